This design comes from an exercise in tuning for small area and a short achievable clock period on the open sky130 flow, not from production work. At most, simulation tests tie the RTL to the original design; equivalence was not proved. Runs are listed by start time; runs that overlapped did not see each other's results, and the first one shown may already differ from the original design. Some runs may be left out. An edit can pass the tests and still lose a function that they never use. Only the layout flow was run in runs 2 to 6 and 15; the RTL was not checked for function there. Power and IR drop assume default switching activity.

### design/flow/config.mk
export PLATFORM = sky130hd
export DESIGN_NAME = bcd_adder100
export DESIGN_NICKNAME = bcd_adder100
export VERILOG_FILES = /design/flow/design.v
export SDC_FILE = /design/flow/constraint.sdc
export NUM_CORES = 4
export LEC_CHECK = 0
export CAP_MARGIN = 20
export CORE_MARGIN = 2
export CORE_UTILIZATION = 40
export SLEW_MARGIN = 20
### design/flow/constraint.sdc
create_clock -name core_clock -period 180.0 [get_ports {clk}]
set_input_delay 36.0000 -clock core_clock [delete_from_list [all_inputs] [get_ports {clk}]]
set_output_delay 36.0000 -clock core_clock [all_outputs]
set_load 0.01 [all_outputs]
### design/flow/design.v
module bcd_fadd(
    input  [3:0] a,
    input  [3:0] b,
    input        cin,
    output       cout,
    output [3:0] sum );
    wire [4:0] s = a + b + cin;
    assign cout = (s > 5'd9);
    assign sum  = cout ? (s[3:0] + 4'd6) : s[3:0];
endmodule
module bcd_adder100_core( 
    input [399:0] a, b,
    input cin,
    output cout,
    output [399:0] sum );
	wire [99:0] cout_temp;
	bcd_fadd u_bcd_fadd(
		.a(a[3:0]),
		.b(b[3:0]),
		.cin(cin),
		.cout(cout_temp[0]),
		.sum(sum[3:0])
	);
	generate
		genvar i;
		for(i=1; i<100; i=i+1)
		begin : block1
			bcd_fadd u_bcd_fadd(
				.a(a[4*i+3 : 4*i]),
				.b(b[4*i+3 : 4*i]),
				.cin(cout_temp[i-1]),
				.cout(cout_temp[i]),
				.sum(sum[4*i+3 : 4*i])
			);
		end
	endgenerate
	assign cout = cout_temp[99]; 
endmodule
module bcd_adder100(
    input              clk,
    input      [399:0] a,
    input      [399:0] b,
    input              cin,
    output reg         cout,
    output reg [399:0] sum );
    reg  [399:0] a_r;
    reg  [399:0] b_r;
    reg          cin_r;
    wire         cout_w;
    wire [399:0] sum_w;
    bcd_adder100_core u_core(
        .a(a_r), .b(b_r), .cin(cin_r), .cout(cout_w), .sum(sum_w));
    always @(posedge clk) begin
        a_r   <= a;
        b_r   <= b;
        cin_r <= cin;
        cout  <= cout_w;
        sum   <= sum_w;
    end
endmodule
### design/flow/run.sh
#!/bin/bash
# synth_recipe.tcl (not shown) runs the flow's synth.tcl, then flattens the netlist and writes it again
# the make line also repeats each setting of config.mk as NAME=value (left out here)
make -C /OpenROAD-flow-scripts/flow DESIGN_CONFIG=/design/flow/config.mk WORK_HOME=/design/flow/orfs CLKGATE_MAP_FILE= SYNTH_SCRIPT=/design/flow/synth_recipe.tcl finish
==> run_results.csv, run 1 <==
group,metric,value,unit
timing,slew_headroom,65.8,%
grt,overflow,0,
layout,fillCellCount,10100,
grt,grt_pass1_wl,220000,um
setup_path,cp_max_fo,5,
power_and_ir_drop,p_switching,299,uW
routing,drcViolationCount,0,
clocking,cts.clk_slew.worst_paths,60,ps
clocking,cts.sinks,1202,
grt,grt_util_all_layers,24.9,%
timing,fin_crit,172610,ps
setup_path,critPathMostFrequentCell,"inv_1",
yosys,syn-num-nets,5550,
placement,hpwl,135000,um
power_and_ir_drop,totalPowerFinal,976,uW
routing,drt_iter0_markers,1557,
timing,finClkSkew,29.4,ps
clocking,ctsHtreeMaxLevel,4,
power_and_ir_drop,comb_power,357,uW
power_and_ir_drop,swShare,30.6,%
floorplan,start_util,40.2,%
routing,wire_per_inst,21.9,um
setup_path,cp_top_family,"adder cells",
setup_path,worstSetupPathType,"reg -> reg",
yosys,synth.area.top_cells,"dfxtp_1 (50%), ha_1 (13%), fa_1 (8.3%)",
hold_path,hold_class,"reg -> reg",
yosys,yosys.area.top_type_share,50.0,%
placement,io_buffers,1202,
power_and_ir_drop,p_leak,30.9,nW
timing,finalSetupViolCount,0,
clocking,root_buffer,"clkbuf_16",
layout,nets,7075,
timing,holdWs,610,ps
setup_path,crit_path_start,"a_r[0]$_DFF_P_",
routing,antenna_left,0,
grt,antenna_found_initial,102,
yosys,synth-seq-cells,1202,
placement,gp_congestion,0.946,
layout,mostFrequentLayoutCells,"dfxtp_1 (1,202), clkdlybuf4s50_1 (1,202), ha_1 (498)",
routing,viasPerCell,4.80,
clocking,clock_latency,760,ps
timing,max_freq,0.00579,GHz
yosys,syn_area,48200,um^2
yosys,synthesis.instances,4050,
setup_path,slowest_stage,"fa_2",
yosys,avgSynthCellArea,11.9,um^2
yosys,yosysWarnings,1,
setup_path,endpoint_kind,"register",
setup_path,cp.arrival,173230,ps
hold_path,hp-start,"b_r[0]$_DFF_P_",
run,maxCapViolCount,0,
floorplan,num_rows,127,
setup_path,slowest_delay,560,ps
floorplan,die-area,123000,um^2
power_and_ir_drop,seqPwrFrac,34.4,%
power_and_ir_drop,p_clk_share,29.1,%
timing,worst_pin_slew,511,ps
yosys,seq_area_frac_synth,50.0,%
setup_path,ff2ff_path_depth,796,
setup_path,worstSetupEndpoint,"sum[399]$_DFF_P_",
setup_path,cp-start-kind,"register",
layout,drive_above_1_share,11.4,%
floorplan,die_h,351,um
power_and_ir_drop,p_clk,284,uW
grt,grt_max_degree,17,
power_and_ir_drop,p_int,677,uW
timing,fin_crit_sh,95.9,%
clocking,cts_hold_buf,0,
yosys,yosysTopAreaCell,"dfxtp_1",
outcome,outcome,"no timing/DRC/antenna violations",
floorplan,core_area,120000,um^2
layout,area_delta_synth_final,43.8,%
clocking,cts_tree,"yes",
hold_path,holdPathStages,1,
setup_path,reg2reg_slack,7390,ps
setup_path,timing.rr.end,"sum[399]$_DFF_P_",
setup_path,crit_cells,955,
routing,wl,161000,um
floorplan,die_w,351,um
routing,vias,35300,
power_and_ir_drop,powerDensity,14.1,nW/um^2
clocking,numCtsBuffers,136,
setup_path,rr_startpoint,"a_r[0]$_DFF_P_",
power_and_ir_drop,top_power_group,"combinational cells",
setup_path,required,180620,ps
timing,hold_viol,0,
clocking,clk_path_buf_depth,3,
timing,slew_viol_final,0,
power_and_ir_drop,ir_worst_vdd,9.60,uV
power_and_ir_drop,sequentialPower,336,uW
yosys,yosysUniqueCellTypes,26,
power_and_ir_drop,p_comb_share,36.6,%
grt,grt_pass1_vias,34500,
setup_path,crit_buf_inv,236,
hold_path,hold_end,"sum[0]$_DFF_P_",
routing,firstDrtPassIters,5,
floorplan,ioPinCount,1203,
[cell usage after synthesis]
cell type	count
inv_1	495
nand3_1	2
nand2b_1	97
nand3b_1	98
o31ai_4	1
a31o_2	41
nor2_1	155
xnor2_1	200
dfxtp_1	1202
and3_1	2
o31a_1	137
a31oi_1	58
and3b_1	98
or2_2	2
o22ai_1	99
fa_1	200
nor2b_1	3
mux2i_1	100
a21oi_1	203
o41a_1	1
a22o_1	97
ha_1	498
a21boi_0	157
and3_4	1
a2111oi_0	3
a21o_1	100
[flip-flops by register name (all words and copies together) (netlist names)]
signal,flops
sum,400
cout,1
a_r,400
cin_r,1
b_r,400
[layout make-up]
class | instances | area [um^2] | share of cell area (%)
flip-flops and latches | 1202 | 24100 | 34.8
multi-input cells | 2353 | 23100 | 33.4
repair buffers | 1387 | 13400 | 19.4
clock buffers | 208 | 4130 | 5.97
well taps | 1612 | 2020 | 2.91
inverters | 495 | 1860 | 2.68
clock inverters | 38 | 487 | 0.703
diodes | 48 | 120 | 0.173
[cells by family after synthesis]
family / Yosys count / share of synthesized area (%)
flip-flops: 1202 / 50.0
AO/OA/AOI/OAI: 897 / 13.3
adder cells (fa/ha/maj): 698 / 21.3
buffers and inverters: 495 / 3.86
AND/OR/NAND/NOR: 458 / 5.91
XOR/XNOR: 200 / 3.64
multiplexers: 100 / 2.08
[metrics by stage]
step           cell area [um^2]  TNS [ps]  utilization (%)  instances  worst slack, ps
6_report                  69200         0             57.9       7343             7390
5_1_grt                   69200     -3350             57.8       7325             -915
4_1_cts                   66800         0             55.8       7110             4010
3_5_place_dp              62200         0             52.0       6864             4620
3_3_place_gp              62200         0             52.0       6864             7120
2_1_floorplan             48200         0                -       4050            17470
[routing by layer]
| layer | track usage (%) | share of wire [%] |
|---|---|---|
| met1 | 25.9 | 36 |
| met2 | 43.9 | 50 |
| met3 | 9.15 | 8.8 |
| met4 | 12.6 | 4.6 |
| met5 | 0 | 0.32 |
[what timing repair did]
item / in CTS / in global routing
endpoints found under the setup margin: 0 / 20
gates resized for setup: 0 / 208
buffers inserted: 0 / 185
==> run 2, diff against run 1 <==
==> design/flow/design.v (replaced) <==
module bcd_fadd(
    input  [3:0] a,
    input  [3:0] b,
    output       g,
    output [3:0] l );
    wire [4:0] s = a + b;
    assign g = (s > 5'd9);
    assign l = g ? (s[3:0] + 4'd6) : s[3:0];
endmodule
module bcd_finc(
    input  [3:0] l,
    input        g,
    input        c,
    output       cout,
    output [3:0] sum );
    assign cout = g | (l[3] & l[0] & c);            
    assign sum  = (c & l[3] & l[0]) ? 4'd0 : (l + {3'd0, c});
endmodule
module bcd_adder100_core(
    input  [399:0] l,
    input  [99:0]  g,
    input          cin,
    output         cout,
    output [399:0] sum );
    wire [100:0] c;
    assign c[0] = cin;
    genvar i;
    generate
        for (i = 0; i < 100; i = i + 1) begin : digit
            bcd_finc u_inc(
                .l(l[4*i+3 : 4*i]),
                .g(g[i]),
                .c(c[i]),
                .cout(c[i+1]),
                .sum(sum[4*i+3 : 4*i]));
        end
    endgenerate
    assign cout = c[100];
endmodule
module bcd_adder100(
    input              clk,
    input      [399:0] a,
    input      [399:0] b,
    input              cin,
    output reg         cout,
    output reg [399:0] sum );
    wire [399:0] l_w;
    wire [99:0]  g_w;
    reg  [399:0] l_r;
    reg  [99:0]  g_r;
    reg          cin_r;
    wire         cout_w;
    wire [399:0] sum_w;
    genvar i;
    generate
        for (i = 0; i < 100; i = i + 1) begin : pre
            bcd_fadd u_pre(
                .a(a[4*i+3 : 4*i]),
                .b(b[4*i+3 : 4*i]),
                .g(g_w[i]),
                .l(l_w[4*i+3 : 4*i]));
        end
    endgenerate
    bcd_adder100_core u_core(
        .l(l_r), .g(g_r), .cin(cin_r), .cout(cout_w), .sum(sum_w));
    always @(posedge clk) begin
        l_r   <= l_w;
        g_r   <= g_w;
        cin_r <= cin;
        cout  <= cout_w;
        sum   <= sum_w;
    end
endmodule
==> run 2 against run 1 <==
Effect of this change:
- die area is 1.7% lower
- utilization decreased by 2.9 points
- clock power is 27% lower
- synthesized area shrank 1.8%
- flip-flop and latch count is 300 lower
- hold slack lost 120 ps
- design area down 6.6%
- non-clock buffer count fell by 181
- worst setup slack improved by 130000 ps
- sequential power barely moved
- count of clock-buffer cells in the layout decreased by 56
- critical path type is now in -> reg
- critical endpoint is now l_r[267]$_DFF_P_
- highest routed layer unchanged
==> run_results.csv, run 2 <==
group,metric,value,unit
timing,holdWs,485,ps
power_and_ir_drop,ir_worst_vdd,7.52,uV
outcome,outcome,"no timing/DRC/antenna violations",
layout,final_area,64700,um^2
grt,grt_pass1_vias,37400,
setup_path,path_cells,"clkdlybuf4s50_1 > ha_1 > fa_1 > xnor2_1 > ha_1 > nor2b_1 > a31oi_1 > a221o_1 > nand2b_1 > xnor2_1",
timing,rsz0062_at_grt,"no",
placement,io_buffers,1202,
routing,viasPerCell,5.08,
yosys,yosysWarnings,1,
clocking,post_cts_buffers,0,
yosys,yosysUniqueCellTypes,72,
hold_path,hold_class,"reg -> reg",
layout,drive_above_1_share,3.86,%
layout,final_cells,7322,
setup_path,required,180580,ps
placement,gp_congestion,0.957,
setup_path,crit_buf_inv,1,
yosys,async_flop_share,0,%
setup_path,endpoint_kind,"register",
floorplan,die-area,121000,um^2
run,maxCapViolCount,0,
clocking,cts_tree,"yes",
yosys,yosys.area.top_type_share,38.2,%
grt,antenna_found_initial,62,
routing,drcViolationCount,0,
clocking,cts.sinks,902,
setup_path,cp.arrival,38630,ps
timing,slew_headroom,32.3,%
placement,placed_cell_area,61300,um^2
floorplan,num_rows,126,
layout,regArea,18100,um^2
clocking,ctsResizeCount,0,
floorplan,start_util,40.2,%
layout,final_util,55.0,%
clocking,clk_path_buf_depth,3,
setup_path,cp-start-kind,"input port",
timing,setup_ws,141950,ps
yosys,syn_area,47300,um^2
placement,place_inst,7118,
yosys,yosysTopAreaCell,"dfxtp_1",
grt,grt_util_all_layers,27.5,%
setup_path,slowest_delay,550,ps
clocking,root_buffer,"clkbuf_16",
floorplan,die_w,348,um
layout,mostFrequentLayoutCell,"clkdlybuf4s50_1",
yosys,synth_most_common_cell,"dfxtp_1",
floorplan,ioPinCount,1203,
grt,grt_pass1_wl,244000,um
setup_path,worstSetupPathType,"in -> reg",
yosys,synth.area.top_cells,"dfxtp_1 (38%), ha_1 (20%), xnor2_1 (9.1%)",
grt,overflow,0,
yosys,synth-edff-count,0,
power_and_ir_drop,p_leak,28.4,nW
routing,drt_iter0_markers,1561,
timing,fin_crit,38050,ps
yosys,syn-num-nets,6039,
timing,hold_viol,0,
timing,finalSetupViolCount,0,
timing,slew_viol_final,0,
routing,vias,37200,
placement,hpwl,151000,um
layout,mostFrequentLayoutCells,"clkdlybuf4s50_1 (1,202), dfxtp_1 (902), ha_1 (754)",
timing,fin_crit_sh,21.1,%
setup_path,cp_top_family,"adder cells",
grt,grt_max_degree,15,
floorplan,core_area,118000,um^2
yosys,avgSynthCellArea,10.8,um^2
floorplan,die_h,348,um
routing,antenna_left,0,
yosys,seq_area_frac_synth,38.2,%
layout,nets,7339,
routing,wl,172000,um
routing,firstDrtPassIters,5,
placement,place_ws,141320,ps
clocking,cts_hold_buf,0,
power_and_ir_drop,powerDensity,14.4,nW/um^2
layout,multi_input_area,28800,um^2
clocking,clock_latency,670,ps
routing,wire_per_inst,23.5,um
layout,top_regs,"l_r (400), sum (400), g_r (100)",
yosys,synth_ff_type,"dfxtp_1",
setup_path,cp_max_fo,4,
timing,worst_pin_slew,1010,ps
layout,area_delta_synth_final,36.7,%
clocking,ctsHtreeMaxLevel,3,
setup_path,slowest_stage,"clkdlybuf4s50_1",
yosys,synthesis.instances,4383,
timing,max_freq,0.0263,GHz
power_and_ir_drop,totalPowerFinal,929,uW
clocking,cts.clk_slew.worst_paths,60,ps
clocking,numCtsBuffers,99,
timing,tns,0,ps
timing,finClkSkew,24.0,ps
layout,fillCellCount,10500,
yosys,synth-seq-cells,902,
yosys,synth_common_cells,"dfxtp_1 (902), ha_1 (754), xnor2_1 (493)",
-- run 2: worst reg2reg max path, cell delays in order, from the launching register on --
cell and delay (ps):
dfxtp_1 400, a31oi_1 290, nor2_1 180, nor3_1 510, a2111oi_0 250, o31ai_1 610
o21a_1 470, a31o_2 530, a31oi_1 280, or2_2 370, ha_1 210, ha_1 280
nor3b_1 350
-- run 2: path summary, 6_finish.rpt --
kind | from | endpoint | slack (ps) | depth (start not counted)
worst max register to register | g_r[63]$_DFF_P_ | sum[377]$_SDFF_PP0_ | 175160 | 12
worst max-delay path | a[264] | l_r[267]$_DFF_P_ | 141950 | 10
worst min-delay path | l_r[151]$_DFF_P_ | sum[151]$_SDFF_PP0_ | 490 | 2
worst min register to register | l_r[151]$_DFF_P_ | sum[151]$_SDFF_PP0_ | 490 | 2
-- run 2: layout make-up --
| type | count | share of cell area (%) |
|---|---|---|
| antenna | 30 | 0.116 |
| clock buffer | 152 | 4.58 |
| clock inverter | 22 | 0.546 |
| inverter | 127 | 0.737 |
| multi-input combinational | 3347 | 44.5 |
| sequential | 902 | 27.9 |
| tap | 1536 | 2.97 |
| timing repair buffer | 1206 | 18.7 |
-- run 2: logic make-up (layout without fill, tap and decap cells) --
logic type / count (synthesis) / in the layout / synth area share (%)
flops: 902 / 902 / 38.2
other cells: 0 / 30 / 0
compound gates: 790 / 790 / 12.5
simple gates: 1017 / 1017 / 11.2
fa+ha+maj: 854 / 854 / 24.2
buf+inv: 134 / 1507 / 1.07
mux: 100 / 100 / 2.12
xor+xnor: 586 / 586 / 10.8
-- run 2: power breakdown --
part / internal (mW) / switching, mW / total [mW] / leakage (nW)
clock: 0.125 / 0.0822 / 0.207 / 1.63
sequential: 0.285 / 0.0487 / 0.333 / 7.60
combinational: 0.192 / 0.197 / 0.389 / 19.1
total: 0.601 / 0.328 / 0.929 / 28.4
-- run 2: routing by layer --
metal	GRT usage [%]	share of wire (%)	routed length, um	up-vias
li1	-	-	-	18300
met1	29.8	38	65500	17600
met2	48.8	50	85100	984
met3	8.38	7.3	12600	311
met4	12.9	4.7	8120	60
met5	0	0.24	412	-
==> run 3, diff against run 2 <==
--- a/design/flow/design.v
+++ b/design/flow/design.v
@@ -3,9 +3,20 @@
     input  [3:0] b,
     output       g,
     output [3:0] l );
-    wire [4:0] s = a + b;
-    assign g = (s > 5'd9);
-    assign l = g ? (s[3:0] + 4'd6) : s[3:0];
+    wire       k = a[0] & b[0];
+    wire [3:0] h;
+    wire       c1, c2;
+    assign h[0] = a[1] ^ b[1] ^ k;
+    assign c1   = (a[1] & b[1]) | (a[1] & k) | (b[1] & k);
+    assign h[1] = a[2] ^ b[2] ^ c1;
+    assign c2   = (a[2] & b[2]) | (a[2] & c1) | (b[2] & c1);
+    assign h[2] = a[3] ^ b[3] ^ c2;
+    assign h[3] = (a[3] & b[3]) | (a[3] & c2) | (b[3] & c2);
+    assign g = h[3] | (h[2] & (h[1] | h[0]));
+    assign l[0] = a[0] ^ b[0];
+    assign l[1] = g ? ~(h[0] ^ h[3]) : h[0];
+    assign l[2] = g ? (h[3] | (h[1] & h[0])) & ~(h[3] & h[0]) : h[1];
+    assign l[3] = g ? (h[3] & h[0]) : h[2];
 endmodule
 module bcd_finc(
     input  [3:0] l,
@@ -13,8 +24,12 @@
     input        c,
     output       cout,
     output [3:0] sum );
-    assign cout = g | (l[3] & l[0] & c);            
-    assign sum  = (c & l[3] & l[0]) ? 4'd0 : (l + {3'd0, c});
+    wire w = l[0] & c;
+    assign cout   = g | (w & l[3]);                   
+    assign sum[0] = l[0] ^ c;
+    assign sum[1] = l[1] ^ (w & ~l[3]);
+    assign sum[2] = l[2] ^ (w & l[1]);
+    assign sum[3] = w ? (l[1] & l[2]) : l[3];
 endmodule
 module bcd_adder100_core(
     input  [399:0] l,
==> design/flow/flow/run.sh (new file) <==
#!/bin/bash
set -euo pipefail
export BUFFER_PORTS_ARGS="-buffer_cell sky130_fd_sc_hd__buf_1"
bash standard.sh > standard.log 2>&1
==> design/flow/standard.sh (new file) <==
#!/bin/bash
# synth_recipe.tcl (not shown) runs the flow's synth.tcl, then flattens the netlist and writes it again
# the make line also repeats each setting of config.mk as NAME=value (left out here)
make -C /OpenROAD-flow-scripts/flow DESIGN_CONFIG=/design/flow/config.mk WORK_HOME=/design/flow/orfs CLKGATE_MAP_FILE= SYNTH_SCRIPT=/design/flow/synth_recipe.tcl "${@:-finish}"
removed: design/flow/run.sh
==> run 3 against run 2 <==
Effect of this change:
- the flow now stops in I/O pin placement (3_2_place_iop)
- synthesized area is 11% lower
- synthesized cell count is 7.4% lower
==> run_results.csv, run 3 <==
group,metric,value,unit
yosys,synth_most_common_cell,"dfxtp_1",
yosys,synth_ff_type,"dfxtp_1",
yosys,synth-edff-count,0,
floorplan,die_h,329,um
yosys,syn_area,42200,um^2
floorplan,die_w,329,um
outcome,error,"[ERROR PPL-0024] Number of IO pins (1203) exceeds maximum number of available positions (1186). Increase the die perimeter from 1314.66um to 1636.08um.",
outcome,outcome,"did not finish",
yosys,synth.area.top_cells,"dfxtp_1 (43%), fa_1 (14%), ha_1 (8.9%)",
yosys,synth_common_cells,"dfxtp_1 (902), inv_1 (760), fa_1 (300), ha_1 (300), nor2_1 (278)",
yosys,yosys.area.top_type_share,42.8,%
yosys,yosysTopAreaCell,"dfxtp_1",
yosys,synthesis.instances,4058,
floorplan,num_rows,119,
yosys,seq_area_frac_synth,42.8,%
floorplan,start_util,40.2,%
yosys,async_flop_share,0,%
yosys,syn-num-nets,5460,
yosys,synth-seq-cells,902,
yosys,yosysWarnings,1,
yosys,yosysUniqueCellTypes,20,
outcome,haltStage,"I/O pin placement (3_2_place_iop)",
yosys,avgSynthCellArea,10.4,um^2
==> run 3: cells by family after synthesis <==
| group | Yosys count | synth area share (%) |
|---|---|---|
| flops | 902 | 42.8 |
| compound gates | 622 | 11.5 |
| simple gates | 956 | 11.5 |
| xor+xnor | 200 | 4.15 |
| buf+inv | 778 | 6.93 |
| fa+ha+maj | 600 | 23.1 |
==> run 4, diff against run 3 <==
==> design/flow/run.sh (new file) <==
#!/bin/bash
# synth_recipe.tcl (not shown) runs the flow's synth.tcl, then flattens the netlist and writes it again
# the make line also repeats each setting of config.mk as NAME=value (left out here)
make -C /OpenROAD-flow-scripts/flow DESIGN_CONFIG=/design/flow/config.mk WORK_HOME=/design/flow/orfs CLKGATE_MAP_FILE= SYNTH_SCRIPT=/design/flow/synth_recipe.tcl finish
removed: design/flow/flow/run.sh
removed: design/flow/standard.sh
==> run 4 against run 3 <==
Effect of this change:
- the run again fails in I/O pin placement (3_2_place_iop)
- synthesized area is the same
- synthesized cell count unchanged
==> run_results.csv, run 4 <==
group,metric,value,unit
outcome,outcome,"did not finish",
outcome,haltStage,"I/O pin placement (3_2_place_iop)",
outcome,error,"[ERROR PPL-0024] Number of IO pins (1203) exceeds maximum number of available positions (1186). Increase the die perimeter from 1314.66um to 1636.08um.",
yosys,synth_mux_area_share,0,%
yosys,synthSimpleGateAreaFrac,11.5,%
floorplan,die_h,329,um
yosys,synth.area.top_cells,"dfxtp_1 (43%), fa_1 (14%), ha_1 (8.9%)",
yosys,synth_most_common_cell,"dfxtp_1",
yosys,synth-edff-count,0,
yosys,avgSynthCellArea,10.4,um^2
floorplan,start_util,40.2,%
yosys,synth-xor-area-share,4.15,%
floorplan,die_w,329,um
yosys,yosysUniqueCellTypes,20,
yosys,synth_common_cells,"dfxtp_1 (902), inv_1 (760), fa_1 (300), ha_1 (300), nor2_1 (278)",
yosys,yosysWarnings,1,
yosys,synthAdderAreaFrac,23.1,%
yosys,synth_top_family_by_area,"adder cells",
yosys,yosys.area.top_type_share,42.8,%
yosys,yosysTopAreaCell,"dfxtp_1",
yosys,syn-num-nets,5460,
yosys,synth_ff_type,"dfxtp_1",
yosys,syn_area,42200,um^2
yosys,seq_area_frac_synth,42.8,%
yosys,async_flop_share,0,%
yosys,synth-seq-cells,902,
yosys,synthesis.instances,4058,
floorplan,num_rows,119,
yosys,synth_compound_area_share,11.5,%
[run 4: cell counts after synthesis]
No cell type changed its count.
[run 4: logic make-up after synthesis]
kind of cell / after synthesis
DFF: 902
and+or+nand+nor: 956
adders and majority gates: 600
xor gates and xnor gates: 200
AOI/OAI and AO/OA: 622
buffers and inverters: 778
==> run 5, diff against run 4 <==
--- a/design/flow/config.mk
+++ b/design/flow/config.mk
@@ -6,6 +6,6 @@
 export NUM_CORES = 4
 export LEC_CHECK = 0
 export CAP_MARGIN = 20
-export CORE_MARGIN = 2
-export CORE_UTILIZATION = 40
+export CORE_AREA = 4 4 346 346
+export DIE_AREA = 0 0 350 350
 export SLEW_MARGIN = 20
==> run 5 against run 4 <==
Effect of this change:
- the run now finishes clean
- synthesized cell count unchanged
- synthesized area unchanged
==> run_results.csv, run 5 <==
group,metric,value,unit
outcome,outcome,"no timing/DRC/antenna violations",
routing,drcViolationCount,0,
run,maxCapViolCount,0,
setup_path,critPathMostFrequentCell,"ha_1",
grt,overflow,0,
yosys,syn-num-nets,5460,
placement,hpwl,129000,um
routing,drt_iter0_markers,1594,
yosys,synth.area.top_cells,"dfxtp_1 (43%), fa_1 (14%), ha_1 (8.9%)",
clocking,clock_latency,670,ps
layout,drive_above_1_share,5.59,%
routing,wl,148000,um
grt,grt_max_degree,15,
yosys,yosysUniqueCellTypes,20,
yosys,yosysWarnings,1,
timing,finClkSkew,28.2,ps
clocking,numCtsBuffers,99,
timing,rsz0062_at_grt,"no",
routing,antenna_left,0,
floorplan,die-area,123000,um^2
layout,final_area,59500,um^2
floorplan,num_rows,125,
timing,finalSetupViolCount,0,
timing,fin_crit,43130,ps
setup_path,worstSetupPathType,"reg -> reg",
layout,mostFrequentLayoutCells,"clkdlybuf4s50_1 (1,202), dfxtp_1 (902), inv_1 (760)",
clocking,cts_tree,"yes",
clocking,cts.clk_slew.worst_paths,60,ps
yosys,avgSynthCellArea,10.4,um^2
yosys,syn_area,42200,um^2
layout,mostFrequentLayoutCell,"clkdlybuf4s50_1",
grt,busiest_layer,"met2",
yosys,synthesis.instances,4058,
layout,nets,6763,
clocking,post_cts_buffers,0,
yosys,yosysTopAreaCell,"dfxtp_1",
yosys,synth-edff-count,0,
setup_path,cp-start-kind,"register",
routing,viasPerCell,4.56,
clocking,cts.sinks,902,
power_and_ir_drop,totalPowerFinal,760,uW
yosys,synth-seq-cells,902,
clocking,clk_path_buf_depth,3,
routing,wire_per_inst,21.2,um
timing,max_freq,0.0232,GHz
hold_path,hold_class,"reg -> reg",
timing,hold_viol,0,
routing,firstDrtPassIters,5,
floorplan,start_util,36.3,%
timing,tns,0,ps
placement,io_buffers,1202,
power_and_ir_drop,p_leak,26.1,nW
yosys,synth_ff_type,"dfxtp_1",
layout,multi_input_area,21200,um^2
grt,antenna_found_initial,24,
yosys,synth_common_cells,"dfxtp_1 (902), inv_1 (760), fa_1 (300), ha_1 (300), nor2_1 (278)",
setup_path,endpoint_kind,"register",
placement,placed_cell_area,56100,um^2
placement,gp_congestion,0.961,
hold_path,hp-start,"g_r[99]$_DFF_P_",
layout,fillCellCount,10400,
timing,slew_viol_final,0,
yosys,seq_area_frac_synth,42.8,%
floorplan,die_w,350,um
routing,vias,31800,
yosys,synth_most_common_cell,"dfxtp_1",
setup_path,cp_max_fo,5,
timing,holdWs,420,ps
setup_path,slowest_stage,"ha_1",
grt,use_met1,26.4,%
clocking,cts_hold_buf,0,
setup_path,required,180600,ps
layout,area_delta_synth_final,41.1,%
grt,grt_pass1_vias,31200,
setup_path,rr_startpoint,"l_r[0]$_DFF_P_",
grt,use_met2,41.3,%
timing,slew_headroom,57.2,%
clocking,ctsHtreeMaxLevel,3,
yosys,async_flop_share,0,%
floorplan,ioPinCount,1203,
floorplan,core_area,116000,um^2
grt,grt_pass1_wl,205000,um
setup_path,slowest_delay,320,ps
layout,top_regs,"l_r (400), sum (400), g_r (100)",
setup_path,crit_path_start,"l_r[0]$_DFF_P_",
power_and_ir_drop,ir_worst_vdd,8.16,uV
grt,grt_util_all_layers,23.2,%
floorplan,die_h,350,um
layout,regArea,18100,um^2
timing,fin_crit_sh,24.0,%
timing,worst_pin_slew,635,ps
yosys,yosys.area.top_type_share,42.8,%
grt,met3_usage,6.12,%
clocking,ctsResizeCount,0,
clocking,root_buffer,"clkbuf_16",
setup_path,cp.arrival,43730,ps
power_and_ir_drop,powerDensity,12.8,nW/um^2
[run 5: logic make-up (layout without fill, tap and decap cells)]
family          after synthesis  count (layout)  share of synthesized area, %
buf+inv                     778            2156                          6.93
xor+xnor                    200             200                          4.15
other cells                   0              10                             0
compound gates              622             622                          11.5
simple gates                956             956                          11.5
flops                       902             902                          42.8
fa+ha+maj                   600             600                          23.1
[run 5: final timing paths]
path                            depth (start not counted)  slack [ps]          endpoint
worst max-delay path                                  201      136870  sum[397]$_DFF_P_
worst min-delay path                                    1         420      cout$_DFF_P_
worst max register to register                        201      136870  sum[397]$_DFF_P_
worst min register to register                          1         420      cout$_DFF_P_
[run 5: power breakdown]
part | switching [mW] | internal, mW
Sequential | 0.0261 | 0.257
Clock | 0.0821 | 0.126
Combinational | 0.134 | 0.135
Total | 0.242 | 0.518
[run 5: stage by stage]
step	cells	util (%)	setup WS, ps
3_3_place_gp	6784	48.3	137260
4_1_cts	6960	51.2	136530
3_5_place_dp	6784	48.3	136710
2_1_floorplan	4058	-	141610
5_1_grt	6967	51.2	134090
6_report	6970	51.2	136870
[run 5: layer usage]
metal / up-vias / share of wire [%] / routed length [um]
li1: 15600 / - / -
met5: - / 0.036 / 53
met2: 965 / 50 / 74100
met3: 221 / 7.2 / 10600
met1: 15000 / 38 / 56700
met4: 8 / 4.3 / 6390
[run 5: critical path, delay by kind of cell, from the launching register on]
family	cells	cell delay (ps)
adders and majority gates	100	23340
AOI/OAI and AO/OA	99	19180
xor gates and xnor gates	1	110
DFF	1	300
and+or+nand+nor	1	100
[run 5: final cells by class]
cell class              instances  area share, %
clock inverters                39          0.889
repair buffers               1202           20.2
flip-flops and latches        902           30.3
inverters                     778           4.91
diodes                         10         0.0421
multi-input cells            2378           35.6
well taps                    1524           3.20
clock buffers                 137           4.79
==> run 6, diff against run 5 <==
==> design/flow/flow/run.sh (new file) <==
#!/bin/bash
set -euo pipefail
export BUFFER_PORTS_ARGS="-buffer_cell sky130_fd_sc_hd__buf_1"
bash standard.sh > standard.log 2>&1
==> design/flow/standard.sh (new file) <==
#!/bin/bash
# synth_recipe.tcl (not shown) runs the flow's synth.tcl, then flattens the netlist and writes it again
# the make line also repeats each setting of config.mk as NAME=value (left out here)
make -C /OpenROAD-flow-scripts/flow DESIGN_CONFIG=/design/flow/config.mk WORK_HOME=/design/flow/orfs CLKGATE_MAP_FILE= SYNTH_SCRIPT=/design/flow/synth_recipe.tcl "${@:-finish}"
removed: design/flow/run.sh
==> run 6 against run 5 <==
Effect of this change:
- still clean on timing, DRC and antenna
- utilization fell by 6.5 points
- register-to-register slack got worse by 70 ps
- worst setup slack got worse by 73 ps
- wire length fell by 6.6%
- die area did not move
- sequential power rose by 2%
- synthesized cell count did not move
- clock skew rose by 1.1 ps
- critical path depth fell by 1
- fmax fell by 0.17%
- largest power group unchanged
==> run_results.csv, run 6 <==
group,metric,value,unit
placement,gp_congestion,1.04,
floorplan,die_w,350,um
timing,setup_ws,136790,ps
clocking,cts.sinks,902,
clocking,cts_hold_buf,0,
routing,drcViolationCount,0,
yosys,avgSynthCellArea,10.4,um^2
clocking,clk_path_buf_depth,3,
yosys,synth-seq-cells,902,
floorplan,ioPinCount,1203,
yosys,syn_area,42200,um^2
grt,grt_pass1_vias,31400,
placement,hpwl,119000,um
setup_path,required,180550,ps
setup_path,cp-start-kind,"register",
yosys,synthesis.instances,4058,
layout,fillCellCount,11200,
yosys,synth_compound_area_share,11.5,%
yosys,yosysUniqueCellTypes,20,
yosys,synth.area.top_cells,"dfxtp_1 (43%), fa_1 (14%), ha_1 (8.9%)",
setup_path,endpoint_kind,"register",
timing,slew_viol_final,0,
layout,top_regs,"l_r (400), sum (400), g_r (100)",
layout,regArea,18100,um^2
placement,place_ws,136480,ps
run,maxCapViolCount,0,
yosys,syn-num-nets,5460,
floorplan,num_rows,125,
timing,fin_crit_sh,24.0,%
setup_path,cp.arrival,43760,ps
placement,io_buffers,1202,
timing,worst_pin_slew,985,ps
grt,grt_pass1_wl,195000,um
yosys,yosysWarnings,1,
grt,grt_max_degree,14,
yosys,synthAdderAreaFrac,23.1,%
power_and_ir_drop,p_leak,22.8,nW
setup_path,slowest_delay,320,ps
routing,vias,32100,
clocking,clock_latency,660,ps
clocking,cts.clk_slew.worst_paths,60,ps
routing,wl,138000,um
grt,overflow,0,
floorplan,die-area,123000,um^2
clocking,ctsResizeCount,0,
layout,multi_input_area,21200,um^2
timing,hold_viol,0,
grt,antenna_found_initial,22,
hold_path,hold_class,"reg -> reg",
layout,mostFrequentLayoutCells,"buf_1 (1,202), dfxtp_1 (902), inv_1 (760)",
yosys,synth_common_cells,"dfxtp_1 (902), inv_1 (760), fa_1 (300), ha_1 (300), nor2_1 (278)",
floorplan,core_area,116000,um^2
clocking,ctsHtreeMaxLevel,3,
timing,tns,0,ps
layout,final_cells,6971,
yosys,synth-xor-area-share,4.15,%
yosys,yosysTopAreaCell,"dfxtp_1",
yosys,yosys.area.top_type_share,42.8,%
timing,slew_headroom,33.7,%
layout,mostFrequentLayoutCell,"buf_1",
routing,antenna_left,0,
clocking,cts_tree,"yes",
placement,place_inst,6784,
timing,finClkSkew,29.3,ps
yosys,synth_ff_type,"dfxtp_1",
yosys,synth_mux_area_share,0,%
grt,grt_util_all_layers,21.6,%
clocking,numCtsBuffers,97,
floorplan,die_h,350,um
timing,max_freq,0.0231,GHz
timing,rsz0062_at_grt,"no",
yosys,async_flop_share,0,%
yosys,synthSimpleGateAreaFrac,11.5,%
layout,area_delta_synth_final,23.3,%
yosys,synth-edff-count,0,
yosys,seq_area_frac_synth,42.8,%
yosys,synth_top_family_by_area,"adder cells",
timing,finalSetupViolCount,0,
floorplan,start_util,36.3,%
clocking,post_cts_buffers,0,
setup_path,cp_max_fo,5,
layout,nets,6761,
power_and_ir_drop,ir_worst_vdd,8.64,uV
clocking,root_buffer,"clkbuf_16",
routing,drt_iter0_markers,1777,
yosys,synth_most_common_cell,"dfxtp_1",
setup_path,worstSetupPathType,"reg -> reg",
routing,firstDrtPassIters,5,
layout,drive_above_1_share,5.41,%
routing,wire_per_inst,19.8,um
routing,viasPerCell,4.61,
power_and_ir_drop,powerDensity,13.5,nW/um^2
setup_path,slowest_stage,"ha_1",
timing,fin_crit,43210,ps
outcome,outcome,"no timing/DRC/antenna violations",
[run 6: cell counts after synthesis]
Identical to the previous run, type by type.
[run 6: per-stage QoR]
step           hold WS [ps]  instance area, um^2  power [mW]  utilization, %
6_report                444                52000       0.703            44.7
5_1_grt                 450                52000       0.741            44.7
4_1_cts                 452                51900       0.712            44.7
3_5_place_dp            439                48600       0.500            41.8
3_3_place_gp            435                48600       0.498            41.8
2_1_floorplan           382                42200       0.402               -
[run 6: final timing paths]
kind	cells after the start	from	end	slack (ps)
setup / recovery	200	l_r[0]$_DFF_P_	cout$_DFF_P_	136790
hold / removal	1	l_r[92]$_DFF_P_	sum[92]$_DFF_P_	440
setup reg to reg	200	l_r[0]$_DFF_P_	cout$_DFF_P_	136790
hold reg to reg	1	l_r[92]$_DFF_P_	sum[92]$_DFF_P_	440
[run 6: worst max-delay path: cells and delay by family, from the launching register on]
| family | cells | cell delay [ps] |
|---|---|---|
| flip-flops | 1 | 300 |
| adder cells (fa/ha/maj) | 100 | 23270 |
| AO/OA/AOI/OAI | 100 | 19450 |
[run 6: cell families (layout without fill, tap and decap cells)]
group                      after synthesis  count (layout)
DFF                                    902             902
adders and majority gates              600             600
xor gates and xnor gates               200             200
buffers and inverters                  778            2153
AOI/OAI and AO/OA                      622             622
other                                    0              14
and+or+nand+nor                        956             956
[run 6: report_power, final]
group          switching (mW)  internal (mW)
logic                   0.125         0.0819
registers              0.0310          0.257
clock network          0.0815          0.127
total                   0.237          0.466
[run 6: layer usage]
metal  up-vias  global-route usage [%]  wire, um
li1      15600                       -         -
met1     15200                    26.1     56100
met2      1073                    36.3     66200
met3       253                    4.69      8610
met4         8                    10.8      7050
met5         -                   0.706       137
[run 6: cell type report]
cell class | instances | share of cell area [%]
antenna | 14 | 0.0674
clock buffer | 144 | 5.47
clock inverter | 29 | 0.982
inverter | 778 | 5.62
multi-input combinational | 2378 | 40.8
sequential | 902 | 34.7
tap | 1524 | 3.67
timing repair buffer | 1202 | 8.68
==> run 7, diff against run 6 <==
--- a/design/flow/design.v
+++ b/design/flow/design.v
@@ -3,20 +3,15 @@
     input  [3:0] b,
     output       g,
     output [3:0] l );
-    wire       k = a[0] & b[0];
-    wire [3:0] h;
-    wire       c1, c2;
-    assign h[0] = a[1] ^ b[1] ^ k;
+    wire k = a[0] & b[0];
+    wire c1, c2;
+    assign l[0] = a[0] ^ b[0];
+    assign l[1] = a[1] ^ b[1] ^ k;
     assign c1   = (a[1] & b[1]) | (a[1] & k) | (b[1] & k);
-    assign h[1] = a[2] ^ b[2] ^ c1;
+    assign l[2] = a[2] ^ b[2] ^ c1;
     assign c2   = (a[2] & b[2]) | (a[2] & c1) | (b[2] & c1);
-    assign h[2] = a[3] ^ b[3] ^ c2;
-    assign h[3] = (a[3] & b[3]) | (a[3] & c2) | (b[3] & c2);
-    assign g = h[3] | (h[2] & (h[1] | h[0]));
-    assign l[0] = a[0] ^ b[0];
-    assign l[1] = g ? ~(h[0] ^ h[3]) : h[0];
-    assign l[2] = g ? (h[3] | (h[1] & h[0])) & ~(h[3] & h[0]) : h[1];
-    assign l[3] = g ? (h[3] & h[0]) : h[2];
+    assign l[3] = a[3] ^ b[3] ^ c2;
+    assign g    = (a[3] & b[3]) | (a[3] & c2) | (b[3] & c2);
 endmodule
 module bcd_finc(
     input  [3:0] l,
@@ -24,12 +19,22 @@
     input        c,
     output       cout,
     output [3:0] sum );
-    wire w = l[0] & c;
-    assign cout   = g | (w & l[3]);                   
+    wire [3:0] h = {g, l[3:1]};
+    wire gen  = h[3] | (h[2] & (h[1] | h[0]));       
+    wire prop = (h[2] & ~h[1] & ~h[0]) & l[0];        
+    assign cout = gen | (c & prop);
+    wire is4 = h[2] & ~h[1] & ~h[0];
+    wire is9 = h[3] & h[0];
+    wire is3 = ~h[2] & h[1] & h[0];
+    wire is8 = h[3] & ~h[0];
+    wire [2:0] m;    
+    assign m[0] = h[0] ^ gen;
+    assign m[1] = h[1] ^ (~h[0] & (h[3] | (h[2] & h[1])));
+    assign m[2] = is4 | is9;
     assign sum[0] = l[0] ^ c;
-    assign sum[1] = l[1] ^ (w & ~l[3]);
-    assign sum[2] = l[2] ^ (w & l[1]);
-    assign sum[3] = w ? (l[1] & l[2]) : l[3];
+    assign sum[1] = m[0] ^ (c & (l[0] & ~m[2]));
+    assign sum[2] = m[1] ^ (c & (l[0] & m[0]));
+    assign sum[3] = m[2] ^ (c & (l[0] & (m[2] | is3 | is8)));
 endmodule
 module bcd_adder100_core(
     input  [399:0] l,
==> design/flow/flow/run.sh (replaced) <==
#!/bin/bash
# The standard layout (standard.sh), with two changes:
#  - synthesis maps with an area-oriented ABC script (flow/abc_area.script)
#    and skips the early "abc -fast" of Yosys's synth (-noabc), so the full
#    and half adders are extracted from the design as written;
#  - every port is buffered with the smallest buffer, buf_1.
# The rest of ORFS's scripts is used unchanged, from a copy in this folder.
set -euo pipefail
rm -rf scripts_local
cp -r "$FLOW_HOME/scripts" scripts_local
cp flow/abc_area.script scripts_local/abc_speed.script
export SCRIPTS_DIR="$PWD/scripts_local"
export SYNTH_ARGS="-noabc"
export BUFFER_PORTS_ARGS="-buffer_cell sky130_fd_sc_hd__buf_1"
bash standard.sh > standard.log 2>&1
==> design/flow/flow/abc_area.script (new file) <==
&get -n
&st
&dch
&nf -R 1000
&put
topo
stime -c
--- a/design/flow/config.mk
+++ b/design/flow/config.mk
@@ -7,5 +7,6 @@
 export LEC_CHECK = 0
 export CAP_MARGIN = 20
 export CORE_AREA = 4 4 346 346
+export CTS_BUF_LIST = sky130_fd_sc_hd__clkbuf_4
 export DIE_AREA = 0 0 350 350
 export SLEW_MARGIN = 20
==> run 7 against run 6 <==
Effect of this change:
- via count fell by 13%
- critical endpoint is now sum[168]
- wire length is 12% lower
- largest power group unchanged
- critical path depth shrank 199
- flip-flop and latch count unchanged
==> run_results.csv, run 7 <==
group,metric,value,unit
outcome,outcome,"no timing/DRC/antenna violations",
floorplan,die_h,350,um
yosys,syn-num-nets,4403,
yosys,synth.area.top_cells,"dfxtp_1 (49%), fa_1 (16%), xnor2_1 (7.1%)",
timing,rsz0062_at_grt,"no",
floorplan,die-area,123000,um^2
yosys,synth_top_family_by_area,"adder cells",
timing,finalSetupViolCount,0,
layout,mostFrequentLayoutCells,"buf_1 (1,202), dfxtp_1 (902), clkbuf_4 (317)",
clocking,ctsHtreeMaxLevel,4,
grt,grt_pass1_vias,28200,
clocking,numCtsBuffers,228,
setup_path,crit_buf_inv,1,
yosys,synthSimpleGateAreaFrac,10.2,%
yosys,synth_common_cells,"dfxtp_1 (902), nor2_1 (308), xnor2_1 (301)",
clocking,cts_tree,"yes",
placement,gp_congestion,0.914,
clocking,cts.sinks,902,
yosys,seq_area_frac_synth,49.0,%
layout,drive_above_1_share,7.02,%
layout,nets,5835,
yosys,yosysWarnings,1,
floorplan,die_w,350,um
yosys,yosysUniqueCellTypes,27,
setup_path,endpoint_kind,"output port",
grt,overflow,0,
run,maxCapViolCount,0,
setup_path,cp_top_family,"buffers and inverters",
yosys,yosys.area.top_type_share,49.0,%
clocking,root_buffer,"clkbuf_4",
floorplan,ioPinCount,1203,
yosys,synth_mux_area_share,0,%
routing,drt_iter0_markers,1450,
setup_path,slowest_stage,"buf_1",
timing,slew_viol_final,0,
setup_path,slowest_delay,600,ps
layout,area_delta_synth_final,24.8,%
timing,slew_headroom,46.5,%
placement,placed_cell_area,43300,um^2
routing,vias,27900,
power_and_ir_drop,p_leak,18.6,nW
power_and_ir_drop,swShare,35.9,%
yosys,synth-xor-area-share,12.2,%
timing,max_freq,0.0263,GHz
power_and_ir_drop,p_clk_share,25.7,%
power_and_ir_drop,p_switching,230,uW
timing,finClkSkew,85.0,ps
power_and_ir_drop,ir_worst_vdd,6.68,uV
timing,fin_crit,38010,ps
floorplan,num_rows,125,
routing,wire_per_inst,19.2,um
setup_path,worstSetupPathType,"reg -> out",
timing,tns,0,ps
yosys,syn_area,36900,um^2
setup_path,cp.arrival,2010,ps
yosys,synth_ff_type,"dfxtp_1",
hold_path,hold_class,"reg -> reg",
setup_path,path_cells,"buf_1",
grt,antenna_found_initial,28,
setup_path,cp-start-kind,"register",
timing,fin_crit_sh,21.1,%
routing,viasPerCell,4.41,
clocking,clock_latency,1140,ps
timing,hold_viol,0,
clocking,cts_hold_buf,0,
power_and_ir_drop,seqPwrFrac,44.9,%
timing,worst_pin_slew,806,ps
yosys,async_flop_share,0,%
floorplan,start_util,31.7,%
power_and_ir_drop,p_int,410,uW
routing,antenna_left,0,
routing,wl,122000,um
layout,final_area,46000,um^2
routing,firstDrtPassIters,5,
placement,io_buffers,1202,
clocking,clk_path_buf_depth,3,
placement,hpwl,104000,um
routing,drcViolationCount,0,
yosys,synth_compound_area_share,8.06,%
layout,mostFrequentLayoutCell,"buf_1",
clocking,cts.clk_slew.worst_paths,60,ps
setup_path,cp_max_fo,1,
yosys,synth-seq-cells,902,
yosys,synthesis.instances,3201,
setup_path,required,144000,ps
layout,fillCellCount,11600,
power_and_ir_drop,powerDensity,13.9,nW/um^2
yosys,avgSynthCellArea,11.5,um^2
grt,grt_pass1_wl,170000,um
power_and_ir_drop,p_comb_share,29.4,%
clocking,post_cts_buffers,0,
grt,grt_max_degree,17,
yosys,synth_most_common_cell,"dfxtp_1",
yosys,synthAdderAreaFrac,19.7,%
yosys,synth-edff-count,0,
layout,top_regs,"l_r (400), sum (400), g_r (100)",
clocking,ctsResizeCount,0,
yosys,yosysTopAreaCell,"dfxtp_1",
floorplan,core_area,116000,um^2
grt,grt_util_all_layers,19.0,%
run 7: final cells by class:
cell class              count  area (um^2)  area share (%)
repair buffers           1202         4510            9.80
multi-input cells        2204        18500            40.1
flip-flops and latches    902        18100            39.2
clock buffers             317         2380            5.17
inverters                  95          357           0.774
diodes                     20         50.0           0.109
well taps                1524         1910            4.14
clock inverters            53          315           0.685
run 7: path summary, 6_finish.rpt:
check | from | to | slack [ps] | cells after the start
worst max-delay path | sum[168]$_DFF_P_ | sum[168] | 141990 | 1
worst min-delay path | l_r[20]$_DFF_P_ | sum[20]$_DFF_P_ | 460 | 1
worst max register to register | l_r[1]$_DFF_P_ | sum[399]$_DFF_P_ | 148060 | 201
worst min register to register | l_r[20]$_DFF_P_ | sum[20]$_DFF_P_ | 460 | 1
run 7: routing by layer:
metal | GRT usage (%) | wire length [um] | part of all wire [%]
met2 | 32.5 | 59700 | 49
met3 | 5.97 | 9140 | 7.5
met4 | 7.21 | 3540 | 2.9
met5 | 0 | 40 | 0.033
met1 | 22.3 | 49100 | 40
run 7: kinds of logic (layout without fill, tap and decap cells):
kind of cell	count (synthesis)	after routing
adder cells (fa/ha/maj)	400	400
XOR/XNOR	512	512
AND/OR/NAND/NOR	819	819
buffers and inverters	95	1667
flip-flops	902	902
other	0	20
AO/OA/AOI/OAI	473	473
run 7: metrics by stage:
stage                     setup slack, ps  total power, mW  hold WS (ps)  instances  utilization [%]
final                              141990            0.640           456       6317             39.6
after global routing               141740            0.679           484       6312             39.6
after CTS                          141820            0.650           422       6297             39.6
after detailed placement           142140            0.481           484       5927             37.3
after global placement             142170            0.480           484       5927             37.3
after floorplan                    142520            0.386           457       3201                -
run 7: power groups by stage:
stage	registers (mW)	clock network (mW)	logic, mW
floorplan	0.300	0	0.0855
detailed placement	0.291	0	0.190
global placement	0.291	0	0.189
CTS	0.288	0.171	0.191
finish	0.287	0.164	0.188
global route	0.293	0.182	0.205
==> run 8, diff against run 7 <==
--- a/design/flow/config.mk
+++ b/design/flow/config.mk
@@ -7,6 +7,5 @@
 export LEC_CHECK = 0
 export CAP_MARGIN = 20
 export CORE_AREA = 4 4 346 346
-export CTS_BUF_LIST = sky130_fd_sc_hd__clkbuf_4
 export DIE_AREA = 0 0 350 350
 export SLEW_MARGIN = 20
==> run 8 against run 7 <==
Effect of this change:
- sequential share of layout area is 0.40 points lower
- cell count down 3.3%
- global-route usage fell by 0.32 points
- total power increased by 5.2%
- critical path type unchanged
- sequential power barely moved
==> run_results.csv, run 8 <==
group,metric,value,unit
grt,grt_pass1_wl,168000,um
yosys,avgSynthCellArea,11.5,um^2
routing,antenna_left,0,
setup_path,cp-start-kind,"register",
yosys,seq_area_frac_synth,49.0,%
setup_path,endpoint_kind,"output port",
yosys,yosys.area.top_type_share,49.0,%
layout,fillCellCount,11500,
clocking,ctsResizeCount,0,
clocking,ctsHtreeMaxLevel,3,
routing,wl,120000,um
hold_path,hold_class,"reg -> reg",
placement,place_ws,142140,ps
timing,tns,0,ps
power_and_ir_drop,p_leak,18.5,nW
clocking,root_buffer,"clkbuf_16",
layout,final_area,46500,um^2
power_and_ir_drop,totalPowerFinal,673,uW
layout,mostFrequentLayoutCells,"buf_1 (1,202), dfxtp_1 (902), nor2_1 (308)",
setup_path,cp.arrival,1580,ps
layout,drive_above_1_share,3.22,%
outcome,outcome,"no timing/DRC/antenna violations",
setup_path,cp_max_fo,1,
clocking,post_cts_buffers,0,
routing,vias,27100,
setup_path,rr_startpoint,"l_r[1]$_DFF_P_",
floorplan,die_w,350,um
floorplan,start_util,31.7,%
timing,rsz0062_at_grt,"no",
floorplan,die_h,350,um
hold_path,hp-start,"l_r[4]$_DFF_P_",
hold_path,holdPathStages,1,
grt,antenna_found_initial,23,
layout,nets,5704,
layout,final_util,40.0,%
yosys,syn_area,36900,um^2
floorplan,core_area,116000,um^2
placement,placed_cell_area,43300,um^2
grt,grt_util_all_layers,18.7,%
routing,firstDrtPassIters,5,
layout,top_regs,"l_r (400), sum (400), g_r (100)",
timing,fin_crit_sh,20.9,%
yosys,synth_common_cells,"dfxtp_1 (902), nor2_1 (308), xnor2_1 (301)",
setup_path,crit_cells,1,
yosys,synth-seq-cells,902,
yosys,synth_most_common_cell,"dfxtp_1",
routing,drt_iter0_markers,1544,
floorplan,num_rows,125,
placement,place_inst,5927,
timing,fin_crit,37580,ps
layout,final_cells,6107,
setup_path,path_cells,"buf_1",
yosys,syn-num-nets,4403,
grt,overflow,0,
clocking,cts_hold_buf,0,
routing,wire_per_inst,19.7,um
setup_path,ff2ff_path_depth,201,
routing,drcViolationCount,0,
grt,grt_max_degree,15,
timing,finClkSkew,23.5,ps
routing,viasPerCell,4.44,
setup_path,slowest_stage,"buf_1",
floorplan,ioPinCount,1203,
power_and_ir_drop,powerDensity,14.5,nW/um^2
clocking,cts.clk_slew.worst_paths,60,ps
clocking,cts_tree,"yes",
yosys,synth.area.top_cells,"dfxtp_1 (49%), fa_1 (16%), xnor2_1 (7.1%)",
timing,finalSetupViolCount,0,
setup_path,required,144000,ps
placement,gp_congestion,0.914,
floorplan,die-area,123000,um^2
yosys,async_flop_share,0,%
setup_path,slowest_delay,610,ps
run,maxCapViolCount,0,
setup_path,cp_top_family,"buffers and inverters",
timing,slew_headroom,45.8,%
timing,max_freq,0.0266,GHz
yosys,yosysWarnings,1,
yosys,synth-edff-count,0,
layout,mostFrequentLayoutCell,"buf_1",
timing,setup_ws,142420,ps
yosys,yosysUniqueCellTypes,27,
yosys,synthesis.instances,3201,
grt,grt_pass1_vias,27100,
timing,holdWs,490,ps
yosys,yosysTopAreaCell,"dfxtp_1",
placement,hpwl,104000,um
timing,slew_viol_final,0,
clocking,clock_latency,650,ps
timing,hold_viol,0,
placement,io_buffers,1202,
timing,worst_pin_slew,816,ps
setup_path,worstSetupPathType,"reg -> out",
clocking,numCtsBuffers,97,
yosys,synth_ff_type,"dfxtp_1",
setup_path,crit_buf_inv,1,
clocking,cts.sinks,902,
power_and_ir_drop,ir_worst_vdd,7.51,uV
setup_path,crit_path_start,"sum[168]$_DFF_P_",
clocking,clk_path_buf_depth,3,
layout,area_delta_synth_final,26.1,%
-- run 8: final timing paths --
path	slack (ps)	to
max	142420	sum[168]
min	490	sum[4]$_DFF_P_
max reg2reg	148020	sum[399]$_DFF_P_
min reg2reg	490	sum[4]$_DFF_P_
-- run 8: logic make-up (layout without fill, tap and decap cells) --
logic type / after synthesis / after routing / synth area share, %
adders and majority gates: 400 / 400 / 19.7
buffers and inverters: 95 / 1465 / 0.967
and+or+nand+nor: 819 / 819 / 10.2
DFF: 902 / 902 / 49.0
other: 0 / 12 / 0
AOI/OAI and AO/OA: 473 / 473 / 8.06
xor gates and xnor gates: 512 / 512 / 12.2
-- run 8: layout make-up --
type	count	area, um^2	share of cell area, %
timing repair buffer	1202	4510	9.70
sequential	902	18100	38.8
multi-input combinational	2204	18500	39.7
inverter	95	357	0.767
clock inverter	38	503	1.08
tap	1524	1910	4.10
antenna	12	30.0	0.0646
clock buffer	130	2680	5.77
-- run 8: routing by layer --
layer	share of wire [%]	vias up	wire, um	global-route usage, %
li1	-	13200	-	-
met1	41	12800	49300	22.4
met2	49	907	58500	32.2
met3	7.0	182	8420	4.95
met4	3.4	6	4100	6.72
met5	0.032	-	39	0
-- run 8: power by group --
part	switching (mW)	internal, mW
combinational	0.117	0.0704
clock	0.0814	0.117
sequential	0.0324	0.255
total	0.231	0.442
==> run 9, diff against run 8 <==
--- a/design/flow/design.v
+++ b/design/flow/design.v
@@ -23,18 +23,17 @@
     wire gen  = h[3] | (h[2] & (h[1] | h[0]));       
     wire prop = (h[2] & ~h[1] & ~h[0]) & l[0];        
     assign cout = gen | (c & prop);
+    wire w = l[0] & c;
+    assign sum[0] = l[0] ^ c;
     wire is4 = h[2] & ~h[1] & ~h[0];
     wire is9 = h[3] & h[0];
-    wire is3 = ~h[2] & h[1] & h[0];
-    wire is8 = h[3] & ~h[0];
     wire [2:0] m;    
     assign m[0] = h[0] ^ gen;
     assign m[1] = h[1] ^ (~h[0] & (h[3] | (h[2] & h[1])));
     assign m[2] = is4 | is9;
-    assign sum[0] = l[0] ^ c;
-    assign sum[1] = m[0] ^ (c & (l[0] & ~m[2]));
-    assign sum[2] = m[1] ^ (c & (l[0] & m[0]));
-    assign sum[3] = m[2] ^ (c & (l[0] & (m[2] | is3 | is8)));
+    assign sum[1] = m[0] ^ (w & ~m[2]);
+    assign sum[2] = m[1] ^ (w & m[0]);
+    assign sum[3] = w ? (m[0] & m[1]) : m[2];
 endmodule
 module bcd_adder100_core(
     input  [399:0] l,
--- a/design/flow/config.mk
+++ b/design/flow/config.mk
@@ -7,5 +7,8 @@
 export LEC_CHECK = 0
 export CAP_MARGIN = 20
 export CORE_AREA = 4 4 346 346
+export CTS_BUF_LIST = sky130_fd_sc_hd__clkbuf_16
+export CTS_CLUSTER_DIAMETER = 80
+export CTS_CLUSTER_SIZE = 20
 export DIE_AREA = 0 0 350 350
 export SLEW_MARGIN = 20
==> run 9 against run 8 <==
Effect of this change:
- total power is 12% lower
- cell count is 8.2% lower
- first-iteration DRC count is 10% lower
- largest cell class is now registers
==> run_results.csv, run 9 <==
group,metric,value,unit
floorplan,ioPinCount,1203,
yosys,synthAdderAreaFrac,24.4,%
setup_path,rr_startpoint,"l_r[1]$_DFF_P_",
timing,slew_headroom,37.4,%
layout,area_delta_synth_final,23.0,%
hold_path,hp-start,"l_r[356]$_DFF_P_",
clocking,numCtsBuffers,55,
timing,tns,0,ps
setup_path,worstSetupPathType,"reg -> out",
layout,mostFrequentLayoutCell,"buf_1",
setup_path,path_cells,"buf_1",
routing,viasPerCell,4.39,
yosys,yosys.area.top_type_share,51.9,%
setup_path,slowest_stage,"buf_1",
grt,antenna_found_initial,23,
grt,grt_util_all_layers,18.3,%
grt,grt_pass1_vias,25000,
yosys,synth_ff_type,"dfxtp_1",
yosys,synth_compound_area_share,5.39,%
timing,slew_viol_final,0,
yosys,synth_mux_area_share,0,%
setup_path,reg2reg_slack,155030,ps
setup_path,required,144000,ps
yosys,yosysUniqueCellTypes,12,
clocking,clk_path_buf_depth,3,
hold_path,holdPathStages,1,
yosys,syn-num-nets,4104,
grt,grt_pass1_wl,161000,um
hold_path,hold_end,"sum[356]$_DFF_P_",
routing,wl,118000,um
timing,finClkSkew,26.7,ps
placement,hpwl,104000,um
clocking,cts.sinks,902,
floorplan,die_w,350,um
yosys,synth_common_cells,"dfxtp_1 (902), fa_1 (300), nand2_1 (300), xnor2_1 (300)",
power_and_ir_drop,totalPowerFinal,591,uW
clocking,ctsResizeCount,0,
yosys,syn_area,34800,um^2
setup_path,crit_buf_inv,1,
setup_path,cp_top_family,"buffers and inverters",
placement,io_buffers,1202,
routing,wire_per_inst,21.1,um
setup_path,timing.rr.end,"sum[398]$_DFF_P_",
yosys,seq_area_frac_synth,51.9,%
yosys,synth_most_common_cell,"dfxtp_1",
grt,grt_max_degree,21,
yosys,synthSimpleGateAreaFrac,7.19,%
setup_path,cp.arrival,1630,ps
layout,nets,5363,
layout,top_regs,"l_r (400), sum (400), g_r (100)",
yosys,synth.area.top_cells,"dfxtp_1 (52%), fa_1 (17%), xnor2_1 (7.5%)",
routing,vias,24600,
timing,worst_pin_slew,943,ps
clocking,ctsHtreeMaxLevel,2,
clocking,post_cts_buffers,0,
setup_path,cp_max_fo,1,
routing,firstDrtPassIters,6,
yosys,yosysWarnings,1,
clocking,cts.clk_slew.worst_paths,80,ps
yosys,async_flop_share,0,%
yosys,synth-xor-area-share,10.1,%
routing,drcViolationCount,0,
setup_path,ff2ff_path_depth,202,
layout,regArea,18100,um^2
setup_path,endpoint_kind,"output port",
floorplan,num_rows,125,
floorplan,die-area,123000,um^2
yosys,yosysTopAreaCell,"dfxtp_1",
power_and_ir_drop,p_leak,16.2,nW
power_and_ir_drop,powerDensity,13.8,nW/um^2
clocking,clock_latency,630,ps
timing,finalSetupViolCount,0,
timing,fin_crit_sh,20.9,%
clocking,cts_hold_buf,0,
clocking,cts_tree,"yes",
routing,antenna_left,0,
yosys,synth-edff-count,0,
layout,multi_input_area,16400,um^2
layout,drive_above_1_share,1.57,%
layout,mostFrequentLayoutCells,"buf_1 (1,202), dfxtp_1 (902), nand2_1 (300), xnor2_1 (300), fa_1 (300)",
timing,hold_viol,0,
setup_path,slowest_delay,700,ps
timing,rsz0062_at_grt,"no",
floorplan,core_area,116000,um^2
yosys,avgSynthCellArea,12.4,um^2
clocking,root_buffer,"clkbuf_16",
routing,drt_iter0_markers,1382,
yosys,synth_top_family_by_area,"adder cells",
yosys,synth-seq-cells,902,
placement,gp_congestion,0.943,
yosys,synthesis.instances,2802,
timing,fin_crit,37630,ps
floorplan,die_h,350,um
floorplan,start_util,30.0,%
setup_path,cp-start-kind,"register",
outcome,outcome,"no timing/DRC/antenna violations",
power_and_ir_drop,ir_worst_vdd,8.68,uV
run,maxCapViolCount,0,
hold_path,hold_class,"reg -> reg",
timing,max_freq,0.0266,GHz
layout,fillCellCount,11600,
grt,overflow,0,
-- run 9: cell count changes in the layout (fill, tap and decap cells not counted), moves of 41 or more --
| cell | delta |
|---|---|
| a31o_1 | -86 |
| o22ai_1 | +99 |
| nand4_1 | +100 |
| xor2_1 | -111 |
| a22oi_1 | +100 |
| nand2_1 | +105 |
| or2_0 | -90 |
| clkbuf_16 | -41 |
| and3_1 | -104 |
| nor2_1 | -108 |
| a21oi_1 | -178 |
| ha_1 | +100 |
| a21o_1 | -87 |
| nand3_1 | -102 |
-- run 9: kinds of logic (layout without fill, tap and decap cells) --
| kind of cell | Yosys count | in the layout |
|---|---|---|
| fa+ha+maj | 500 | 500 |
| xor+xnor | 400 | 400 |
| flops | 902 | 902 |
| simple gates | 600 | 600 |
| other cells | 0 | 11 |
| buf+inv | 100 | 1369 |
| compound gates | 300 | 300 |
-- run 9: final cells by class --
type                    instances  share of cell area [%]
clock inverters                10                   0.283
multi-input cells            1800                    38.3
well taps                    1524                    4.45
repair buffers               1202                    10.5
flip-flops and latches        902                    42.2
clock buffers                  57                    3.33
diodes                         11                  0.0643
inverters                     100                   0.877
-- run 9: worst max path at each step --
stage / start / endpoint / slack [ps] / cells after the start
floorplan: a[100] / l_r[103]$_DFF_P_ / 142520 / 4
global placement: b[184] / l_r[187]$_DFF_P_ / 142280 / 5
detailed placement: b[184] / l_r[187]$_DFF_P_ / 142240 / 5
CTS: sum[349]$_DFF_P_ / sum[349] / 142290 / 1
global route: sum[191]$_DFF_P_ / sum[191] / 142280 / 1
finish: sum[349]$_DFF_P_ / sum[349] / 142370 / 1
-- run 9: stage by stage --
| stage | hold slack [ps] | utilization (%) | instances | cell area [um^2] | worst slack [ps] |
|---|---|---|---|---|---|
| final | 480 | 36.8 | 5606 | 42800 | 142370 |
| after detailed placement | 466 | 35.5 | 5528 | 41200 | 142240 |
| after floorplan | 443 | - | 2802 | 34800 | 142520 |
| after CTS | 490 | 36.8 | 5595 | 42800 | 142290 |
| after global routing | 502 | 36.8 | 5604 | 42800 | 142280 |
| after global placement | 463 | 35.5 | 5528 | 41200 | 142280 |
-- run 9: power breakdown --
part	internal, mW	switching, mW	total [mW]	leakage [nW]
combinational	0.0646	0.117	0.181	7.82
clock	0.0576	0.0669	0.125	0.767
sequential	0.255	0.0303	0.285	7.60
-- run 9: per-layer routing --
metal  GRT usage (%)  share of wire (%)  routed length [um]  vias up
li1                -                  -                   -    11900
met1            21.8                 40               47300    11600
met2            29.3                 46               54000      886
met3            7.10                9.8               11500      192
met4            7.96                4.4                5160       10
met5            1.53               0.28                 333        -
==> run 10, diff against run 9 <==
--- a/design/flow/config.mk
+++ b/design/flow/config.mk
@@ -9,6 +9,6 @@
 export CORE_AREA = 4 4 346 346
 export CTS_BUF_LIST = sky130_fd_sc_hd__clkbuf_16
 export CTS_CLUSTER_DIAMETER = 80
-export CTS_CLUSTER_SIZE = 20
+export CTS_CLUSTER_SIZE = 28
 export DIE_AREA = 0 0 350 350
 export SLEW_MARGIN = 20
==> run 10 against run 9 <==
Effect of this change:
- still clean
- design area down 0.43%
- fmax barely moved
- count of clock-buffer cells in the layout is 12 lower
- combinational power about the same
- utilization fell by 0.16 points
- worst setup slack got worse by 33 ps
- critical path type unchanged
- largest power group unchanged
- highest routed layer unchanged
==> run_results.csv, run 10 <==
group,metric,value,unit
outcome,outcome,"no timing/DRC/antenna violations",
timing,slew_viol_final,0,
floorplan,die_w,350,um
power_and_ir_drop,powerDensity,13.6,nW/um^2
clocking,cts.sinks,902,
power_and_ir_drop,totalPowerFinal,581,uW
timing,fin_crit_sh,20.9,%
timing,slew_headroom,34.0,%
routing,firstDrtPassIters,7,
yosys,avgSynthCellArea,12.4,um^2
timing,finalSetupViolCount,0,
yosys,yosysTopAreaCell,"dfxtp_1",
floorplan,die_h,350,um
routing,wire_per_inst,21.1,um
setup_path,cp_max_fo,1,
yosys,synthesis.instances,2802,
timing,max_freq,0.0265,GHz
power_and_ir_drop,p_leak,16.1,nW
yosys,synth-seq-cells,902,
floorplan,num_rows,125,
yosys,synth_ff_type,"dfxtp_1",
timing,tns,0,ps
layout,drive_above_1_share,1.50,%
clocking,root_buffer,"clkbuf_16",
routing,vias,24600,
floorplan,ioPinCount,1203,
floorplan,start_util,30.0,%
setup_path,endpoint_kind,"output port",
grt,grt_util_all_layers,18.3,%
routing,viasPerCell,4.38,
yosys,syn-num-nets,4104,
clocking,post_cts_buffers,0,
yosys,yosysWarnings,1,
yosys,async_flop_share,0,%
routing,drcViolationCount,0,
clocking,cts_tree,"yes",
yosys,yosysUniqueCellTypes,12,
power_and_ir_drop,ir_worst_vdd,7.85,uV
yosys,yosys.area.top_type_share,51.9,%
timing,worst_pin_slew,994,ps
placement,gp_congestion,0.943,
setup_path,slowest_stage,"buf_1",
placement,io_buffers,1202,
setup_path,required,144000,ps
setup_path,path_cells,"buf_1",
layout,mostFrequentLayoutCells,"buf_1 (1,202), dfxtp_1 (902), nand2_1 (300), xnor2_1 (300), fa_1 (300)",
floorplan,core_area,116000,um^2
setup_path,slowest_delay,740,ps
layout,top_regs,"l_r (400), sum (400), g_r (100)",
timing,finClkSkew,47.1,ps
yosys,syn_area,34800,um^2
run,maxCapViolCount,0,
floorplan,die-area,123000,um^2
setup_path,cp.arrival,1670,ps
grt,grt_pass1_vias,24900,
timing,fin_crit,37670,ps
yosys,synth.area.top_cells,"dfxtp_1 (52%), fa_1 (17%), xnor2_1 (7.5%)",
clocking,numCtsBuffers,44,
yosys,synth_common_cells,"dfxtp_1 (902), fa_1 (300), nand2_1 (300), xnor2_1 (300)",
placement,placed_cell_area,41200,um^2
grt,antenna_found_initial,23,
routing,drt_iter0_markers,1447,
grt,overflow,0,
routing,antenna_left,0,
setup_path,cp_top_family,"buffers and inverters",
setup_path,worstSetupPathType,"reg -> out",
clocking,clk_path_buf_depth,3,
layout,nets,5352,
setup_path,cp-start-kind,"register",
layout,final_area,42600,um^2
layout,area_delta_synth_final,22.4,%
grt,grt_pass1_wl,160000,um
clocking,cts.clk_slew.worst_paths,100,ps
routing,wl,118000,um
timing,holdWs,451,ps
grt,grt_max_degree,29,
clocking,cts_hold_buf,0,
clocking,ctsResizeCount,0,
placement,hpwl,104000,um
clocking,ctsHtreeMaxLevel,2,
layout,mostFrequentLayoutCell,"buf_1",
clocking,clock_latency,630,ps
hold_path,hold_class,"reg -> reg",
yosys,synth_most_common_cell,"dfxtp_1",
yosys,seq_area_frac_synth,51.9,%
timing,rsz0062_at_grt,"no",
layout,fillCellCount,11600,
yosys,synth-edff-count,0,
setup_path,crit_buf_inv,1,
layout,final_util,36.7,%
timing,hold_viol,0,
## run 10: changes by cell type in the layout (fill, tap and decap cells not counted), sizes merged
cell / before / now
clkinvlp: 0 / 3
clkbuf: 57 / 45
diode: 11 / 13
clkinv: 102 / 109
## run 10: cell families after synthesis
| logic type | Yosys count | share of synthesized area, % |
|---|---|---|
| DFF | 902 | 51.9 |
| and+or+nand+nor | 600 | 7.19 |
| adders and majority gates | 500 | 24.4 |
| xor gates and xnor gates | 400 | 10.1 |
| AOI/OAI and AO/OA | 300 | 5.39 |
| buffers and inverters | 100 | 1.08 |
## run 10: power by group
| part | internal, mW | leakage (nW) | total, mW | switching [mW] |
|---|---|---|---|---|
| Clock | 0.0478 | 0.657 | 0.115 | 0.0670 |
| Sequential | 0.255 | 7.60 | 0.285 | 0.0303 |
| Combinational | 0.0646 | 7.82 | 0.181 | 0.116 |
## run 10: area by class of cell
class                   instances  area, um^2  share of cell area (%)
clock buffers                  45        1130                    2.64
diodes                         13        32.5                  0.0763
inverters                     100         375                   0.880
well taps                    1524        1910                    4.47
repair buffers               1202        4510                    10.6
clock inverters                20         231                   0.543
flip-flops and latches        902       18100                    42.4
multi-input cells            1800       16400                    38.4
## run 10: path summary, 6_finish.rpt
kind | slack, ps | to | startpoint | cells past startpoint
setup / recovery | 142330 | sum[349] | sum[349]$_DFF_P_ | 1
hold / removal | 450 | sum[356]$_DFF_P_ | l_r[356]$_DFF_P_ | 1
setup reg to reg | 155280 | sum[398]$_DFF_P_ | l_r[1]$_DFF_P_ | 202
hold reg to reg | 450 | sum[356]$_DFF_P_ | l_r[356]$_DFF_P_ | 1
## run 10: per-layer routing
layer / part of all wire [%] / global-route usage, %
met3: 9.6 / 6.75
met4: 4.3 / 7.84
met2: 46 / 29.2
met5: 0.25 / 1.30
met1: 40 / 22.0
## run 10: per-stage QoR
step,setup slack [ps],std cells
global route,142250,5601
CTS,142290,5593
finish,142330,5606
global placement,142280,5528
floorplan,142520,2802
detailed placement,142240,5528
==> run 11, diff against run 10 <==
--- a/design/flow/config.mk
+++ b/design/flow/config.mk
@@ -6,9 +6,9 @@
 export NUM_CORES = 4
 export LEC_CHECK = 0
 export CAP_MARGIN = 20
-export CORE_AREA = 4 4 346 346
+export CORE_AREA = 4 4 616 156
 export CTS_BUF_LIST = sky130_fd_sc_hd__clkbuf_16
 export CTS_CLUSTER_DIAMETER = 80
 export CTS_CLUSTER_SIZE = 28
-export DIE_AREA = 0 0 350 350
+export DIE_AREA = 0 0 620 160
 export SLEW_MARGIN = 20
==> run 11 against run 10 <==
Effect of this change:
- cell count decreased by 5.3%
- count of clock-buffer cells in the layout decreased by 4
- fmax increased by 0.38%
- worst setup slack improved by 140 ps
- utilization increased by 9.2 points
- total power decreased by 1.9%
- design area decreased by 1.5%
- synthesized area unchanged
- largest cell class unchanged
==> run_results.csv, run 11 <==
group,metric,value,unit
floorplan,num_rows,55,
timing,tns,0,ps
yosys,yosys.area.top_type_share,51.9,%
clocking,cts.sinks,902,
yosys,avgSynthCellArea,12.4,um^2
clocking,clk_path_buf_depth,3,
routing,route.met2.wl,59800,um
timing,finalSetupViolCount,0,
timing,hold_viol,0,
yosys,async_flop_share,0,%
yosys,yosysUniqueCellTypes,12,
routing,drt_iter0_markers,1513,
layout,mostFrequentLayoutCells,"buf_1 (1,202), dfxtp_1 (902), nand2_1 (300), xnor2_1 (300), fa_1 (300)",
hold_path,hold_class,"reg -> reg",
yosys,syn_area,34800,um^2
yosys,syn-num-nets,4104,
run,maxCapViolCount,0,
layout,top_regs,"l_r (400), sum (400), g_r (100)",
floorplan,core_area,91500,um^2
yosys,synth_compound_area_share,5.39,%
power_and_ir_drop,powerDensity,13.6,nW/um^2
setup_path,endpoint_kind,"output port",
grt,grt_pass1_wl,164000,um
yosys,synth_ff_type,"dfxtp_1",
setup_path,required,144000,ps
routing,met1Wirelength,50000,um
placement,io_buffers,1202,
yosys,synth-edff-count,0,
yosys,synthAdderAreaFrac,24.4,%
setup_path,crit_buf_inv,1,
yosys,yosysWarnings,1,
yosys,yosysTopAreaCell,"dfxtp_1",
timing,fin_crit,37520,ps
outcome,outcome,"no timing/DRC/antenna violations",
layout,area_delta_synth_final,20.6,%
grt,grt_max_degree,29,
timing,fin_crit_sh,20.8,%
routing,topRoutingLayerUsed,"met5",
clocking,post_cts_buffers,0,
setup_path,cp-start-kind,"register",
routing,antenna_left,0,
grt,grt_pass1_vias,24300,
floorplan,die_w,620,um
floorplan,die-area,99200,um^2
clocking,ctsHtreeMaxLevel,2,
setup_path,cp.arrival,1520,ps
yosys,synth_top_family_by_area,"adder cells",
yosys,synth_most_common_cell,"dfxtp_1",
clocking,numCtsBuffers,38,
routing,vias,24500,
timing,finClkSkew,51.5,ps
setup_path,path_cells,"buf_1",
yosys,synthSimpleGateAreaFrac,7.19,%
routing,firstDrtPassIters,5,
power_and_ir_drop,ir_worst_vdd,6.03,uV
setup_path,slowest_stage,"buf_1",
setup_path,cp_top_family,"buffers and inverters",
clocking,cts_hold_buf,0,
setup_path,worstSetupPathType,"reg -> out",
grt,antenna_found_initial,20,
setup_path,slowest_delay,590,ps
timing,worst_pin_slew,965,ps
clocking,root_buffer,"clkbuf_16",
yosys,synth_common_cells,"dfxtp_1 (902), fa_1 (300), nand2_1 (300), xnor2_1 (300)",
routing,wire_per_inst,22.0,um
routing,viasPerCell,4.61,
clocking,ctsResizeCount,0,
power_and_ir_drop,p_leak,15.9,nW
routing,wl,117000,um
setup_path,cp_max_fo,1,
placement,hpwl,103000,um
yosys,seq_area_frac_synth,51.9,%
yosys,synth.area.top_cells,"dfxtp_1 (52%), fa_1 (17%), xnor2_1 (7.5%)",
floorplan,start_util,38.0,%
timing,max_freq,0.0266,GHz
timing,holdWs,489,ps
timing,slew_viol_final,0,
grt,grt_util_all_layers,22.9,%
layout,nets,5346,
yosys,synth_mux_area_share,0,%
floorplan,ioPinCount,1203,
timing,slew_headroom,35.2,%
yosys,synthesis.instances,2802,
timing,rsz0062_at_grt,"no",
clocking,clock_latency,620,ps
yosys,synth-xor-area-share,10.1,%
floorplan,die_h,160,um
clocking,cts_tree,"yes",
routing,drcViolationCount,0,
routing,routed-wl-met3,4610,um
layout,mostFrequentLayoutCell,"buf_1",
layout,drive_above_1_share,1.04,%
grt,overflow,0,
yosys,synth-seq-cells,902,
clocking,cts.clk_slew.worst_paths,100,ps
placement,gp_congestion,1.02,
run 11: area by class of cell:
type | instances | area [um^2]
multi-input cells | 1800 | 16400
repair buffers | 1202 | 4510
inverters | 100 | 375
clock inverters | 1 | 30.0
fillers | 8710 | 49500
flip-flops and latches | 902 | 18100
well taps | 1254 | 1570
clock buffers | 41 | 1030
diodes | 10 | 25.0
run 11: per-layer routing:
metal  vias up  track usage (%)
met5         -                0
met4         2             4.69
met3       122             3.64
met2       458             40.5
met1     12100             29.8
li1      11800                -
run 11: per-stage QoR:
| step | cell area, um^2 | total power, mW | util (%) | setup WS, ps | instances |
|---|---|---|---|---|---|
| final | 42000 | 0.569 | 45.9 | 142480 | 5310 |
| after global routing | 42000 | 0.601 | 45.9 | 142370 | 5306 |
| after CTS | 42000 | 0.576 | 45.8 | 142450 | 5300 |
| after detailed placement | 40900 | 0.470 | 44.7 | 142260 | 5258 |
| after global placement | 40900 | 0.469 | 44.7 | 142290 | 5258 |
| after floorplan | 34800 | 0.375 | - | 142520 | 2802 |
run 11: logic make-up (layout without fill, tap and decap cells):
family                     Yosys count  after routing
DFF                                902            902
and+or+nand+nor                    600            600
xor gates and xnor gates           400            400
AOI/OAI and AO/OA                  300            300
other                                0             10
adders and majority gates          500            500
buffers and inverters              100           1344
run 11: worst paths after layout:
kind / endpoint / slack (ps) / depth (start not counted) / startpoint
max: sum[265] / 142480 / 1 / sum[265]$_DFF_P_
min: sum[184]$_DFF_P_ / 490 / 1 / l_r[184]$_DFF_P_
max reg2reg: sum[398]$_DFF_P_ / 155750 / 202 / l_r[1]$_DFF_P_
min reg2reg: sum[184]$_DFF_P_ / 490 / 1 / l_r[184]$_DFF_P_
run 11: report_power, final:
group          switching (mW)  internal (mW)
sequential             0.0286          0.255
combinational           0.117         0.0646
clock                  0.0635         0.0414
==> run 12, diff against run 11 <==
==> design/flow/flow/run.sh (replaced) <==
#!/bin/bash
# The standard layout (standard.sh), with two changes:
#  - synthesis maps with an area-oriented ABC script (flow/abc_area.script)
#    and skips the early "abc -fast" of Yosys's synth (-noabc), so the full
#    and half adders are extracted from the design as written;
#  - every port is buffered with the smallest buffer, buf_1;
#  - the ports are placed digit by digit along the die (flow/io.tcl).
# The rest of ORFS's scripts is used unchanged, from a copy in this folder.
set -euo pipefail
rm -rf scripts_local
cp -r "$FLOW_HOME/scripts" scripts_local
cp flow/abc_area.script scripts_local/abc_speed.script
export SCRIPTS_DIR="$PWD/scripts_local"
export SYNTH_ARGS="-noabc"
export BUFFER_PORTS_ARGS="-buffer_cell sky130_fd_sc_hd__buf_1"
export IO_CONSTRAINTS="$PWD/flow/io.tcl"
bash standard.sh > standard.log 2>&1
==> design/flow/flow/io.tcl (new file) <==
# Pin placement: digit i of a, b and sum gets the edge slice of the die
# above and below x = [M + i*DW, M + (i+1)*DW): a and two sum bits on the
# top edge, b and the other two sum bits on the bottom edge, so each
# digit's logic sits in one column and its port wires stay short.
set M 10.0
set W [expr {[lindex [ord::get_die_area] 2] - [lindex [ord::get_die_area] 0]}]
set DW [expr {($W - 2 * $M) / 100.0}]
for {set i 0} {$i < 100} {incr i} {
  set x0 [expr {$M + $i * $DW}]
  set x1 [expr {$x0 + $DW}]
  set top {}
  set bot {}
  for {set j 0} {$j < 4} {incr j} {
    set k [expr {4 * $i + $j}]
    lappend top "a\[$k\]"
    lappend bot "b\[$k\]"
  }
  lappend top "sum\[[expr {4 * $i}]\]" "sum\[[expr {4 * $i + 1}]\]"
  lappend bot "sum\[[expr {4 * $i + 2}]\]" "sum\[[expr {4 * $i + 3}]\]"
  set_io_pin_constraint -pin_names $top -region top:[format %.2f $x0]-[format %.2f $x1]
  set_io_pin_constraint -pin_names $bot -region bottom:[format %.2f $x0]-[format %.2f $x1]
}
set_io_pin_constraint -pin_names {cin} -region left:*
set_io_pin_constraint -pin_names {cout} -region right:*
set xm [expr {$W / 2.0}]
set_io_pin_constraint -pin_names {clk} -region left:*
--- a/design/flow/config.mk
+++ b/design/flow/config.mk
@@ -6,9 +6,9 @@
 export NUM_CORES = 4
 export LEC_CHECK = 0
 export CAP_MARGIN = 20
-export CORE_AREA = 4 4 616 156
+export CORE_AREA = 4 4 756 126
 export CTS_BUF_LIST = sky130_fd_sc_hd__clkbuf_16
 export CTS_CLUSTER_DIAMETER = 80
 export CTS_CLUSTER_SIZE = 28
-export DIE_AREA = 0 0 620 160
+export DIE_AREA = 0 0 760 130
 export SLEW_MARGIN = 20
==> run 12 against run 11 <==
Effect of this change:
- worst setup slack improved by 310 ps
- non-clock buffer count stayed put
- largest cell class unchanged
- first-iteration DRC count down 30%
- die area down 0.40%
- wire length grew 4.1%
- sequential power about the same
- fmax is 0.84% higher
- synthesized cell count did not move
- count of clock-buffer cells in the layout fell by 2
==> run_results.csv, run 12 <==
group,metric,value,unit
floorplan,ioPinCount,1203,
clocking,post_cts_buffers,0,
timing,fin_crit_sh,20.7,%
setup_path,cp-start-kind,"register",
setup_path,worstSetupPathType,"reg -> out",
grt,overflow,0,
setup_path,cp.arrival,1210,ps
timing,finClkSkew,34.3,ps
yosys,synthAdderAreaFrac,24.4,%
clocking,ctsHtreeMaxLevel,2,
power_and_ir_drop,totalPowerFinal,558,uW
floorplan,core_area,90000,um^2
clocking,cts_tree,"yes",
grt,antenna_found_initial,0,
yosys,yosys.area.top_type_share,51.9,%
timing,finalSetupViolCount,0,
yosys,yosysTopAreaCell,"dfxtp_1",
floorplan,start_util,38.7,%
yosys,synth_ff_type,"dfxtp_1",
power_and_ir_drop,powerDensity,13.3,nW/um^2
setup_path,cp_max_fo,1,
clocking,clk_path_buf_depth,3,
timing,tns,0,ps
hold_path,hold_class,"reg -> reg",
grt,grt_pass1_vias,24600,
routing,wl,122000,um
timing,slew_viol_final,0,
yosys,syn_area,34800,um^2
yosys,yosysWarnings,1,
hold_path,hp-start,"l_r[348]$_DFF_P_",
yosys,synth_common_cells,"dfxtp_1 (902), fa_1 (300), nand2_1 (300), xnor2_1 (300)",
placement,gp_congestion,0.883,
clocking,ctsResizeCount,0,
yosys,synth_top_family_by_area,"adder cells",
setup_path,crit_buf_inv,1,
layout,mostFrequentLayoutCells,"buf_1 (1,202), dfxtp_1 (902), nand2_1 (300), xnor2_1 (300), fa_1 (300)",
routing,wire_per_inst,23.0,um
floorplan,die_w,760,um
timing,hold_viol,0,
setup_path,rr_startpoint,"l_r[1]$_DFF_P_",
routing,vias,24100,
yosys,synthesis.instances,2802,
layout,drive_above_1_share,1.01,%
yosys,synth_compound_area_share,5.39,%
setup_path,required,144000,ps
routing,viasPerCell,4.56,
setup_path,slowest_stage,"dfxtp_1",
yosys,async_flop_share,0,%
timing,slew_headroom,70.2,%
grt,grt_max_degree,29,
routing,firstDrtPassIters,5,
power_and_ir_drop,ir_worst_vdd,6.63,uV
routing,antenna_left,0,
yosys,avgSynthCellArea,12.4,um^2
yosys,syn-num-nets,4104,
yosys,synth-xor-area-share,10.1,%
timing,max_freq,0.0269,GHz
setup_path,path_cells,"buf_1",
floorplan,num_rows,44,
outcome,outcome,"no timing/DRC/antenna violations",
power_and_ir_drop,p_leak,15.9,nW
floorplan,die-area,98800,um^2
grt,grt_pass1_wl,161000,um
setup_path,cp_top_family,"flip-flops",
timing,worst_pin_slew,446,ps
layout,mostFrequentLayoutCell,"buf_1",
routing,drt_iter0_markers,1063,
clocking,cts_hold_buf,0,
layout,final_util,46.6,%
yosys,synth.area.top_cells,"dfxtp_1 (52%), fa_1 (17%), xnor2_1 (7.5%)",
grt,grt_util_all_layers,23.7,%
yosys,synthSimpleGateAreaFrac,7.19,%
yosys,synth_most_common_cell,"dfxtp_1",
layout,fillCellCount,8473,
yosys,synth-edff-count,0,
layout,n_antenna_cell,0,
yosys,synth_mux_area_share,0,%
setup_path,endpoint_kind,"output port",
yosys,seq_area_frac_synth,51.9,%
yosys,yosysUniqueCellTypes,12,
layout,nets,5346,
floorplan,die_h,130,um
run,maxCapViolCount,0,
clocking,numCtsBuffers,38,
timing,rsz0062_at_grt,"no",
routing,drcViolationCount,0,
setup_path,slowest_delay,400,ps
timing,fin_crit,37210,ps
clocking,cts.clk_slew.worst_paths,120,ps
setup_path,crit_path_start,"sum[17]$_DFF_P_",
clocking,root_buffer,"clkbuf_16",
clocking,cts.sinks,902,
setup_path,reg2reg_slack,157610,ps
layout,top_regs,"l_r (400), sum (400), g_r (100)",
yosys,synth-seq-cells,902,
placement,io_buffers,1202,
clocking,clock_latency,650,ps
layout,area_delta_synth_final,20.3,%
placement,hpwl,106000,um
## run 12: cell counts after synthesis
No cell type changed its count.
## run 12: cells by family after synthesis
family / Yosys count
simple gates: 600
flops: 902
fa+ha+maj: 500
buf+inv: 100
xor+xnor: 400
compound gates: 300
## run 12: worst register-to-register path: cells and delay by family, from the launching register on
family / cells / cell delay [ps]
fa+ha+maj: 1 / 190
flops: 1 / 360
simple gates: 200 / 21370
compound gates: 1 / 310
## run 12: per-stage QoR
step / hold slack [ps] / cells / setup WS (ps) / area (um^2)
CTS: 479 / 5287 / 142700 / 41900
floorplan: 443 / 2802 / 142520 / 34800
global route: 504 / 5287 / 142690 / 41900
global placement: 471 / 5246 / 142320 / 40900
finish: 480 / 5287 / 142790 / 41900
detailed placement: 464 / 5246 / 142240 / 40900
## run 12: final cells by class
class | count | area [um^2] | share of cell area (%)
clock buffers | 39 | 976 | 2.33
clock inverters | 2 | 38.8 | 0.0926
inverters | 100 | 375 | 0.896
multi-input cells | 1800 | 16400 | 39.1
flip-flops and latches | 902 | 18100 | 43.1
well taps | 1242 | 1550 | 3.71
repair buffers | 1202 | 4510 | 10.8
## run 12: worst paths after layout
kind,cells past startpoint,to
max,1,sum[17]
min reg2reg,1,sum[348]$_DFF_P_
max reg2reg,202,sum[399]$_DFF_P_
min,1,sum[348]$_DFF_P_
## run 12: routing by layer
| metal | wire [um] | vias up | part of all wire [%] | global-route usage [%] |
|---|---|---|---|---|
| li1 | - | 11800 | - | - |
| met1 | 27800 | 11900 | 23 | 14.7 |
| met2 | 86700 | 260 | 71 | 62.4 |
| met3 | 2230 | 164 | 1.8 | 3.18 |
| met4 | 4910 | 0 | 4.0 | 9.10 |
| met5 | 0 | - | 0 | 0 |
## run 12: power by group
part           switching [mW]  internal [mW]  total [mW]
Combinational           0.109         0.0631       0.172
Clock                  0.0656         0.0398       0.105
Sequential             0.0262          0.255       0.281
Total                   0.201          0.358       0.558
==> run 13, diff against run 12 <==
--- a/design/flow/flow/run.sh
+++ b/design/flow/flow/run.sh
@@ -1,5 +1,5 @@
 #!/bin/bash
-# The standard layout (standard.sh), with two changes:
+# The standard layout (standard.sh), with these changes:
 #  - synthesis maps with an area-oriented ABC script (flow/abc_area.script)
 #    and skips the early "abc -fast" of Yosys's synth (-noabc), so the full
 #    and half adders are extracted from the design as written;
--- a/design/flow/flow/io.tcl
+++ b/design/flow/flow/io.tcl
@@ -22,5 +22,4 @@
 }
 set_io_pin_constraint -pin_names {cin} -region left:*
 set_io_pin_constraint -pin_names {cout} -region right:*
-set xm [expr {$W / 2.0}]
 set_io_pin_constraint -pin_names {clk} -region left:*
==> run 13 against run 12 <==
Effect of this change:
- clock power is essentially flat
- wire length is the same
- design area unchanged
==> run_results.csv, run 13 <==
group,metric,value,unit
outcome,outcome,"no timing/DRC/antenna violations",
floorplan,die-area,98800,um^2
layout,drive_above_1_share,1.01,%
clocking,numCtsBuffers,38,
clocking,ctsHtreeMaxLevel,2,
power_and_ir_drop,p_int,358,uW
clocking,post_cts_buffers,0,
floorplan,core_area,90000,um^2
layout,mostFrequentLayoutCells,"buf_1 (1,202), dfxtp_1 (902), nand2_1 (300), xnor2_1 (300), fa_1 (300)",
setup_path,crit_buf_inv,1,
timing,finalSetupViolCount,0,
setup_path,cp-start-kind,"register",
grt,grt_max_degree,29,
routing,viasPerCell,4.56,
power_and_ir_drop,ir_worst_vdd,6.63,uV
setup_path,ff2ff_path_depth,202,
floorplan,start_util,38.7,%
yosys,synth-seq-cells,902,
clocking,root_buffer,"clkbuf_16",
yosys,synthSimpleGateAreaFrac,7.19,%
clocking,clock_latency,650,ps
setup_path,endpoint_kind,"output port",
setup_path,path_cells,"buf_1",
yosys,synth_most_common_cell,"dfxtp_1",
power_and_ir_drop,seqPwrFrac,50.3,%
timing,fin_crit,37210,ps
yosys,avgSynthCellArea,12.4,um^2
layout,top_regs,"l_r (400), sum (400), g_r (100)",
routing,wire_per_inst,23.0,um
power_and_ir_drop,p_switching,201,uW
timing,slew_headroom,70.2,%
clocking,clk_path_buf_depth,3,
placement,hpwl,106000,um
routing,vias,24100,
power_and_ir_drop,swShare,35.9,%
floorplan,die_h,130,um
timing,fin_crit_sh,20.7,%
yosys,synth_ff_type,"dfxtp_1",
setup_path,cp_top_family,"flip-flops",
yosys,synthesis.instances,2802,
clocking,cts.sinks,902,
routing,firstDrtPassIters,5,
routing,antenna_left,0,
yosys,synth_common_cells,"dfxtp_1 (902), fa_1 (300), nand2_1 (300), xnor2_1 (300)",
setup_path,crit_cells,1,
floorplan,die_w,760,um
yosys,yosysTopAreaCell,"dfxtp_1",
yosys,synthAdderAreaFrac,24.4,%
clocking,cts.clk_slew.worst_paths,120,ps
grt,antenna_found_initial,0,
timing,rsz0062_at_grt,"no",
floorplan,num_rows,44,
timing,worst_pin_slew,446,ps
yosys,synth-xor-area-share,10.1,%
timing,hold_viol,0,
timing,finClkSkew,34.3,ps
setup_path,cp.arrival,1210,ps
routing,drt_iter0_markers,1063,
placement,io_buffers,1202,
layout,n_antenna_cell,0,
timing,tns,0,ps
setup_path,slowest_delay,400,ps
yosys,yosysWarnings,1,
grt,grt_util_all_layers,23.7,%
yosys,synth-edff-count,0,
yosys,synth_top_family_by_area,"adder cells",
yosys,seq_area_frac_synth,51.9,%
clocking,cts_tree,"yes",
grt,grt_pass1_wl,161000,um
power_and_ir_drop,powerDensity,13.3,nW/um^2
yosys,syn-num-nets,4104,
grt,overflow,0,
yosys,async_flop_share,0,%
hold_path,hold_class,"reg -> reg",
layout,area_delta_synth_final,20.3,%
placement,gp_congestion,0.883,
timing,holdWs,480,ps
clocking,ctsResizeCount,0,
setup_path,cp_max_fo,1,
power_and_ir_drop,p_leak,15.9,nW
yosys,yosysUniqueCellTypes,12,
yosys,syn_area,34800,um^2
power_and_ir_drop,p_clk_share,18.9,%
routing,drcViolationCount,0,
grt,grt_pass1_vias,24600,
yosys,synth.area.top_cells,"dfxtp_1 (52%), fa_1 (17%), xnor2_1 (7.5%)",
setup_path,worstSetupPathType,"reg -> out",
run,maxCapViolCount,0,
routing,wl,122000,um
yosys,synth_mux_area_share,0,%
yosys,yosys.area.top_type_share,51.9,%
layout,mostFrequentLayoutCell,"buf_1",
timing,max_freq,0.0269,GHz
setup_path,required,144000,ps
yosys,synth_compound_area_share,5.39,%
setup_path,slowest_stage,"dfxtp_1",
clocking,cts_hold_buf,0,
layout,nets,5346,
floorplan,ioPinCount,1203,
hold_path,holdPathStages,1,
timing,slew_viol_final,0,
power_and_ir_drop,p_comb_share,30.8,%
## run 13: area by class of cell
| class | instances | area (um^2) |
|---|---|---|
| flip-flops and latches | 902 | 18100 |
| multi-input cells | 1800 | 16400 |
| inverters | 100 | 375 |
| well taps | 1242 | 1550 |
| clock buffers | 39 | 976 |
| clock inverters | 2 | 38.8 |
| repair buffers | 1202 | 4510 |
| fillers | 8473 | 48100 |
## run 13: logic make-up after synthesis
kind of cell / Yosys count
adder cells (fa/ha/maj): 500
buffers and inverters: 100
AND/OR/NAND/NOR: 600
flip-flops: 902
XOR/XNOR: 400
AO/OA/AOI/OAI: 300
## run 13: path summary, 6_finish.rpt
path | from | endpoint | slack (ps)
setup reg to reg | l_r[1]$_DFF_P_ | sum[399]$_DFF_P_ | 157610
hold reg to reg | l_r[348]$_DFF_P_ | sum[348]$_DFF_P_ | 480
hold / removal | l_r[348]$_DFF_P_ | sum[348]$_DFF_P_ | 480
setup / recovery | sum[17]$_DFF_P_ | sum[17] | 142790
## run 13: power groups by stage
stage / logic (mW) / clock network [mW] / registers, mW
after global placement: 0.174 / 0 / 0.286
after detailed placement: 0.175 / 0 / 0.286
after global routing: 0.188 / 0.117 / 0.286
after floorplan: 0.0765 / 0 / 0.299
after CTS: 0.176 / 0.110 / 0.282
final: 0.172 / 0.105 / 0.281
## run 13: per-stage QoR
step	power [mW]	worst slack [ps]	instance area, um^2	std cells	utilization [%]
after detailed placement	0.461	142240	40900	5246	45.5
after global placement	0.461	142320	40900	5246	45.5
final	0.558	142790	41900	5287	46.6
after floorplan	0.375	142520	34800	2802	-
after CTS	0.568	142700	41900	5287	46.6
after global routing	0.592	142690	41900	5287	46.6
## run 13: metal layers
layer | share of wire (%) | global-route usage [%]
met4 | 4.0 | 9.10
met2 | 71 | 62.4
met1 | 23 | 14.7
met5 | 0 | 0
met3 | 1.8 | 3.18
==> run 14, diff against run 13 <==
--- a/design/flow/flow/io.tcl
+++ b/design/flow/flow/io.tcl
@@ -22,4 +22,4 @@
 }
 set_io_pin_constraint -pin_names {cin} -region left:*
 set_io_pin_constraint -pin_names {cout} -region right:*
-set_io_pin_constraint -pin_names {clk} -region left:*
+set_io_pin_constraint -pin_names {clk} -region bottom:[format %.2f [expr {$W / 2.0 - 3.0}]]-[format %.2f [expr {$W / 2.0 + 3.0}]]
==> run 14 against run 13 <==
Effect of this change:
- still clean
- sequential power about the same
- non-clock buffer count unchanged
- flip-flop and latch count unchanged
- wire length down 0.14%
- register-to-register slack about the same
- synthesized area unchanged
- count of clock-buffer cells in the layout unchanged
- total power up 0.14%
- fmax about the same
- clock skew down 2.4 ps
- die area unchanged
- largest cell class unchanged
- highest routed layer unchanged
==> run_results.csv, run 14 <==
group,metric,value,unit
clocking,cts_hold_buf,0,
routing,firstDrtPassIters,5,
outcome,outcome,"no timing/DRC/antenna violations",
floorplan,num_rows,44,
yosys,synth_common_cells,"dfxtp_1 (902), fa_1 (300), nand2_1 (300), xnor2_1 (300)",
timing,fin_crit,37220,ps
timing,max_freq,0.0269,GHz
clocking,clk_path_buf_depth,3,
layout,mostFrequentLayoutCell,"buf_1",
clocking,cts.sinks,902,
placement,io_buffers,1202,
layout,nets,5346,
yosys,synth_most_common_cell,"dfxtp_1",
routing,viasPerCell,4.56,
routing,vias,24100,
yosys,synth_mux_area_share,0,%
layout,mostFrequentLayoutCells,"buf_1 (1,202), dfxtp_1 (902), nand2_1 (300), xnor2_1 (300), fa_1 (300)",
timing,rsz0062_at_grt,"no",
setup_path,slowest_delay,410,ps
routing,wire_per_inst,23.0,um
routing,antenna_left,0,
setup_path,cp_top_family,"flip-flops",
layout,top_regs,"l_r (400), sum (400), g_r (100)",
yosys,yosysTopAreaCell,"dfxtp_1",
clocking,post_cts_buffers,0,
layout,n_antenna_cell,0,
power_and_ir_drop,powerDensity,13.3,nW/um^2
hold_path,holdPathStages,1,
yosys,synth-edff-count,0,
setup_path,cp.arrival,1220,ps
setup_path,required,144000,ps
yosys,synth-xor-area-share,10.1,%
clocking,ctsHtreeMaxLevel,2,
yosys,synth-seq-cells,902,
setup_path,worstSetupPathType,"reg -> out",
floorplan,core_area,90000,um^2
clocking,root_buffer,"clkbuf_16",
setup_path,cp_max_fo,1,
yosys,async_flop_share,0,%
setup_path,crit_cells,1,
yosys,syn-num-nets,4104,
grt,overflow,0,
timing,finalSetupViolCount,0,
yosys,synth_compound_area_share,5.39,%
hold_path,hold_class,"reg -> reg",
setup_path,timing.rr.end,"sum[399]$_DFF_P_",
routing,wl,121000,um
yosys,synthAdderAreaFrac,24.4,%
yosys,synth.area.top_cells,"dfxtp_1 (52%), fa_1 (17%), xnor2_1 (7.5%)",
yosys,yosys.area.top_type_share,51.9,%
power_and_ir_drop,p_leak,15.9,nW
timing,worst_pin_slew,475,ps
yosys,yosysWarnings,1,
placement,hpwl,106000,um
timing,finClkSkew,31.9,ps
yosys,synth_top_family_by_area,"adder cells",
setup_path,ff2ff_path_depth,203,
yosys,syn_area,34800,um^2
clocking,cts.clk_slew.worst_paths,120,ps
setup_path,cp-start-kind,"register",
floorplan,start_util,38.7,%
timing,tns,0,ps
setup_path,endpoint_kind,"output port",
floorplan,die-area,98800,um^2
clocking,clock_latency,640,ps
power_and_ir_drop,ir_worst_vdd,6.03,uV
routing,drt_iter0_markers,1290,
run,maxCapViolCount,0,
yosys,avgSynthCellArea,12.4,um^2
setup_path,reg2reg_slack,157600,ps
setup_path,slowest_stage,"dfxtp_1",
grt,antenna_found_initial,0,
grt,grt_pass1_vias,24500,
floorplan,ioPinCount,1203,
layout,area_delta_synth_final,20.3,%
routing,drcViolationCount,0,
timing,hold_viol,0,
yosys,seq_area_frac_synth,51.9,%
layout,final_cells,5287,
setup_path,rr_startpoint,"l_r[1]$_DFF_P_",
placement,place_inst,5246,
clocking,ctsResizeCount,0,
placement,gp_congestion,0.889,
timing,slew_headroom,68.4,%
hold_path,hp-start,"l_r[276]$_DFF_P_",
yosys,yosysUniqueCellTypes,12,
grt,grt_pass1_wl,161000,um
yosys,synthSimpleGateAreaFrac,7.19,%
floorplan,die_w,760,um
layout,drive_above_1_share,1.01,%
grt,grt_util_all_layers,23.6,%
floorplan,die_h,130,um
yosys,synth_ff_type,"dfxtp_1",
timing,fin_crit_sh,20.7,%
setup_path,crit_buf_inv,1,
clocking,cts_tree,"yes",
grt,grt_max_degree,29,
hold_path,hold_end,"sum[276]$_DFF_P_",
setup_path,path_cells,"buf_1",
timing,slew_viol_final,0,
yosys,synthesis.instances,2802,
clocking,numCtsBuffers,38,
setup_path,crit_path_start,"sum[321]$_DFF_P_",
run 14: cell counts in the layout (fill, tap and decap cells not counted):
No cell type changed its count.
run 14: routing by layer:
layer	track usage [%]	vias up	part of all wire, %
li1	-	11800	-
met1	14.9	11900	23
met2	62.1	311	71
met3	2.11	162	1.6
met4	9.64	0	4.3
met5	0	-	0
run 14: how the worst max path moves through the flow:
| stage | slack [ps] | endpoint |
|---|---|---|
| after detailed placement | 142250 | l_r[231]$_DFF_P_ |
| after CTS | 142710 | sum[321] |
| after global placement | 142320 | l_r[255]$_DFF_P_ |
| after floorplan | 142520 | l_r[103]$_DFF_P_ |
| final | 142780 | sum[321] |
| after global routing | 142710 | sum[321] |
run 14: metrics by stage:
stage	cell area (um^2)	util [%]	power (mW)	hold WS, ps	setup slack (ps)
4_1_cts	41900	46.6	0.568	494	142710
2_1_floorplan	34800	-	0.375	443	142520
6_report	41900	46.6	0.559	495	142780
3_3_place_gp	40900	45.5	0.461	470	142320
5_1_grt	41900	46.6	0.592	514	142710
3_5_place_dp	40900	45.5	0.461	469	142250
run 14: layout make-up:
type                            instances  area [um^2]
Timing Repair Buffer                 1202         4510
Clock inverter                          2         38.8
Inverter                              100          375
Fill cell                            8446        48100
Sequential cell                       902        18100
Multi-Input combinational cell       1800        16400
Clock buffer                           39          976
Tap cell                             1242         1550
run 14: power by group:
part	total [mW]	internal, mW	switching (mW)	leakage [nW]
registers	0.281	0.255	0.0261	7.60
logic	0.172	0.0630	0.109	7.82
clock network	0.106	0.0398	0.0664	0.497
run 14: logic make-up after synthesis:
family                   after synthesis
AO/OA/AOI/OAI                        300
flip-flops                           902
AND/OR/NAND/NOR                      600
buffers and inverters                100
XOR/XNOR                             400
adder cells (fa/ha/maj)              500
==> run 15, diff against run 14 <==
--- a/design/flow/design.v
+++ b/design/flow/design.v
@@ -10,8 +10,8 @@
     assign c1   = (a[1] & b[1]) | (a[1] & k) | (b[1] & k);
     assign l[2] = a[2] ^ b[2] ^ c1;
     assign c2   = (a[2] & b[2]) | (a[2] & c1) | (b[2] & c1);
-    assign l[3] = a[3] ^ b[3] ^ c2;
-    assign g    = (a[3] & b[3]) | (a[3] & c2) | (b[3] & c2);
+    assign l[3] = a[3] | b[3] | c2;                        
+    assign g    = (a[3] & b[3]) | (a[3] & c2) | (b[3] & c2);  
 endmodule
 module bcd_finc(
     input  [3:0] l,
@@ -19,7 +19,7 @@
     input        c,
     output       cout,
     output [3:0] sum );
-    wire [3:0] h = {g, l[3:1]};
+    wire [3:0] h = {g, l[3] & ~g, l[2:1]};
     wire gen  = h[3] | (h[2] & (h[1] | h[0]));       
     wire prop = (h[2] & ~h[1] & ~h[0]) & l[0];        
     assign cout = gen | (c & prop);
--- a/design/flow/flow/io.tcl
+++ b/design/flow/flow/io.tcl
@@ -22,4 +22,4 @@
 }
 set_io_pin_constraint -pin_names {cin} -region left:*
 set_io_pin_constraint -pin_names {cout} -region right:*
-set_io_pin_constraint -pin_names {clk} -region bottom:[format %.2f [expr {$W / 2.0 - 3.0}]]-[format %.2f [expr {$W / 2.0 + 3.0}]]
+set_io_pin_constraint -pin_names {clk} -region left:*
==> run 15 against run 14 <==
Effect of this change:
- utilization shrank 0.41 points
- critical path type unchanged
- critical path depth unchanged
- synthesized area fell by 1.1%
- critical endpoint is now sum[137]
- worst setup slack worse by 30 ps
- sequential share of layout area up 0.38 points
- cell count grew 1.9%
- first-iteration DRC count is 3.0% lower
- largest power group unchanged
- via count is 4.2% higher
==> run_results.csv, run 15 <==
group,metric,value,unit
setup_path,path_cells,"buf_1",
grt,busiest_layer,"met2",
yosys,syn_area,34400,um^2
yosys,yosysWarnings,1,
clocking,post_cts_buffers,0,
setup_path,endpoint_kind,"output port",
yosys,synth_ff_type,"dfxtp_1",
floorplan,die_w,760,um
setup_path,cp-start-kind,"register",
clocking,cts.clk_slew.worst_paths,110,ps
floorplan,num_rows,44,
clocking,cts_tree,"yes",
yosys,syn-num-nets,4104,
power_and_ir_drop,powerDensity,12.7,nW/um^2
timing,tns,0,ps
setup_path,cp_max_fo,1,
yosys,synth-seq-cells,902,
layout,area_delta_synth_final,20.6,%
grt,use_met2,62.3,%
timing,fin_crit_sh,20.7,%
grt,grt_pass1_wl,163000,um
placement,io_buffers,1202,
routing,firstDrtPassIters,5,
setup_path,required,144000,ps
outcome,outcome,"no timing/DRC/antenna violations",
clocking,clk_path_buf_depth,3,
layout,fillCellCount,8623,
routing,wire_per_inst,22.9,um
yosys,avgSynthCellArea,11.9,um^2
routing,vias,25100,
timing,max_freq,0.0268,GHz
timing,fin_crit,37250,ps
layout,drive_above_1_share,0.989,%
routing,drcViolationCount,0,
setup_path,cp.arrival,1250,ps
power_and_ir_drop,ir_worst_vdd,6.61,uV
timing,finClkSkew,34.8,ps
yosys,synth.area.top_cells,"dfxtp_1 (52%), fa_1 (12%), ha_1 (7.3%)",
yosys,yosys.area.top_type_share,52.4,%
routing,antenna_left,0,
layout,top_regs,"l_r (400), sum (400), g_r (100)",
grt,grt_pass1_vias,25200,
routing,wl,123000,um
setup_path,worstSetupPathType,"reg -> out",
setup_path,slowest_stage,"dfxtp_1",
timing,worst_pin_slew,458,ps
timing,holdWs,480,ps
floorplan,start_util,38.3,%
yosys,synth_common_cells,"dfxtp_1 (902), a21oi_1 (400)",
run,maxCapViolCount,0,
yosys,seq_area_frac_synth,52.4,%
floorplan,die-area,98800,um^2
timing,slew_viol_final,0,
clocking,cts_hold_buf,0,
grt,grt_util_all_layers,23.9,%
clocking,clock_latency,660,ps
setup_path,cp_top_family,"flip-flops",
routing,drt_iter0_markers,1251,
yosys,async_flop_share,0,%
yosys,synth-edff-count,0,
layout,mostFrequentLayoutCell,"buf_1",
timing,finalSetupViolCount,0,
grt,antenna_found_initial,3,
placement,gp_congestion,0.894,
clocking,ctsResizeCount,0,
clocking,ctsHtreeMaxLevel,2,
grt,grt_max_degree,29,
timing,slew_headroom,69.5,%
yosys,synth_most_common_cell,"dfxtp_1",
floorplan,ioPinCount,1203,
yosys,synthesis.instances,2902,
grt,use_met1,15.5,%
clocking,cts.sinks,902,
floorplan,die_h,130,um
layout,nets,5346,
layout,final_area,41500,um^2
timing,hold_viol,0,
clocking,numCtsBuffers,38,
layout,mostFrequentLayoutCells,"buf_1 (1,202), dfxtp_1 (902), a21oi_1 (400)",
yosys,yosysUniqueCellTypes,14,
setup_path,slowest_delay,420,ps
placement,placed_cell_area,40500,um^2
timing,rsz0062_at_grt,"no",
routing,viasPerCell,4.66,
placement,hpwl,106000,um
clocking,root_buffer,"clkbuf_16",
grt,overflow,0,
setup_path,crit_buf_inv,1,
yosys,yosysTopAreaCell,"dfxtp_1",
floorplan,core_area,90000,um^2
hold_path,hold_class,"reg -> reg",
power_and_ir_drop,p_leak,15.2,nW
grt,met3_usage,3.31,%
-- run 15: logic make-up after synthesis --
| kind of cell | synth area share (%) |
|---|---|
| DFF | 52.4 |
| and+or+nand+nor | 10.5 |
| AOI/OAI and AO/OA | 7.63 |
| adders and majority gates | 21.8 |
| xor gates and xnor gates | 7.63 |
-- run 15: routing by layer --
layer	vias to the layer above	wire, um
met2	347	86500
met4	0	4520
met3	180	2680
met5	-	0
li1	12500	-
met1	12100	29600
-- run 15: final timing paths --
check                                       from               end  slack [ps]  cells after the start
worst min-delay path            l_r[396]$_DFF_P_      cout$_DFF_P_         480                      2
worst min register to register  l_r[396]$_DFF_P_      cout$_DFF_P_         480                      2
worst max register to register    l_r[1]$_DFF_P_  sum[399]$_DFF_P_      159210                    203
worst max-delay path            sum[137]$_DFF_P_          sum[137]      142750                      1
-- run 15: area by class of cell --
class                           instances  area (um^2)  share of cell area, %
Tap cell                             1242         1550                   3.74
Clock inverter                          2         38.8                 0.0934
Sequential cell                       902        18100                   43.5
Clock buffer                           39          976                   2.35
Antenna cell                            3         7.51                 0.0181
Multi-Input combinational cell       2000        16400                   39.5
Timing Repair Buffer                 1202         4510                   10.9
-- run 15: where the power goes --
part           switching, mW  leakage [nW]  total, mW  internal [mW]
combinational         0.0963          7.08      0.152         0.0554
sequential            0.0213          7.59      0.267          0.246
clock                 0.0675         0.497      0.107         0.0398
total                  0.185          15.2      0.526          0.341
-- run 15: through the flow --
step                util (%)  instances  setup slack (ps)  total power [mW]
finish                  46.2       5390            142750             0.526
global route            46.2       5389            142690             0.557
CTS                     46.2       5387            142700             0.534
detailed placement      45.0       5346            142350             0.426
global placement        45.0       5346            142380             0.426
floorplan                  -       2902            142590             0.351
==> run 16, diff against run 15 <==
--- a/design/flow/design.v
+++ b/design/flow/design.v
@@ -19,7 +19,7 @@
     input        c,
     output       cout,
     output [3:0] sum );
-    wire [3:0] h = {g, l[3] & ~g, l[2:1]};
+    wire [3:0] h = {g, l[3] & ~g, l[2:1]};            
     wire gen  = h[3] | (h[2] & (h[1] | h[0]));       
     wire prop = (h[2] & ~h[1] & ~h[0]) & l[0];        
     assign cout = gen | (c & prop);
==> run 16 against run 15 <==
Effect of this change:
- worst setup slack unchanged
- cell count unchanged
- wire length unchanged
- combinational power about the same
- fmax unchanged
- first-iteration DRC count unchanged
- synthesized cell count unchanged
- sequential power about the same
- largest power group unchanged
==> run_results.csv, run 16 <==
group,metric,value,unit
floorplan,die-area,98800,um^2
grt,grt_util_all_layers,23.9,%
placement,placed_cell_area,40500,um^2
timing,setup_ws,142750,ps
grt,grt_pass1_wl,163000,um
clocking,ctsResizeCount,0,
yosys,synthSimpleGateAreaFrac,10.5,%
setup_path,path_cells,"buf_1",
floorplan,num_rows,44,
timing,holdWs,480,ps
power_and_ir_drop,ir_worst_vdd,6.61,uV
setup_path,ff2ff_path_depth,203,
yosys,synth_most_common_cell,"dfxtp_1",
grt,busiest_layer,"met2",
timing,rsz0062_at_grt,"no",
power_and_ir_drop,p_leak,15.2,nW
yosys,synthesis.instances,2902,
yosys,syn-num-nets,4104,
layout,mostFrequentLayoutCells,"buf_1 (1,202), dfxtp_1 (902), a21oi_1 (400)",
layout,nets,5346,
timing,slew_headroom,69.5,%
routing,drt_iter0_markers,1251,
yosys,synth.area.top_cells,"dfxtp_1 (52%), fa_1 (12%), ha_1 (7.3%)",
yosys,synth_ff_type,"dfxtp_1",
routing,vias,25100,
timing,fin_crit_sh,20.7,%
setup_path,slowest_stage,"dfxtp_1",
yosys,seq_area_frac_synth,52.4,%
yosys,avgSynthCellArea,11.9,um^2
yosys,yosys.area.top_type_share,52.4,%
grt,overflow,0,
clocking,cts.clk_slew.worst_paths,110,ps
layout,top_regs,"l_r (400), sum (400), g_r (100)",
clocking,ctsHtreeMaxLevel,2,
layout,drive_above_1_share,0.989,%
power_and_ir_drop,powerDensity,12.7,nW/um^2
yosys,synth_compound_area_share,7.63,%
layout,final_cells,5390,
routing,wl,123000,um
grt,use_met2,62.3,%
setup_path,crit_buf_inv,1,
grt,grt_pass1_vias,25200,
placement,io_buffers,1202,
clocking,cts_tree,"yes",
yosys,synth_mux_area_share,0,%
run,maxCapViolCount,0,
timing,finClkSkew,34.8,ps
yosys,synth-seq-cells,902,
yosys,yosysUniqueCellTypes,14,
setup_path,required,144000,ps
floorplan,die_w,760,um
timing,fin_crit,37250,ps
grt,antenna_found_initial,3,
floorplan,start_util,38.3,%
layout,final_area,41500,um^2
clocking,numCtsBuffers,38,
layout,area_delta_synth_final,20.6,%
yosys,yosysTopAreaCell,"dfxtp_1",
hold_path,hold_class,"reg -> reg",
clocking,clk_path_buf_depth,3,
timing,hold_viol,0,
floorplan,core_area,90000,um^2
setup_path,cp.arrival,1250,ps
placement,gp_congestion,0.894,
routing,drcViolationCount,0,
clocking,cts.sinks,902,
routing,firstDrtPassIters,5,
setup_path,worstSetupPathType,"reg -> out",
timing,tns,0,ps
clocking,clock_latency,660,ps
clocking,post_cts_buffers,0,
setup_path,crit_cells,1,
floorplan,die_h,130,um
setup_path,cp-start-kind,"register",
timing,slew_viol_final,0,
placement,hpwl,106000,um
setup_path,slowest_delay,420,ps
grt,met3_usage,3.31,%
grt,grt_max_degree,29,
placement,place_ws,142350,ps
power_and_ir_drop,totalPowerFinal,526,uW
yosys,synthAdderAreaFrac,21.8,%
timing,worst_pin_slew,458,ps
setup_path,endpoint_kind,"output port",
hold_path,holdPathStages,2,
layout,final_util,46.2,%
yosys,syn_area,34400,um^2
setup_path,cp_max_fo,1,
yosys,async_flop_share,0,%
yosys,synth_common_cells,"dfxtp_1 (902), a21oi_1 (400)",
routing,antenna_left,0,
yosys,synth-edff-count,0,
grt,use_met1,15.5,%
routing,wire_per_inst,22.9,um
outcome,outcome,"no timing/DRC/antenna violations",
floorplan,ioPinCount,1203,
setup_path,cp_top_family,"flip-flops",
clocking,root_buffer,"clkbuf_16",
timing,finalSetupViolCount,0,
yosys,yosysWarnings,1,
placement,place_inst,5346,
timing,max_freq,0.0268,GHz
routing,viasPerCell,4.66,
yosys,synth_top_family_by_area,"adder cells",
clocking,cts_hold_buf,0,
layout,mostFrequentLayoutCell,"buf_1",
yosys,synth-xor-area-share,7.63,%
-- run 16: cell counts in the layout (fill, tap and decap cells not counted) --
Identical to the previous run, type by type.
-- run 16: final timing paths --
path / from / to / slack (ps)
setup / recovery: sum[137]$_DFF_P_ / sum[137] / 142750
setup reg to reg: l_r[1]$_DFF_P_ / sum[399]$_DFF_P_ / 159210
hold / removal: l_r[396]$_DFF_P_ / cout$_DFF_P_ / 480
hold reg to reg: l_r[396]$_DFF_P_ / cout$_DFF_P_ / 480
-- run 16: kinds of logic (layout without fill, tap and decap cells) --
| group | after synthesis | count (layout) |
|---|---|---|
| other cells | 0 | 3 |
| flops | 902 | 902 |
| simple gates | 700 | 700 |
| xor+xnor | 300 | 300 |
| fa+ha+maj | 500 | 500 |
| compound gates | 500 | 500 |
| buf+inv | 0 | 1243 |
-- run 16: report_power, final --
group,total (mW),switching (mW),internal (mW),leakage (nW)
combinational,0.152,0.0963,0.0554,7.08
clock,0.107,0.0675,0.0398,0.497
sequential,0.267,0.0213,0.246,7.59
total,0.526,0.185,0.341,15.2
-- run 16: layout make-up --
cell class	count	area, um^2
repair buffers	1202	4510
multi-input cells	2000	16400
clock inverters	2	38.8
diodes	3	7.51
well taps	1242	1550
flip-flops and latches	902	18100
fillers	8623	48400
clock buffers	39	976
-- run 16: metal layers --
| metal | part of all wire [%] | wire [um] | vias to the layer above |
|---|---|---|---|
| met5 | 0 | 0 | - |
| met4 | 3.7 | 4520 | 0 |
| met3 | 2.2 | 2680 | 180 |
| met2 | 70 | 86500 | 347 |
| met1 | 24 | 29600 | 12100 |
| li1 | - | - | 12500 |
-- run 16: tightest hold or removal path, cell delays in order (launching register included) --
cell	delay (ps)
dfxtp_1	330
nand3_1	60
nand2_1	60

==> port drivers added, routing unchanged <==
Ports are ideal in the flow. The routed layouts listed here were re-timed in OpenROAD.
Step 1 assumes that a clkbuf_16 drives the clock port and a buf_2 every other input.
Step 2 moves the port delays by t, midway between the first and last clock arrival at a register: inputs arrive t later, outputs are due t later. That takes back most of the time a late clock gives input paths.
Slacks: no drivers / after step 1 / after step 2; pairs: no drivers / after step 1.
| run | shift t [ns] | setup WS [ns] | slew at the worst register clock pin (ns) | cell pins on the clock port's net |
|---|---|---|---|---|
| run 1 | 0.826 | 7.390 / 7.390 / 7.390 | 0.06 / 0.06 | 1 |
| run 2 | 0.742 | 141.954 / 142.006 / 141.271 | 0.06 / 0.06 | 1 |
| run 5 | 0.738 | 136.866 / 136.866 / 136.866 | 0.06 / 0.06 | 1 |
| run 6 | 0.724 | 136.793 / 136.793 / 136.793 | 0.07 / 0.07 | 1 |
| run 7 | 1.171 | 141.991 / 141.918 / 142.202 | 0.08 / 0.08 | 1 |
| run 8 | 0.718 | 142.421 / 142.346 / 142.180 | 0.06 / 0.06 | 1 |
| run 9 | 0.698 | 142.367 / 142.290 / 142.242 | 0.09 / 0.09 | 1 |
| run 10 | 0.682 | 142.334 / 142.261 / 142.264 | 0.11 / 0.11 | 1 |
| run 11 | 0.665 | 142.476 / 142.407 / 142.225 | 0.12 / 0.12 | 1 |
| run 12 | 0.722 | 142.788 / 142.697 / 142.249 | 0.12 / 0.12 | 1 |
| run 13 | 0.722 | 142.788 / 142.697 / 142.249 | 0.12 / 0.12 | 1 |
| run 14 | 0.655 | 142.780 / 142.746 / 142.282 | 0.12 / 0.12 | 1 |
| run 15 | 0.734 | 142.750 / 142.656 / 142.365 | 0.12 / 0.12 | 1 |
| run 16 | 0.734 | 142.750 / 142.656 / 142.365 | 0.12 / 0.12 | 1 |
After both steps every run listed still meets setup and hold. For run 2, which loses most, drivers alone change the setup slack by +0.052 ns; drivers and shift together by -0.683 ns.
